Source: an optimization exercise on an open RTL-to-GDS flow (aim: small area). Production flows keep margins and buffers that such runs may drop. At most, simulation tests tie the RTL to the original design; equivalence was not proved. Order is by start time. A run may have started before the one above it ended, and the first run may already hold edits. Some runs may be left out. An edit can pass the tests and still lose a function that they never use. For runs 1 and 2, only the layout was checked, not whether the RTL still works. Power figures rest on the tool's default switching activity, not on a simulated workload.

--- flow/design.v ---
module TypeDecode(
  input  [4:0] io_opcode,
  output       io_rtype,
  output       io_itype,
  output       io_load,
  output       io_stype,
  output       io_sbtype,
  output       io_lui,
  output       io_auipc,
  output       io_ujtype,
  output       io_jalr
);
  wire  _T;  
  wire  _T_1;  
  wire  _T_2;  
  wire  _T_3;  
  wire  _T_4;  
  wire  _T_5;  
  wire  _T_6;  
  wire  _T_7;  
  wire  _T_8;  
  wire  _GEN_2;  
  wire  _GEN_4;  
  wire  _GEN_5;  
  wire  _GEN_7;  
  wire  _GEN_8;  
  wire  _GEN_9;  
  wire  _GEN_11;  
  wire  _GEN_12;  
  wire  _GEN_13;  
  wire  _GEN_14;  
  wire  _GEN_16;  
  wire  _GEN_17;  
  wire  _GEN_18;  
  wire  _GEN_19;  
  wire  _GEN_20;  
  wire  _GEN_22;  
  wire  _GEN_23;  
  wire  _GEN_24;  
  wire  _GEN_25;  
  wire  _GEN_26;  
  wire  _GEN_27;  
  wire  _GEN_29;  
  wire  _GEN_30;  
  wire  _GEN_31;  
  wire  _GEN_32;  
  wire  _GEN_33;  
  wire  _GEN_34;  
  wire  _GEN_35;  
  assign _T = io_opcode == 5'hc;  
  assign _T_1 = io_opcode == 5'h4;  
  assign _T_2 = io_opcode == 5'h0;  
  assign _T_3 = io_opcode == 5'h8;  
  assign _T_4 = io_opcode == 5'h18;  
  assign _T_5 = io_opcode == 5'hd;  
  assign _T_6 = io_opcode == 5'h5;  
  assign _T_7 = io_opcode == 5'h1b;  
  assign _T_8 = io_opcode == 5'h19;  
  assign _GEN_2 = _T_7 ? 1'h0 : _T_8;  
  assign _GEN_4 = _T_6 ? 1'h0 : _T_7;  
  assign _GEN_5 = _T_6 ? 1'h0 : _GEN_2;  
  assign _GEN_7 = _T_5 ? 1'h0 : _T_6;  
  assign _GEN_8 = _T_5 ? 1'h0 : _GEN_4;  
  assign _GEN_9 = _T_5 ? 1'h0 : _GEN_5;  
  assign _GEN_11 = _T_4 ? 1'h0 : _T_5;  
  assign _GEN_12 = _T_4 ? 1'h0 : _GEN_7;  
  assign _GEN_13 = _T_4 ? 1'h0 : _GEN_8;  
  assign _GEN_14 = _T_4 ? 1'h0 : _GEN_9;  
  assign _GEN_16 = _T_3 ? 1'h0 : _T_4;  
  assign _GEN_17 = _T_3 ? 1'h0 : _GEN_11;  
  assign _GEN_18 = _T_3 ? 1'h0 : _GEN_12;  
  assign _GEN_19 = _T_3 ? 1'h0 : _GEN_13;  
  assign _GEN_20 = _T_3 ? 1'h0 : _GEN_14;  
  assign _GEN_22 = _T_2 ? 1'h0 : _T_3;  
  assign _GEN_23 = _T_2 ? 1'h0 : _GEN_16;  
  assign _GEN_24 = _T_2 ? 1'h0 : _GEN_17;  
  assign _GEN_25 = _T_2 ? 1'h0 : _GEN_18;  
  assign _GEN_26 = _T_2 ? 1'h0 : _GEN_19;  
  assign _GEN_27 = _T_2 ? 1'h0 : _GEN_20;  
  assign _GEN_29 = _T_1 ? 1'h0 : _T_2;  
  assign _GEN_30 = _T_1 ? 1'h0 : _GEN_22;  
  assign _GEN_31 = _T_1 ? 1'h0 : _GEN_23;  
  assign _GEN_32 = _T_1 ? 1'h0 : _GEN_24;  
  assign _GEN_33 = _T_1 ? 1'h0 : _GEN_25;  
  assign _GEN_34 = _T_1 ? 1'h0 : _GEN_26;  
  assign _GEN_35 = _T_1 ? 1'h0 : _GEN_27;  
  assign io_rtype = io_opcode == 5'hc;  
  assign io_itype = _T ? 1'h0 : _T_1;  
  assign io_load = _T ? 1'h0 : _GEN_29;  
  assign io_stype = _T ? 1'h0 : _GEN_30;  
  assign io_sbtype = _T ? 1'h0 : _GEN_31;  
  assign io_lui = _T ? 1'h0 : _GEN_32;  
  assign io_auipc = _T ? 1'h0 : _GEN_33;  
  assign io_ujtype = _T ? 1'h0 : _GEN_34;  
  assign io_jalr = _T ? 1'h0 : _GEN_35;  
endmodule
module ControlDecode(
  input        io_rtype,
  input        io_itype,
  input        io_load,
  input        io_stype,
  input        io_sbtype,
  input        io_lui,
  input        io_auipc,
  input        io_ujtype,
  input        io_jalr,
  output       io_regWrite,
  output       io_memtoReg,
  output       io_memRead,
  output       io_memWrite,
  output       io_branch,
  output [1:0] io_oprndAsel,
  output       io_oprndBsel,
  output [1:0] io_immSel,
  output [1:0] io_nextPCsel,
  output [2:0] io_aluOP
);
  wire [1:0] _GEN_1;  
  wire [1:0] _GEN_2;  
  wire  _GEN_3;  
  wire [1:0] _GEN_4;  
  wire [1:0] _GEN_5;  
  wire [1:0] _GEN_6;  
  wire  _GEN_7;  
  wire [1:0] _GEN_8;  
  wire [1:0] _GEN_10;  
  wire [2:0] _GEN_11;  
  wire [1:0] _GEN_12;  
  wire  _GEN_13;  
  wire  _GEN_14;  
  wire [1:0] _GEN_15;  
  wire [2:0] _GEN_16;  
  wire [1:0] _GEN_17;  
  wire [1:0] _GEN_18;  
  wire [1:0] _GEN_20;  
  wire [2:0] _GEN_21;  
  wire  _GEN_22;  
  wire  _GEN_23;  
  wire [1:0] _GEN_24;  
  wire [1:0] _GEN_25;  
  wire  _GEN_27;  
  wire [1:0] _GEN_28;  
  wire [2:0] _GEN_29;  
  wire  _GEN_30;  
  wire [1:0] _GEN_31;  
  wire  _GEN_32;  
  wire [1:0] _GEN_33;  
  wire  _GEN_34;  
  wire  _GEN_36;  
  wire [2:0] _GEN_37;  
  wire  _GEN_38;  
  wire [1:0] _GEN_39;  
  wire  _GEN_40;  
  wire [1:0] _GEN_41;  
  wire [1:0] _GEN_42;  
  wire  _GEN_43;  
  wire  _GEN_44;  
  wire [2:0] _GEN_45;  
  wire  _GEN_46;  
  wire  _GEN_47;  
  wire [1:0] _GEN_48;  
  wire  _GEN_49;  
  wire [1:0] _GEN_50;  
  wire [1:0] _GEN_51;  
  assign _GEN_1 = io_jalr ? 2'h2 : 2'h0;  
  assign _GEN_2 = io_jalr ? 2'h3 : 2'h0;  
  assign _GEN_3 = io_ujtype | io_jalr;  
  assign _GEN_4 = io_ujtype ? 2'h2 : _GEN_1;  
  assign _GEN_5 = io_ujtype ? 2'h2 : _GEN_2;  
  assign _GEN_6 = io_ujtype ? 2'h3 : _GEN_2;  
  assign _GEN_7 = io_auipc | _GEN_3;  
  assign _GEN_8 = io_auipc ? 2'h1 : _GEN_4;  
  assign _GEN_10 = io_auipc ? 2'h2 : 2'h0;  
  assign _GEN_11 = io_auipc ? 3'h4 : {{1'd0}, _GEN_6};  
  assign _GEN_12 = io_auipc ? 2'h0 : _GEN_5;  
  assign _GEN_13 = io_lui | _GEN_7;  
  assign _GEN_14 = io_lui | io_auipc;  
  assign _GEN_15 = io_lui ? 2'h2 : _GEN_10;  
  assign _GEN_16 = io_lui ? 3'h4 : _GEN_11;  
  assign _GEN_17 = io_lui ? 2'h0 : _GEN_8;  
  assign _GEN_18 = io_lui ? 2'h0 : _GEN_12;  
  assign _GEN_20 = io_sbtype ? 2'h1 : _GEN_18;  
  assign _GEN_21 = io_sbtype ? 3'h2 : _GEN_16;  
  assign _GEN_22 = io_sbtype ? 1'h0 : _GEN_13;  
  assign _GEN_23 = io_sbtype ? 1'h0 : _GEN_14;  
  assign _GEN_24 = io_sbtype ? 2'h0 : _GEN_15;  
  assign _GEN_25 = io_sbtype ? 2'h0 : _GEN_17;  
  assign _GEN_27 = io_stype | _GEN_23;  
  assign _GEN_28 = io_stype ? 2'h1 : _GEN_24;  
  assign _GEN_29 = io_stype ? 3'h4 : _GEN_21;  
  assign _GEN_30 = io_stype ? 1'h0 : io_sbtype;  
  assign _GEN_31 = io_stype ? 2'h0 : _GEN_20;  
  assign _GEN_32 = io_stype ? 1'h0 : _GEN_22;  
  assign _GEN_33 = io_stype ? 2'h0 : _GEN_25;  
  assign _GEN_34 = io_load | _GEN_32;  
  assign _GEN_36 = io_load | _GEN_27;  
  assign _GEN_37 = io_load ? 3'h4 : _GEN_29;  
  assign _GEN_38 = io_load ? 1'h0 : io_stype;  
  assign _GEN_39 = io_load ? 2'h0 : _GEN_28;  
  assign _GEN_40 = io_load ? 1'h0 : _GEN_30;  
  assign _GEN_41 = io_load ? 2'h0 : _GEN_31;  
  assign _GEN_42 = io_load ? 2'h0 : _GEN_33;  
  assign _GEN_43 = io_itype | _GEN_34;  
  assign _GEN_44 = io_itype | _GEN_36;  
  assign _GEN_45 = io_itype ? 3'h1 : _GEN_37;  
  assign _GEN_46 = io_itype ? 1'h0 : io_load;  
  assign _GEN_47 = io_itype ? 1'h0 : _GEN_38;  
  assign _GEN_48 = io_itype ? 2'h0 : _GEN_39;  
  assign _GEN_49 = io_itype ? 1'h0 : _GEN_40;  
  assign _GEN_50 = io_itype ? 2'h0 : _GEN_41;  
  assign _GEN_51 = io_itype ? 2'h0 : _GEN_42;  
  assign io_regWrite = io_rtype | _GEN_43;  
  assign io_memtoReg = io_rtype ? 1'h0 : _GEN_46;  
  assign io_memRead = io_rtype ? 1'h0 : _GEN_46;  
  assign io_memWrite = io_rtype ? 1'h0 : _GEN_47;  
  assign io_branch = io_rtype ? 1'h0 : _GEN_49;  
  assign io_oprndAsel = io_rtype ? 2'h0 : _GEN_51;  
  assign io_oprndBsel = io_rtype ? 1'h0 : _GEN_44;  
  assign io_immSel = io_rtype ? 2'h0 : _GEN_48;  
  assign io_nextPCsel = io_rtype ? 2'h0 : _GEN_50;  
  assign io_aluOP = io_rtype ? 3'h0 : _GEN_45;  
endmodule
module Control(
  input   [4:0] io_opcode,
  output       io_regWrite,
  output       io_memtoReg,
  output       io_memRead,
  output       io_memWrite,
  output       io_branch,
  output [1:0] io_oprndAsel,
  output       io_oprndBsel,
  output [1:0] io_immSel,
  output [1:0] io_nextPCsel,
  output [2:0] io_aluOP
);
  wire [4:0] typeDecode_io_opcode;  
  wire  typeDecode_io_rtype;  
  wire  typeDecode_io_itype;  
  wire  typeDecode_io_load;  
  wire  typeDecode_io_stype;  
  wire  typeDecode_io_sbtype;  
  wire  typeDecode_io_lui;  
  wire  typeDecode_io_auipc;  
  wire  typeDecode_io_ujtype;  
  wire  typeDecode_io_jalr;  
  wire  controlDecode_io_rtype;  
  wire  controlDecode_io_itype;  
  wire  controlDecode_io_load;  
  wire  controlDecode_io_stype;  
  wire  controlDecode_io_sbtype;  
  wire  controlDecode_io_lui;  
  wire  controlDecode_io_auipc;  
  wire  controlDecode_io_ujtype;  
  wire  controlDecode_io_jalr;  
  wire  controlDecode_io_regWrite;  
  wire  controlDecode_io_memtoReg;  
  wire  controlDecode_io_memRead;  
  wire  controlDecode_io_memWrite;  
  wire  controlDecode_io_branch;  
  wire [1:0] controlDecode_io_oprndAsel;  
  wire  controlDecode_io_oprndBsel;  
  wire [1:0] controlDecode_io_immSel;  
  wire [1:0] controlDecode_io_nextPCsel;  
  wire [2:0] controlDecode_io_aluOP;  
  TypeDecode typeDecode (  
    .io_opcode(typeDecode_io_opcode),
    .io_rtype(typeDecode_io_rtype),
    .io_itype(typeDecode_io_itype),
    .io_load(typeDecode_io_load),
    .io_stype(typeDecode_io_stype),
    .io_sbtype(typeDecode_io_sbtype),
    .io_lui(typeDecode_io_lui),
    .io_auipc(typeDecode_io_auipc),
    .io_ujtype(typeDecode_io_ujtype),
    .io_jalr(typeDecode_io_jalr)
  );
  ControlDecode controlDecode (  
    .io_rtype(controlDecode_io_rtype),
    .io_itype(controlDecode_io_itype),
    .io_load(controlDecode_io_load),
    .io_stype(controlDecode_io_stype),
    .io_sbtype(controlDecode_io_sbtype),
    .io_lui(controlDecode_io_lui),
    .io_auipc(controlDecode_io_auipc),
    .io_ujtype(controlDecode_io_ujtype),
    .io_jalr(controlDecode_io_jalr),
    .io_regWrite(controlDecode_io_regWrite),
    .io_memtoReg(controlDecode_io_memtoReg),
    .io_memRead(controlDecode_io_memRead),
    .io_memWrite(controlDecode_io_memWrite),
    .io_branch(controlDecode_io_branch),
    .io_oprndAsel(controlDecode_io_oprndAsel),
    .io_oprndBsel(controlDecode_io_oprndBsel),
    .io_immSel(controlDecode_io_immSel),
    .io_nextPCsel(controlDecode_io_nextPCsel),
    .io_aluOP(controlDecode_io_aluOP)
  );
  assign io_regWrite = controlDecode_io_regWrite;  
  assign io_memtoReg = controlDecode_io_memtoReg;  
  assign io_memRead = controlDecode_io_memRead;  
  assign io_memWrite = controlDecode_io_memWrite;  
  assign io_branch = controlDecode_io_branch;  
  assign io_oprndAsel = controlDecode_io_oprndAsel;  
  assign io_oprndBsel = controlDecode_io_oprndBsel;  
  assign io_immSel = controlDecode_io_immSel;  
  assign io_nextPCsel = controlDecode_io_nextPCsel;  
  assign io_aluOP = controlDecode_io_aluOP;  
  assign typeDecode_io_opcode = io_opcode;  
  assign controlDecode_io_rtype = typeDecode_io_rtype;  
  assign controlDecode_io_itype = typeDecode_io_itype;  
  assign controlDecode_io_load = typeDecode_io_load;  
  assign controlDecode_io_stype = typeDecode_io_stype;  
  assign controlDecode_io_sbtype = typeDecode_io_sbtype;  
  assign controlDecode_io_lui = typeDecode_io_lui;  
  assign controlDecode_io_auipc = typeDecode_io_auipc;  
  assign controlDecode_io_ujtype = typeDecode_io_ujtype;  
  assign controlDecode_io_jalr = typeDecode_io_jalr;  
endmodule
module ImmGen(
  input  [31:0] io_pc,
  input  [31:0] io_instruction,
  output [31:0] io_iImm_out,
  output [31:0] io_uImm_out,
  output [31:0] io_sImm_out,
  output [31:0] io_sbImm_out,
  output [31:0] io_ujImm_out
);
  wire [11:0] _T;  
  wire [11:0] i_imm;  
  wire [19:0] _T_1;  
  wire [19:0] u_imm;  
  wire [6:0] _T_2;  
  wire [4:0] _T_3;  
  wire [11:0] s_imm;  
  wire  _T_4;  
  wire  _T_5;  
  wire [5:0] _T_6;  
  wire [3:0] _T_7;  
  wire [12:0] sb_imm;  
  wire [7:0] _T_12;  
  wire  _T_13;  
  wire [9:0] _T_14;  
  wire [20:0] uj_imm;  
  wire  _T_18;  
  wire [19:0] _T_20;  
  wire [11:0] _T_21;  
  wire [31:0] _T_22;  
  wire  _T_24;  
  wire [11:0] _T_26;  
  wire [19:0] _T_27;  
  wire [31:0] _T_28;  
  wire [43:0] _GEN_0;  
  wire [46:0] _T_29;  
  wire [46:0] _T_30;  
  wire  _T_31;  
  wire [19:0] _T_33;  
  wire  _T_35;  
  wire [18:0] _T_37;  
  wire [31:0] _T_38;  
  wire  _T_41;  
  wire [10:0] _T_43;  
  wire [31:0] _T_44;  
  wire [31:0] _GEN_1;  
  assign _T = io_instruction[31:20];  
  assign i_imm = $signed(_T);  
  assign _T_1 = io_instruction[31:12];  
  assign u_imm = $signed(_T_1);  
  assign _T_2 = io_instruction[31:25];  
  assign _T_3 = io_instruction[11:7];  
  assign s_imm = {_T_2,_T_3};  
  assign _T_4 = io_instruction[31];  
  assign _T_5 = io_instruction[7];  
  assign _T_6 = io_instruction[30:25];  
  assign _T_7 = io_instruction[11:8];  
  assign sb_imm = {_T_4,_T_5,_T_6,_T_7,1'h0};  
  assign _T_12 = io_instruction[19:12];  
  assign _T_13 = io_instruction[20];  
  assign _T_14 = io_instruction[30:21];  
  assign uj_imm = {_T_4,_T_12,_T_13,_T_14,1'h0};  
  assign _T_18 = i_imm[11];  
  assign _T_20 = _T_18 ? 20'hfffff : 20'h0;  
  assign _T_21 = $unsigned(i_imm);  
  assign _T_22 = {_T_20,_T_21};  
  assign _T_24 = u_imm[19];  
  assign _T_26 = _T_24 ? 12'hfff : 12'h0;  
  assign _T_27 = $unsigned(u_imm);  
  assign _T_28 = {_T_26,_T_27};  
  assign _GEN_0 = {_T_28, 12'h0};  
  assign _T_29 = {{3'd0}, _GEN_0};  
  assign _T_30 = $signed(_T_29);  
  assign _T_31 = s_imm[11];  
  assign _T_33 = _T_31 ? 20'hfffff : 20'h0;  
  assign _T_35 = sb_imm[12];  
  assign _T_37 = _T_35 ? 19'h7ffff : 19'h0;  
  assign _T_38 = {_T_37,_T_4,_T_5,_T_6,_T_7,1'h0};  
  assign _T_41 = uj_imm[20];  
  assign _T_43 = _T_41 ? 11'h7ff : 11'h0;  
  assign _T_44 = {_T_43,_T_4,_T_12,_T_13,_T_14,1'h0};  
  assign io_iImm_out = $signed(_T_22);  
  assign _GEN_1 = _T_30[31:0];  
  assign io_uImm_out = $signed(_GEN_1);  
  assign io_sImm_out = {_T_33,s_imm};  
  assign io_sbImm_out = io_pc + _T_38;  
  assign io_ujImm_out = io_pc + _T_44;  
endmodule
module ALU(
  input  [31:0] io_oprndA,
  input  [31:0] io_oprndB,
  input  [4:0]  io_aluControl,
  output        io_branch,
  output [31:0] io_aluOUT
);
  wire [4:0] shamt;  
  wire [1:0] _T;  
  wire  _T_1;  
  wire  _T_2;  
  wire  _T_4;  
  wire [31:0] _T_6;  
  wire [31:0] _T_7;  
  wire  _T_8;  
  wire [62:0] _GEN_25;  
  wire [62:0] _T_9;  
  wire  _T_10;  
  wire  _T_11;  
  wire  _T_12;  
  wire [31:0] _T_13;  
  wire [31:0] _T_14;  
  wire  _T_15;  
  wire  _T_16;  
  wire [31:0] _T_17;  
  wire [31:0] _T_18;  
  wire  _T_19;  
  wire [31:0] _T_20;  
  wire  _T_21;  
  wire [31:0] _T_22;  
  wire [31:0] _T_23;  
  wire  _T_24;  
  wire [31:0] _T_25;  
  wire [31:0] _T_26;  
  wire  _T_27;  
  wire [31:0] _T_29;  
  wire [31:0] _T_30;  
  wire  _T_31;  
  wire  _T_33;  
  wire  _T_34;  
  wire [1:0] _GEN_2;  
  wire  _T_35;  
  wire  _T_36;  
  wire [1:0] _GEN_3;  
  wire  _T_37;  
  wire [1:0] _GEN_4;  
  wire  _T_39;  
  wire  _T_40;  
  wire [1:0] _GEN_5;  
  wire  _T_41;  
  wire [1:0] _GEN_6;  
  wire  _T_45;  
  wire  _T_48;  
  wire [1:0] _GEN_7;  
  wire  _T_49;  
  wire [31:0] _GEN_8;  
  wire [31:0] _GEN_9;  
  wire [31:0] _GEN_10;  
  wire [31:0] _GEN_11;  
  wire [31:0] _GEN_12;  
  wire [31:0] _GEN_13;  
  wire [31:0] _GEN_14;  
  wire [31:0] _GEN_15;  
  wire [31:0] _GEN_16;  
  wire [31:0] _GEN_17;  
  wire [31:0] _GEN_18;  
  wire [31:0] _GEN_19;  
  wire [31:0] _GEN_20;  
  wire [31:0] _GEN_21;  
  wire [31:0] _GEN_22;  
  wire [62:0] _GEN_23;  
  wire [62:0] _GEN_24;  
  wire [31:0] _GEN_26;  
  assign shamt = io_oprndB[4:0];  
  assign _T = io_aluControl[4:3];  
  assign _T_1 = _T == 2'h2;  
  assign _T_2 = $signed(io_aluOUT) == $signed(32'sh1);  
  assign _T_4 = io_aluControl == 5'h0;  
  assign _T_6 = $signed(io_oprndA) + $signed(io_oprndB);  
  assign _T_7 = $signed(_T_6);  
  assign _T_8 = io_aluControl == 5'h1;  
  assign _GEN_25 = {{31{io_oprndA[31]}},io_oprndA};  
  assign _T_9 = $signed(_GEN_25) << shamt;  
  assign _T_10 = io_aluControl == 5'h2;  
  assign _T_11 = $signed(io_oprndA) < $signed(io_oprndB);  
  assign _T_12 = io_aluControl == 5'h3;  
  assign _T_13 = $unsigned(io_oprndA);  
  assign _T_14 = $unsigned(io_oprndB);  
  assign _T_15 = _T_13 < _T_14;  
  assign _T_16 = io_aluControl == 5'h4;  
  assign _T_17 = $signed(io_oprndA) ^ $signed(io_oprndB);  
  assign _T_18 = $signed(_T_17);  
  assign _T_19 = io_aluControl == 5'h5;  
  assign _T_20 = $signed(io_oprndA) >>> shamt;  
  assign _T_21 = io_aluControl == 5'h6;  
  assign _T_22 = $signed(io_oprndA) | $signed(io_oprndB);  
  assign _T_23 = $signed(_T_22);  
  assign _T_24 = io_aluControl == 5'h7;  
  assign _T_25 = $signed(io_oprndA) & $signed(io_oprndB);  
  assign _T_26 = $signed(_T_25);  
  assign _T_27 = io_aluControl == 5'h8;  
  assign _T_29 = $signed(io_oprndA) - $signed(io_oprndB);  
  assign _T_30 = $signed(_T_29);  
  assign _T_31 = io_aluControl == 5'hd;  
  assign _T_33 = io_aluControl == 5'h10;  
  assign _T_34 = $signed(io_oprndA) == $signed(io_oprndB);  
  assign _GEN_2 = _T_34 ? $signed(2'sh1) : $signed(2'sh0);  
  assign _T_35 = io_aluControl == 5'h11;  
  assign _T_36 = $signed(io_oprndA) != $signed(io_oprndB);  
  assign _GEN_3 = _T_36 ? $signed(2'sh1) : $signed(2'sh0);  
  assign _T_37 = io_aluControl == 5'h12;  
  assign _GEN_4 = _T_11 ? $signed(2'sh1) : $signed(2'sh0);  
  assign _T_39 = io_aluControl == 5'h13;  
  assign _T_40 = $signed(io_oprndA) >= $signed(io_oprndB);  
  assign _GEN_5 = _T_40 ? $signed(2'sh1) : $signed(2'sh0);  
  assign _T_41 = io_aluControl == 5'h14;  
  assign _GEN_6 = _T_15 ? $signed(2'sh1) : $signed(2'sh0);  
  assign _T_45 = io_aluControl == 5'h15;  
  assign _T_48 = _T_13 >= _T_14;  
  assign _GEN_7 = _T_48 ? $signed(2'sh1) : $signed(2'sh0);  
  assign _T_49 = io_aluControl == 5'h1f;  
  assign _GEN_8 = _T_49 ? $signed(io_oprndA) : $signed(32'sh0);  
  assign _GEN_9 = _T_45 ? $signed({{30{_GEN_7[1]}},_GEN_7}) : $signed(_GEN_8);  
  assign _GEN_10 = _T_41 ? $signed({{30{_GEN_6[1]}},_GEN_6}) : $signed(_GEN_9);  
  assign _GEN_11 = _T_39 ? $signed({{30{_GEN_5[1]}},_GEN_5}) : $signed(_GEN_10);  
  assign _GEN_12 = _T_37 ? $signed({{30{_GEN_4[1]}},_GEN_4}) : $signed(_GEN_11);  
  assign _GEN_13 = _T_35 ? $signed({{30{_GEN_3[1]}},_GEN_3}) : $signed(_GEN_12);  
  assign _GEN_14 = _T_33 ? $signed({{30{_GEN_2[1]}},_GEN_2}) : $signed(_GEN_13);  
  assign _GEN_15 = _T_31 ? $signed(_T_20) : $signed(_GEN_14);  
  assign _GEN_16 = _T_27 ? $signed(_T_30) : $signed(_GEN_15);  
  assign _GEN_17 = _T_24 ? $signed(_T_26) : $signed(_GEN_16);  
  assign _GEN_18 = _T_21 ? $signed(_T_23) : $signed(_GEN_17);  
  assign _GEN_19 = _T_19 ? $signed(_T_20) : $signed(_GEN_18);  
  assign _GEN_20 = _T_16 ? $signed(_T_18) : $signed(_GEN_19);  
  assign _GEN_21 = _T_12 ? $signed(32'sh1) : $signed(_GEN_20);  
  assign _GEN_22 = _T_10 ? $signed(32'sh1) : $signed(_GEN_21);  
  assign _GEN_23 = _T_8 ? $signed(_T_9) : $signed({{31{_GEN_22[31]}},_GEN_22});  
  assign _GEN_24 = _T_4 ? $signed({{31{_T_7[31]}},_T_7}) : $signed(_GEN_23);  
  assign io_branch = _T_1 & _T_2;  
  assign _GEN_26 = _GEN_24[31:0];  
  assign io_aluOUT = $signed(_GEN_26);  
endmodule
module ALUcontrol(
  input  [2:0] io_aluOP,
  input  [2:0] io_fun_3,
  input        io_fun_7,
  output [4:0] io_aluControl
);
  wire  _T;  
  wire  _T_1;  
  wire  _T_2;  
  wire [3:0] _T_3;  
  wire  _T_6;  
  wire [3:0] _T_7;  
  wire  _T_8;  
  wire  _T_9;  
  wire  _T_10;  
  wire  _T_12;  
  wire  _T_18;  
  wire  _T_21;  
  wire  _T_22;  
  wire  _T_26;  
  wire [4:0] _T_27;  
  wire  _T_28;  
  wire [4:0] _GEN_0;  
  wire [4:0] _GEN_1;  
  wire [4:0] _GEN_2;  
  wire [4:0] _GEN_3;  
  wire [4:0] _GEN_4;  
  wire [4:0] _GEN_5;  
  wire [4:0] _GEN_6;  
  assign _T = io_aluOP == 3'h0;  
  assign _T_1 = io_fun_7 == 1'h0;  
  assign _T_2 = _T & _T_1;  
  assign _T_3 = {1'h0,io_fun_3};  
  assign _T_6 = _T & io_fun_7;  
  assign _T_7 = {1'h1,io_fun_3};  
  assign _T_8 = io_aluOP == 3'h1;  
  assign _T_9 = io_fun_3 == 3'h5;  
  assign _T_10 = _T_8 & _T_9;  
  assign _T_12 = _T_10 & _T_1;  
  assign _T_18 = _T_10 & io_fun_7;  
  assign _T_21 = io_fun_3 == 3'h1;  
  assign _T_22 = _T_8 & _T_21;  
  assign _T_26 = io_aluOP == 3'h2;  
  assign _T_27 = {2'h2,io_fun_3};  
  assign _T_28 = io_aluOP == 3'h3;  
  assign _GEN_0 = _T_28 ? 5'h1f : 5'h0;  
  assign _GEN_1 = _T_26 ? _T_27 : _GEN_0;  
  assign _GEN_2 = _T_8 ? {{1'd0}, _T_3} : _GEN_1;  
  assign _GEN_3 = _T_22 ? {{1'd0}, _T_3} : _GEN_2;  
  assign _GEN_4 = _T_18 ? {{1'd0}, _T_7} : _GEN_3;  
  assign _GEN_5 = _T_12 ? {{1'd0}, _T_3} : _GEN_4;  
  assign _GEN_6 = _T_6 ? {{1'd0}, _T_7} : _GEN_5;  
  assign io_aluControl = _T_2 ? {{1'd0}, _T_3} : _GEN_6;  
endmodule
module Regfile(
  input         clock,
  input         reset,
  input         io_regWrite,
  input  [4:0]  io_rs1_s,
  input  [4:0]  io_rs2_s,
  input  [4:0]  io_rd,
  input  [31:0] io_writeData,
  output [31:0] io_rs1,
  output [31:0] io_rs2,
  output [31:0] io_regout
);
  reg [31:0] register_0;  
  reg [31:0] register_1;  
  reg [31:0] register_2;  
  reg [31:0] register_3;  
  reg [31:0] register_4;  
  reg [31:0] register_5;  
  reg [31:0] register_6;  
  reg [31:0] register_7;  
  reg [31:0] register_8;  
  reg [31:0] register_9;  
  reg [31:0] register_10;  
  reg [31:0] register_11;  
  reg [31:0] register_12;  
  reg [31:0] register_13;  
  reg [31:0] register_14;  
  reg [31:0] register_15;  
  reg [31:0] register_16;  
  reg [31:0] register_17;  
  reg [31:0] register_18;  
  reg [31:0] register_19;  
  reg [31:0] register_20;  
  reg [31:0] register_21;  
  reg [31:0] register_22;  
  reg [31:0] register_23;  
  reg [31:0] register_24;  
  reg [31:0] register_25;  
  reg [31:0] register_26;  
  reg [31:0] register_27;  
  reg [31:0] register_28;  
  reg [31:0] register_29;  
  reg [31:0] register_30;  
  reg [31:0] register_31;  
  wire [31:0] _GEN_1;  
  wire [31:0] _GEN_2;  
  wire [31:0] _GEN_3;  
  wire [31:0] _GEN_4;  
  wire [31:0] _GEN_5;  
  wire [31:0] _GEN_6;  
  wire [31:0] _GEN_7;  
  wire [31:0] _GEN_8;  
  wire [31:0] _GEN_9;  
  wire [31:0] _GEN_10;  
  wire [31:0] _GEN_11;  
  wire [31:0] _GEN_12;  
  wire [31:0] _GEN_13;  
  wire [31:0] _GEN_14;  
  wire [31:0] _GEN_15;  
  wire [31:0] _GEN_16;  
  wire [31:0] _GEN_17;  
  wire [31:0] _GEN_18;  
  wire [31:0] _GEN_19;  
  wire [31:0] _GEN_20;  
  wire [31:0] _GEN_21;  
  wire [31:0] _GEN_22;  
  wire [31:0] _GEN_23;  
  wire [31:0] _GEN_24;  
  wire [31:0] _GEN_25;  
  wire [31:0] _GEN_26;  
  wire [31:0] _GEN_27;  
  wire [31:0] _GEN_28;  
  wire [31:0] _GEN_29;  
  wire [31:0] _GEN_30;  
  wire [31:0] _GEN_33;  
  wire [31:0] _GEN_34;  
  wire [31:0] _GEN_35;  
  wire [31:0] _GEN_36;  
  wire [31:0] _GEN_37;  
  wire [31:0] _GEN_38;  
  wire [31:0] _GEN_39;  
  wire [31:0] _GEN_40;  
  wire [31:0] _GEN_41;  
  wire [31:0] _GEN_42;  
  wire [31:0] _GEN_43;  
  wire [31:0] _GEN_44;  
  wire [31:0] _GEN_45;  
  wire [31:0] _GEN_46;  
  wire [31:0] _GEN_47;  
  wire [31:0] _GEN_48;  
  wire [31:0] _GEN_49;  
  wire [31:0] _GEN_50;  
  wire [31:0] _GEN_51;  
  wire [31:0] _GEN_52;  
  wire [31:0] _GEN_53;  
  wire [31:0] _GEN_54;  
  wire [31:0] _GEN_55;  
  wire [31:0] _GEN_56;  
  wire [31:0] _GEN_57;  
  wire [31:0] _GEN_58;  
  wire [31:0] _GEN_59;  
  wire [31:0] _GEN_60;  
  wire [31:0] _GEN_61;  
  wire [31:0] _GEN_62;  
  wire  _T_2;  
  assign _GEN_1 = 5'h1 == io_rs1_s ? $signed(register_1) : $signed(register_0);  
  assign _GEN_2 = 5'h2 == io_rs1_s ? $signed(register_2) : $signed(_GEN_1);  
  assign _GEN_3 = 5'h3 == io_rs1_s ? $signed(register_3) : $signed(_GEN_2);  
  assign _GEN_4 = 5'h4 == io_rs1_s ? $signed(register_4) : $signed(_GEN_3);  
  assign _GEN_5 = 5'h5 == io_rs1_s ? $signed(register_5) : $signed(_GEN_4);  
  assign _GEN_6 = 5'h6 == io_rs1_s ? $signed(register_6) : $signed(_GEN_5);  
  assign _GEN_7 = 5'h7 == io_rs1_s ? $signed(register_7) : $signed(_GEN_6);  
  assign _GEN_8 = 5'h8 == io_rs1_s ? $signed(register_8) : $signed(_GEN_7);  
  assign _GEN_9 = 5'h9 == io_rs1_s ? $signed(register_9) : $signed(_GEN_8);  
  assign _GEN_10 = 5'ha == io_rs1_s ? $signed(register_10) : $signed(_GEN_9);  
  assign _GEN_11 = 5'hb == io_rs1_s ? $signed(register_11) : $signed(_GEN_10);  
  assign _GEN_12 = 5'hc == io_rs1_s ? $signed(register_12) : $signed(_GEN_11);  
  assign _GEN_13 = 5'hd == io_rs1_s ? $signed(register_13) : $signed(_GEN_12);  
  assign _GEN_14 = 5'he == io_rs1_s ? $signed(register_14) : $signed(_GEN_13);  
  assign _GEN_15 = 5'hf == io_rs1_s ? $signed(register_15) : $signed(_GEN_14);  
  assign _GEN_16 = 5'h10 == io_rs1_s ? $signed(register_16) : $signed(_GEN_15);  
  assign _GEN_17 = 5'h11 == io_rs1_s ? $signed(register_17) : $signed(_GEN_16);  
  assign _GEN_18 = 5'h12 == io_rs1_s ? $signed(register_18) : $signed(_GEN_17);  
  assign _GEN_19 = 5'h13 == io_rs1_s ? $signed(register_19) : $signed(_GEN_18);  
  assign _GEN_20 = 5'h14 == io_rs1_s ? $signed(register_20) : $signed(_GEN_19);  
  assign _GEN_21 = 5'h15 == io_rs1_s ? $signed(register_21) : $signed(_GEN_20);  
  assign _GEN_22 = 5'h16 == io_rs1_s ? $signed(register_22) : $signed(_GEN_21);  
  assign _GEN_23 = 5'h17 == io_rs1_s ? $signed(register_23) : $signed(_GEN_22);  
  assign _GEN_24 = 5'h18 == io_rs1_s ? $signed(register_24) : $signed(_GEN_23);  
  assign _GEN_25 = 5'h19 == io_rs1_s ? $signed(register_25) : $signed(_GEN_24);  
  assign _GEN_26 = 5'h1a == io_rs1_s ? $signed(register_26) : $signed(_GEN_25);  
  assign _GEN_27 = 5'h1b == io_rs1_s ? $signed(register_27) : $signed(_GEN_26);  
  assign _GEN_28 = 5'h1c == io_rs1_s ? $signed(register_28) : $signed(_GEN_27);  
  assign _GEN_29 = 5'h1d == io_rs1_s ? $signed(register_29) : $signed(_GEN_28);  
  assign _GEN_30 = 5'h1e == io_rs1_s ? $signed(register_30) : $signed(_GEN_29);  
  assign _GEN_33 = 5'h1 == io_rs2_s ? $signed(register_1) : $signed(register_0);  
  assign _GEN_34 = 5'h2 == io_rs2_s ? $signed(register_2) : $signed(_GEN_33);  
  assign _GEN_35 = 5'h3 == io_rs2_s ? $signed(register_3) : $signed(_GEN_34);  
  assign _GEN_36 = 5'h4 == io_rs2_s ? $signed(register_4) : $signed(_GEN_35);  
  assign _GEN_37 = 5'h5 == io_rs2_s ? $signed(register_5) : $signed(_GEN_36);  
  assign _GEN_38 = 5'h6 == io_rs2_s ? $signed(register_6) : $signed(_GEN_37);  
  assign _GEN_39 = 5'h7 == io_rs2_s ? $signed(register_7) : $signed(_GEN_38);  
  assign _GEN_40 = 5'h8 == io_rs2_s ? $signed(register_8) : $signed(_GEN_39);  
  assign _GEN_41 = 5'h9 == io_rs2_s ? $signed(register_9) : $signed(_GEN_40);  
  assign _GEN_42 = 5'ha == io_rs2_s ? $signed(register_10) : $signed(_GEN_41);  
  assign _GEN_43 = 5'hb == io_rs2_s ? $signed(register_11) : $signed(_GEN_42);  
  assign _GEN_44 = 5'hc == io_rs2_s ? $signed(register_12) : $signed(_GEN_43);  
  assign _GEN_45 = 5'hd == io_rs2_s ? $signed(register_13) : $signed(_GEN_44);  
  assign _GEN_46 = 5'he == io_rs2_s ? $signed(register_14) : $signed(_GEN_45);  
  assign _GEN_47 = 5'hf == io_rs2_s ? $signed(register_15) : $signed(_GEN_46);  
  assign _GEN_48 = 5'h10 == io_rs2_s ? $signed(register_16) : $signed(_GEN_47);  
  assign _GEN_49 = 5'h11 == io_rs2_s ? $signed(register_17) : $signed(_GEN_48);  
  assign _GEN_50 = 5'h12 == io_rs2_s ? $signed(register_18) : $signed(_GEN_49);  
  assign _GEN_51 = 5'h13 == io_rs2_s ? $signed(register_19) : $signed(_GEN_50);  
  assign _GEN_52 = 5'h14 == io_rs2_s ? $signed(register_20) : $signed(_GEN_51);  
  assign _GEN_53 = 5'h15 == io_rs2_s ? $signed(register_21) : $signed(_GEN_52);  
  assign _GEN_54 = 5'h16 == io_rs2_s ? $signed(register_22) : $signed(_GEN_53);  
  assign _GEN_55 = 5'h17 == io_rs2_s ? $signed(register_23) : $signed(_GEN_54);  
  assign _GEN_56 = 5'h18 == io_rs2_s ? $signed(register_24) : $signed(_GEN_55);  
  assign _GEN_57 = 5'h19 == io_rs2_s ? $signed(register_25) : $signed(_GEN_56);  
  assign _GEN_58 = 5'h1a == io_rs2_s ? $signed(register_26) : $signed(_GEN_57);  
  assign _GEN_59 = 5'h1b == io_rs2_s ? $signed(register_27) : $signed(_GEN_58);  
  assign _GEN_60 = 5'h1c == io_rs2_s ? $signed(register_28) : $signed(_GEN_59);  
  assign _GEN_61 = 5'h1d == io_rs2_s ? $signed(register_29) : $signed(_GEN_60);  
  assign _GEN_62 = 5'h1e == io_rs2_s ? $signed(register_30) : $signed(_GEN_61);  
  assign _T_2 = io_rd == 5'h0;  
  assign io_rs1 = 5'h1f == io_rs1_s ? $signed(register_31) : $signed(_GEN_30);  
  assign io_rs2 = 5'h1f == io_rs2_s ? $signed(register_31) : $signed(_GEN_62);  
  assign io_regout = register_7; 
  always @(posedge clock) begin
    if (reset) begin
      register_0 <= 32'sh0;
    end else begin
      if (io_regWrite) begin
        if (_T_2) begin
          register_0 <= 32'sh0;
        end else begin
          if (5'h0 == io_rd) begin
            register_0 <= io_writeData;
          end else begin
            register_0 <= 32'sh0;
          end
        end
      end else begin
        register_0 <= 32'sh0;
      end
    end
    if (reset) begin
      register_1 <= 32'sh0;
    end else begin
      if (io_regWrite) begin
        if (_T_2) begin
          if (5'h1 == io_rd) begin
            register_1 <= 32'sh0;
          end
        end else begin
          if (5'h1 == io_rd) begin
            register_1 <= io_writeData;
          end
        end
      end
    end
    if (reset) begin
      register_2 <= 32'sh0;
    end else begin
      if (io_regWrite) begin
        if (_T_2) begin
          if (5'h2 == io_rd) begin
            register_2 <= 32'sh0;
          end
        end else begin
          if (5'h2 == io_rd) begin
            register_2 <= io_writeData;
          end
        end
      end
    end
    if (reset) begin
      register_3 <= 32'sh0;
    end else begin
      if (io_regWrite) begin
        if (_T_2) begin
          if (5'h3 == io_rd) begin
            register_3 <= 32'sh0;
          end
        end else begin
          if (5'h3 == io_rd) begin
            register_3 <= io_writeData;
          end
        end
      end
    end
    if (reset) begin
      register_4 <= 32'sh0;
    end else begin
      if (io_regWrite) begin
        if (_T_2) begin
          if (5'h4 == io_rd) begin
            register_4 <= 32'sh0;
          end
        end else begin
          if (5'h4 == io_rd) begin
            register_4 <= io_writeData;
          end
        end
      end
    end
    if (reset) begin
      register_5 <= 32'sh0;
    end else begin
      if (io_regWrite) begin
        if (_T_2) begin
          if (5'h5 == io_rd) begin
            register_5 <= 32'sh0;
          end
        end else begin
          if (5'h5 == io_rd) begin
            register_5 <= io_writeData;
          end
        end
      end
    end
    if (reset) begin
      register_6 <= 32'sh0;
    end else begin
      if (io_regWrite) begin
        if (_T_2) begin
          if (5'h6 == io_rd) begin
            register_6 <= 32'sh0;
          end
        end else begin
          if (5'h6 == io_rd) begin
            register_6 <= io_writeData;
          end
        end
      end
    end
    if (reset) begin
      register_7 <= 32'sh0;
    end else begin
      if (io_regWrite) begin
        if (_T_2) begin
          if (5'h7 == io_rd) begin
            register_7 <= 32'sh0;
          end
        end else begin
          if (5'h7 == io_rd) begin
            register_7 <= io_writeData;
          end
        end
      end
    end
    if (reset) begin
      register_8 <= 32'sh0;
    end else begin
      if (io_regWrite) begin
        if (_T_2) begin
          if (5'h8 == io_rd) begin
            register_8 <= 32'sh0;
          end
        end else begin
          if (5'h8 == io_rd) begin
            register_8 <= io_writeData;
          end
        end
      end
    end
    if (reset) begin
      register_9 <= 32'sh0;
    end else begin
      if (io_regWrite) begin
        if (_T_2) begin
          if (5'h9 == io_rd) begin
            register_9 <= 32'sh0;
          end
        end else begin
          if (5'h9 == io_rd) begin
            register_9 <= io_writeData;
          end
        end
      end
    end
    if (reset) begin
      register_10 <= 32'sh0;
    end else begin
      if (io_regWrite) begin
        if (_T_2) begin
          if (5'ha == io_rd) begin
            register_10 <= 32'sh0;
          end
        end else begin
          if (5'ha == io_rd) begin
            register_10 <= io_writeData;
          end
        end
      end
    end
    if (reset) begin
      register_11 <= 32'sh0;
    end else begin
      if (io_regWrite) begin
        if (_T_2) begin
          if (5'hb == io_rd) begin
            register_11 <= 32'sh0;
          end
        end else begin
          if (5'hb == io_rd) begin
            register_11 <= io_writeData;
          end
        end
      end
    end
    if (reset) begin
      register_12 <= 32'sh0;
    end else begin
      if (io_regWrite) begin
        if (_T_2) begin
          if (5'hc == io_rd) begin
            register_12 <= 32'sh0;
          end
        end else begin
          if (5'hc == io_rd) begin
            register_12 <= io_writeData;
          end
        end
      end
    end
    if (reset) begin
      register_13 <= 32'sh0;
    end else begin
      if (io_regWrite) begin
        if (_T_2) begin
          if (5'hd == io_rd) begin
            register_13 <= 32'sh0;
          end
        end else begin
          if (5'hd == io_rd) begin
            register_13 <= io_writeData;
          end
        end
      end
    end
    if (reset) begin
      register_14 <= 32'sh0;
    end else begin
      if (io_regWrite) begin
        if (_T_2) begin
          if (5'he == io_rd) begin
            register_14 <= 32'sh0;
          end
        end else begin
          if (5'he == io_rd) begin
            register_14 <= io_writeData;
          end
        end
      end
    end
    if (reset) begin
      register_15 <= 32'sh0;
    end else begin
      if (io_regWrite) begin
        if (_T_2) begin
          if (5'hf == io_rd) begin
            register_15 <= 32'sh0;
          end
        end else begin
          if (5'hf == io_rd) begin
            register_15 <= io_writeData;
          end
        end
      end
    end
    if (reset) begin
      register_16 <= 32'sh0;
    end else begin
      if (io_regWrite) begin
        if (_T_2) begin
          if (5'h10 == io_rd) begin
            register_16 <= 32'sh0;
          end
        end else begin
          if (5'h10 == io_rd) begin
            register_16 <= io_writeData;
          end
        end
      end
    end
    if (reset) begin
      register_17 <= 32'sh0;
    end else begin
      if (io_regWrite) begin
        if (_T_2) begin
          if (5'h11 == io_rd) begin
            register_17 <= 32'sh0;
          end
        end else begin
          if (5'h11 == io_rd) begin
            register_17 <= io_writeData;
          end
        end
      end
    end
    if (reset) begin
      register_18 <= 32'sh0;
    end else begin
      if (io_regWrite) begin
        if (_T_2) begin
          if (5'h12 == io_rd) begin
            register_18 <= 32'sh0;
          end
        end else begin
          if (5'h12 == io_rd) begin
            register_18 <= io_writeData;
          end
        end
      end
    end
    if (reset) begin
      register_19 <= 32'sh0;
    end else begin
      if (io_regWrite) begin
        if (_T_2) begin
          if (5'h13 == io_rd) begin
            register_19 <= 32'sh0;
          end
        end else begin
          if (5'h13 == io_rd) begin
            register_19 <= io_writeData;
          end
        end
      end
    end
    if (reset) begin
      register_20 <= 32'sh0;
    end else begin
      if (io_regWrite) begin
        if (_T_2) begin
          if (5'h14 == io_rd) begin
            register_20 <= 32'sh0;
          end
        end else begin
          if (5'h14 == io_rd) begin
            register_20 <= io_writeData;
          end
        end
      end
    end
    if (reset) begin
      register_21 <= 32'sh0;
    end else begin
      if (io_regWrite) begin
        if (_T_2) begin
          if (5'h15 == io_rd) begin
            register_21 <= 32'sh0;
          end
        end else begin
          if (5'h15 == io_rd) begin
            register_21 <= io_writeData;
          end
        end
      end
    end
    if (reset) begin
      register_22 <= 32'sh0;
    end else begin
      if (io_regWrite) begin
        if (_T_2) begin
          if (5'h16 == io_rd) begin
            register_22 <= 32'sh0;
          end
        end else begin
          if (5'h16 == io_rd) begin
            register_22 <= io_writeData;
          end
        end
      end
    end
    if (reset) begin
      register_23 <= 32'sh0;
    end else begin
      if (io_regWrite) begin
        if (_T_2) begin
          if (5'h17 == io_rd) begin
            register_23 <= 32'sh0;
          end
        end else begin
          if (5'h17 == io_rd) begin
            register_23 <= io_writeData;
          end
        end
      end
    end
    if (reset) begin
      register_24 <= 32'sh0;
    end else begin
      if (io_regWrite) begin
        if (_T_2) begin
          if (5'h18 == io_rd) begin
            register_24 <= 32'sh0;
          end
        end else begin
          if (5'h18 == io_rd) begin
            register_24 <= io_writeData;
          end
        end
      end
    end
    if (reset) begin
      register_25 <= 32'sh0;
    end else begin
      if (io_regWrite) begin
        if (_T_2) begin
          if (5'h19 == io_rd) begin
            register_25 <= 32'sh0;
          end
        end else begin
          if (5'h19 == io_rd) begin
            register_25 <= io_writeData;
          end
        end
      end
    end
    if (reset) begin
      register_26 <= 32'sh0;
    end else begin
      if (io_regWrite) begin
        if (_T_2) begin
          if (5'h1a == io_rd) begin
            register_26 <= 32'sh0;
          end
        end else begin
          if (5'h1a == io_rd) begin
            register_26 <= io_writeData;
          end
        end
      end
    end
    if (reset) begin
      register_27 <= 32'sh0;
    end else begin
      if (io_regWrite) begin
        if (_T_2) begin
          if (5'h1b == io_rd) begin
            register_27 <= 32'sh0;
          end
        end else begin
          if (5'h1b == io_rd) begin
            register_27 <= io_writeData;
          end
        end
      end
    end
    if (reset) begin
      register_28 <= 32'sh0;
    end else begin
      if (io_regWrite) begin
        if (_T_2) begin
          if (5'h1c == io_rd) begin
            register_28 <= 32'sh0;
          end
        end else begin
          if (5'h1c == io_rd) begin
            register_28 <= io_writeData;
          end
        end
      end
    end
    if (reset) begin
      register_29 <= 32'sh0;
    end else begin
      if (io_regWrite) begin
        if (_T_2) begin
          if (5'h1d == io_rd) begin
            register_29 <= 32'sh0;
          end
        end else begin
          if (5'h1d == io_rd) begin
            register_29 <= io_writeData;
          end
        end
      end
    end
    if (reset) begin
      register_30 <= 32'sh0;
    end else begin
      if (io_regWrite) begin
        if (_T_2) begin
          if (5'h1e == io_rd) begin
            register_30 <= 32'sh0;
          end
        end else begin
          if (5'h1e == io_rd) begin
            register_30 <= io_writeData;
          end
        end
      end
    end
    if (reset) begin
      register_31 <= 32'sh0;
    end else begin
      if (io_regWrite) begin
        if (_T_2) begin
          if (5'h1f == io_rd) begin
            register_31 <= 32'sh0;
          end
        end else begin
          if (5'h1f == io_rd) begin
            register_31 <= io_writeData;
          end
        end
      end
    end
  end
endmodule
module Jalr(
  input  [31:0] io_a,
  input  [31:0] io_b,
  output [31:0] io_out
);
  wire [31:0] _T_1;  
  wire [31:0] sum;  
  wire [32:0] _GEN_0;  
  wire [32:0] _T_2;  
  wire [32:0] _T_3;  
  wire [32:0] _T_4;  
  assign _T_1 = $signed(io_a) + $signed(io_b);  
  assign sum = $signed(_T_1);  
  assign _GEN_0 = {{1{sum[31]}},sum};  
  assign _T_2 = $signed(_GEN_0) & $signed(33'shfffffffe);  
  assign _T_3 = $signed(_T_2);  
  assign _T_4 = $unsigned(_T_3);  
  assign io_out = _T_4[31:0];  
endmodule
module PC(
  input         clock,
  input         reset,
  input  [31:0] io_in,
  output [31:0] io_out
);
  reg [31:0] reg_;  
  assign io_out = reg_;  
  always @(posedge clock) begin
    if (reset) begin
      reg_ <= 32'h0;
    end else begin
      reg_ <= io_in;
    end
  end
endmodule
module segment7(
     clock,
     reset,
     fibonacci,
     leda,ledb,ledc,ledd,lede,ledf,ledg
    );
     input clock;
     input reset;
     input [3:0] fibonacci;
     output leda;
     output ledb;
     output ledc;
     output ledd;
     output lede;
     output ledf;
     output ledg;
     reg [6:0] seg_data;
     reg [3:0] bcd;
     always@(posedge clock )begin
       bcd <= fibonacci;
       if (reset==1)    bcd<=4'b0000;
     end
    always @(bcd)
     case (bcd)
     4'b0000:seg_data=7'b0000001;  
     4'b0001:seg_data=7'b1001111;  
     4'b0010:seg_data=7'b0010010;  
     4'b0011:seg_data=7'b0000110;  
     4'b0100:seg_data=7'b1001100;  
     4'b0101:seg_data=7'b0100100;  
     4'b0110:seg_data=7'b0100000;  
     4'b0111:seg_data=7'b0001111;  
     4'b1000:seg_data=7'b0000000;  
     4'b1001:seg_data=7'b0000100;  
     4'b1010:seg_data=7'b0001000;
     4'b1011:seg_data=7'b1100000;
     4'b1100:seg_data=7'b0110001;
     4'b1101:seg_data=7'b1000010;
     4'b1110:seg_data=7'b0110000;
     4'b1111:seg_data=7'b0111000;
     endcase
     assign leda=seg_data[6];
     assign ledb=seg_data[5];
     assign ledc=seg_data[4];
     assign ledd=seg_data[3];
     assign lede=seg_data[2];
     assign ledf=seg_data[1];
     assign ledg=seg_data[0];
endmodule
module segmentTop(
    input clock,
    input reset,
    input [31:0] fibo,
    output led1a,led1b,led1c,led1d,led1e,led1f,led1g,
           led2a,led2b,led2c,led2d,led2e,led2f,led2g,
           led3a,led3b,led3c,led3d,led3e,led3f,led3g
    );
    wire [3:0]bcd0;
    wire [3:0]bcd1;
    wire [3:0]bcd2;
    segment7 seg0(
        .clock(clock),
        .reset(reset),
        .fibonacci(bcd0),
        .leda(led1a),
        .ledb(led1b),
        .ledc(led1c),
        .ledd(led1d),
        .lede(led1e),
        .ledf(led1f),
        .ledg(led1g)
     );
     segment7 seg1(
        .clock(clock),
        .reset(reset),
        .fibonacci(bcd1),
        .leda(led2a),
        .ledb(led2b),
        .ledc(led2c),
        .ledd(led2d),
        .lede(led2e),
        .ledf(led2f),
        .ledg(led2g)    
      );
     segment7 seg2(
        .clock(clock),
        .reset(reset),
        .fibonacci(bcd2),
        .leda(led3a),
        .ledb(led3b),
        .ledc(led3c),
        .ledd(led3d),
        .lede(led3e),
        .ledf(led3f),
        .ledg(led3g)   
      );
     assign bcd0 = fibo[3:0];
     assign bcd1 = fibo[7:4];
     assign bcd2 = fibo[11:8];
endmodule
module Top(
  input         clock,
  input         reset,
  output [9:0]  imem_addr,
  input  [31:0] imem_data,
  output [9:0]  dmem_addr,
  output [31:0] dmem_wdata,
  output        dmem_we,
  output        dmem_re,
  input  [31:0] dmem_rdata,
  output led1a,led1b,led1c,led1d,led1e,led1f,led1g,
         led2a,led2b,led2c,led2d,led2e,led2f,led2g,
         led3a,led3b,led3c,led3d,led3e,led3f,led3g
);
  wire [31:0] io_reg;
  wire  i_mem_clock;  
  wire [9:0] i_mem_io_address;  
  wire [31:0] i_mem_io_instruction;  
  wire  d_mem_clock;  
  wire [9:0] d_mem_io_address;  
  wire [31:0] d_mem_io_dataIn;  
  wire  d_mem_io_readEn;  
  wire  d_mem_io_writeEn;  
  wire [31:0] d_mem_io_dataOut;  
  wire [4:0] control_io_opcode;  
  wire  control_io_regWrite;  
  wire  control_io_memtoReg;  
  wire  control_io_memRead;  
  wire  control_io_memWrite;  
  wire  control_io_branch;  
  wire [1:0] control_io_oprndAsel;  
  wire  control_io_oprndBsel;  
  wire [1:0] control_io_immSel;  
  wire [1:0] control_io_nextPCsel;  
  wire [2:0] control_io_aluOP;  
  wire [31:0] immGen_io_pc;  
  wire [31:0] immGen_io_instruction;  
  wire [31:0] immGen_io_iImm_out;  
  wire [31:0] immGen_io_uImm_out;  
  wire [31:0] immGen_io_sImm_out;  
  wire [31:0] immGen_io_sbImm_out;  
  wire [31:0] immGen_io_ujImm_out;  
  wire [31:0] alu_io_oprndA;  
  wire [31:0] alu_io_oprndB;  
  wire [4:0] alu_io_aluControl;  
  wire  alu_io_branch;  
  wire [31:0] alu_io_aluOUT;  
  wire [2:0] aluCntrl_io_aluOP;  
  wire [2:0] aluCntrl_io_fun_3;  
  wire  aluCntrl_io_fun_7;  
  wire [4:0] aluCntrl_io_aluControl;  
  wire  regfile_clock;  
  wire  regfile_reset;  
  wire  regfile_io_regWrite;  
  wire [4:0] regfile_io_rs1_s;  
  wire [4:0] regfile_io_rs2_s;  
  wire [4:0] regfile_io_rd;  
  wire [31:0] regfile_io_writeData;  
  wire [31:0] regfile_io_rs1;  
  wire [31:0] regfile_io_rs2;  
  wire [31:0] regfile_io_regout;  
  wire [31:0] jalr_io_a;  
  wire [31:0] jalr_io_b;  
  wire [31:0] jalr_io_out;  
  wire  pc_clock;  
  wire  pc_reset;  
  wire [31:0] pc_io_in;  
  wire [31:0] pc_io_out;  
  wire [29:0] _T;  
  wire  _T_7;  
  wire  _T_8;  
  wire [31:0] _T_9;  
  wire  _T_10;  
  wire [31:0] _GEN_0;  
  wire [31:0] _GEN_1;  
  wire  _T_12;  
  wire  _T_13;  
  wire  _T_14;  
  wire [31:0] _T_15;  
  wire  _T_16;  
  wire [31:0] _GEN_3;  
  wire [31:0] _GEN_4;  
  wire [31:0] _GEN_5;  
  wire  _T_18;  
  wire  _T_19;  
  wire  _T_20;  
  wire  _T_21;  
  wire  _T_22;  
  wire  _T_23;  
  wire  _T_24;  
  wire  _T_25;  
  wire [31:0] _T_27;  
  wire [31:0] _GEN_8;  
  wire [31:0] _GEN_9;  
 segmentTop seg4(
      .clock(clock),       
      .reset(reset),
      .fibo(io_reg),
      .led1a(led1a),
      .led1b(led1b),
      .led1c(led1c),
      .led1d(led1d),
      .led1e(led1e),
      .led1f(led1f),
      .led1g(led1g),
      .led2a(led2a),
      .led2b(led2b),
      .led2c(led2c),
      .led2d(led2d),
      .led2e(led2e),
      .led2f(led2f),
      .led2g(led2g),
      .led3a(led3a),
      .led3b(led3b),
      .led3c(led3c),
      .led3d(led3d),
      .led3e(led3e),
      .led3f(led3f),
      .led3g(led3g)   
   );
  assign imem_addr = i_mem_io_address;
  assign i_mem_io_instruction = imem_data;
  assign dmem_addr = d_mem_io_address;
  assign dmem_wdata = d_mem_io_dataIn;
  assign dmem_we = d_mem_io_writeEn;
  assign dmem_re = d_mem_io_readEn;
  assign d_mem_io_dataOut = dmem_rdata;
  Control control (  
    .io_opcode(control_io_opcode),
    .io_regWrite(control_io_regWrite),
    .io_memtoReg(control_io_memtoReg),
    .io_memRead(control_io_memRead),
    .io_memWrite(control_io_memWrite),
    .io_branch(control_io_branch),
    .io_oprndAsel(control_io_oprndAsel),
    .io_oprndBsel(control_io_oprndBsel),
    .io_immSel(control_io_immSel),
    .io_nextPCsel(control_io_nextPCsel),
    .io_aluOP(control_io_aluOP)
  );
  ImmGen immGen (  
    .io_pc(immGen_io_pc),
    .io_instruction(immGen_io_instruction),
    .io_iImm_out(immGen_io_iImm_out),
    .io_uImm_out(immGen_io_uImm_out),
    .io_sImm_out(immGen_io_sImm_out),
    .io_sbImm_out(immGen_io_sbImm_out),
    .io_ujImm_out(immGen_io_ujImm_out)
  );
  ALU alu (  
    .io_oprndA(alu_io_oprndA),
    .io_oprndB(alu_io_oprndB),
    .io_aluControl(alu_io_aluControl),
    .io_branch(alu_io_branch),
    .io_aluOUT(alu_io_aluOUT)
  );
  ALUcontrol aluCntrl (  
    .io_aluOP(aluCntrl_io_aluOP),
    .io_fun_3(aluCntrl_io_fun_3),
    .io_fun_7(aluCntrl_io_fun_7),
    .io_aluControl(aluCntrl_io_aluControl)
  );
  Regfile regfile (  
    .clock(regfile_clock),
    .reset(regfile_reset),
    .io_regWrite(regfile_io_regWrite),
    .io_rs1_s(regfile_io_rs1_s),
    .io_rs2_s(regfile_io_rs2_s),
    .io_rd(regfile_io_rd),
    .io_writeData(regfile_io_writeData),
    .io_rs1(regfile_io_rs1),
    .io_rs2(regfile_io_rs2),
    .io_regout(regfile_io_regout)
  );
  Jalr jalr (  
    .io_a(jalr_io_a),
    .io_b(jalr_io_b),
    .io_out(jalr_io_out)
  );
  PC pc (  
    .clock(pc_clock),
    .reset(pc_reset),
    .io_in(pc_io_in),
    .io_out(pc_io_out)
  );
  assign _T = pc_io_out[31:2];  
  assign _T_7 = control_io_oprndAsel == 2'h0;  
  assign _T_8 = control_io_oprndAsel == 2'h1;  
  assign _T_9 = $signed(pc_io_out);  
  assign _T_10 = control_io_oprndAsel == 2'h2;  
  assign _GEN_0 = _T_10 ? $signed(_T_9) : $signed(regfile_io_rs1);  
  assign _GEN_1 = _T_8 ? $signed(_T_9) : $signed(_GEN_0);  
  assign _T_12 = control_io_oprndBsel;  
  assign _T_13 = control_io_immSel == 2'h0;  
  assign _T_14 = control_io_immSel == 2'h1;  
  assign _T_15 = $signed(immGen_io_sImm_out);  
  assign _T_16 = control_io_immSel == 2'h2;  
  assign _GEN_3 = _T_16 ? $signed(immGen_io_uImm_out) : $signed(32'sh0);  
  assign _GEN_4 = _T_14 ? $signed(_T_15) : $signed(_GEN_3);  
  assign _GEN_5 = _T_13 ? $signed(immGen_io_iImm_out) : $signed(_GEN_4);  
  assign _T_18 = control_io_memtoReg;  
  assign _T_19 = alu_io_branch;  
  assign _T_20 = control_io_branch;  
  assign _T_21 = _T_19 & _T_20;  
  assign _T_22 = control_io_nextPCsel == 2'h1;  
  assign _T_23 = _T_21 & _T_22;  
  assign _T_24 = control_io_nextPCsel == 2'h2;  
  assign _T_25 = control_io_nextPCsel == 2'h3;  
  assign _T_27 = pc_io_out + 32'h4;  
  assign _GEN_8 = _T_25 ? jalr_io_out : _T_27;  
  assign _GEN_9 = _T_24 ? immGen_io_ujImm_out : _GEN_8;  
  assign io_reg = regfile_io_regout;  
  assign i_mem_clock = clock;
  assign i_mem_io_address = _T[9:0];  
  assign d_mem_clock = clock;
  assign d_mem_io_address = alu_io_aluOUT[11:2];  
  assign d_mem_io_dataIn = regfile_io_rs2;  
  assign d_mem_io_readEn = control_io_memRead;  
  assign d_mem_io_writeEn = control_io_memWrite;  
  assign control_io_opcode = i_mem_io_instruction[6:2];  
  assign immGen_io_pc = pc_io_out;  
  assign immGen_io_instruction = i_mem_io_instruction;  
  assign alu_io_oprndA = _T_7 ? $signed(regfile_io_rs1) : $signed(_GEN_1);  
  assign alu_io_oprndB = _T_12 ? $signed(_GEN_5) : $signed(regfile_io_rs2);  
  assign alu_io_aluControl = aluCntrl_io_aluControl;  
  assign aluCntrl_io_aluOP = control_io_aluOP;  
  assign aluCntrl_io_fun_3 = i_mem_io_instruction[14:12];  
  assign aluCntrl_io_fun_7 = i_mem_io_instruction[30];  
  assign regfile_clock = clock;
  assign regfile_reset = reset;
  assign regfile_io_regWrite = control_io_regWrite;  
  assign regfile_io_rs1_s = i_mem_io_instruction[19:15];  
  assign regfile_io_rs2_s = i_mem_io_instruction[24:20];  
  assign regfile_io_rd = i_mem_io_instruction[11:7];  
  assign regfile_io_writeData = _T_18 ? $signed(d_mem_io_dataOut) : $signed(alu_io_aluOUT);  
  assign jalr_io_a = regfile_io_rs1;  
  assign jalr_io_b = immGen_io_iImm_out;  
  assign pc_clock = clock;
  assign pc_reset = reset;
  assign pc_io_in = _T_23 ? immGen_io_sbImm_out : _GEN_9;  
endmodule
--- flow/run.sh ---
#!/bin/bash
# synth_recipe.tcl (not shown) runs the flow's synth.tcl, then flattens the netlist and writes it again
# the make line also repeats each setting of config.mk as NAME=value (left out here)
make -C /OpenROAD-flow-scripts/flow DESIGN_CONFIG=/design/flow/config.mk WORK_HOME=/design/flow/orfs CLKGATE_MAP_FILE= SYNTH_SCRIPT=/design/flow/synth_recipe.tcl finish
--- flow/config.mk ---
export PLATFORM = sky130hd
export DESIGN_NAME = Top
export DESIGN_NICKNAME = Top
export VERILOG_FILES = /design/flow/design.v
export SDC_FILE = /design/flow/constraint.sdc
export NUM_CORES = 4
export LEC_CHECK = 0
export CAP_MARGIN = 20
export CORE_MARGIN = 2
export CORE_UTILIZATION = 30
export PLACE_DENSITY = 0.45
export SLEW_MARGIN = 20
--- flow/constraint.sdc ---
create_clock -name core_clock -period 14.0 [get_ports {clock}]
set_input_delay 2.8000 -clock core_clock [delete_from_list [all_inputs] [get_ports {clock}]]
set_output_delay 2.8000 -clock core_clock [all_outputs]
set_load 0.01 [all_outputs]
==> results of run 1 <==
path summary, 6_finish.rpt:
path | from | to | slack (ns)
setup / recovery | imem_data[22] | dmem_addr[9] | 0.38
hold / removal | regfile.register_29[1]$_SDFFE_PP0P_ | regfile.register_29[1]$_SDFFE_PP0P_ | 0.47
setup reg to reg | regfile.register_7[20]$_SDFFE_PP0P_ | pc.reg_[9]$_SDFF_PP0_ | 5.35
hold reg to reg | regfile.register_29[1]$_SDFFE_PP0P_ | regfile.register_29[1]$_SDFFE_PP0P_ | 0.47
final cells by class:
type                    count  area (um2)  share of cell area
diodes                     22       55.05           0.0006990
clock buffers             180        3786             0.04807
clock inverters            53       604.3            0.007673
inverters                 163       621.8            0.007895
multi-input cells        7068       43210              0.5486
flip-flops and latches   1044       20900              0.2654
well taps                2992        3744             0.04753
repair buffers            714        5842             0.07417
report_power, final:
part / total (uW) / switching [uW] / internal [uW]
clock network: 3570 / 1550 / 2020
registers: 3010 / 22.7 / 2990
logic: 2320 / 1700 / 614
total: 8900 / 3280 / 5630
placed cells by master (no fill, tap or decap), types with 42 or more instances in the layout:
| cell type | n |
|---|---|
| sky130_fd_sc_hd__o21ai_1 | 44 |
| sky130_fd_sc_hd__o22ai_1 | 169 |
| sky130_fd_sc_hd__mux2i_1 | 149 |
| sky130_fd_sc_hd__dfxtp_1 | 1044 |
| sky130_fd_sc_hd__xor2_1 | 45 |
| sky130_fd_sc_hd__clkbuf_16 | 134 |
| sky130_fd_sc_hd__o211ai_1 | 73 |
| sky130_fd_sc_hd__nand3_1 | 869 |
| sky130_fd_sc_hd__nor4_1 | 42 |
| sky130_fd_sc_hd__nor2_1 | 564 |
| sky130_fd_sc_hd__a21o_1 | 81 |
| sky130_fd_sc_hd__nor2_2 | 49 |
| sky130_fd_sc_hd__clkdlybuf4s50_1 | 126 |
| sky130_fd_sc_hd__buf_4 | 567 |
| sky130_fd_sc_hd__a31oi_1 | 126 |
| sky130_fd_sc_hd__a221oi_1 | 86 |
| sky130_fd_sc_hd__o21a_1 | 42 |
| sky130_fd_sc_hd__o221ai_1 | 54 |
| sky130_fd_sc_hd__a21oi_1 | 793 |
| sky130_fd_sc_hd__nand2_1 | 817 |
| sky130_fd_sc_hd__a211oi_1 | 107 |
| sky130_fd_sc_hd__a22o_1 | 78 |
| sky130_fd_sc_hd__nand4_1 | 95 |
| sky130_fd_sc_hd__o31ai_1 | 87 |
| sky130_fd_sc_hd__a22oi_1 | 268 |
| sky130_fd_sc_hd__nor3_1 | 148 |
| sky130_fd_sc_hd__nand2b_1 | 69 |
| sky130_fd_sc_hd__a2111oi_0 | 46 |
| sky130_fd_sc_hd__nor2b_1 | 60 |
| sky130_fd_sc_hd__inv_1 | 154 |
| sky130_fd_sc_hd__o21ai_0 | 956 |
| sky130_fd_sc_hd__xnor2_1 | 87 |
| sky130_fd_sc_hd__ha_1 | 189 |
| sky130_fd_sc_hd__and3_1 | 126 |
per-layer routing:
layer  up-vias  part of all wire
li1      34068                 -
met1     40989              0.40
met2      7273              0.38
met3      1532              0.15
met4        46             0.069
met5         -           0.00064
logic make-up after synthesis:
logic type | count (synthesis) | synth area share
muxes | 184 | 0.02834
adders and majority gates | 194 | 0.03630
and+or+nand+nor | 3134 | 0.2220
AOI/OAI and AO/OA | 3424 | 0.3218
xor gates and xnor gates | 132 | 0.01703
buffers and inverters | 1048 | 0.06662
DFF | 1044 | 0.3078
through the flow:
stage          cells    util  setup WS, ns
6_report       12236  0.3502        0.3763
3_3_place_gp   11979  0.3302        0.7507
5_1_grt        12215  0.3500        0.4518
2_1_floorplan   9160       -         3.635
3_5_place_dp   11980  0.3303        0.8186
4_1_cts        12213  0.3498        0.7890
worst max-delay path, stage by stage:
cell and delay (ns):
sky130_fd_sc_hd__buf_2 0.64, sky130_fd_sc_hd__buf_4 0.38, sky130_fd_sc_hd__nor2_1 0.08, sky130_fd_sc_hd__nand2_1 0.17
sky130_fd_sc_hd__nand2_1 0.61, sky130_fd_sc_hd__a21oi_1 0.34, sky130_fd_sc_hd__nand4_1 0.20, sky130_fd_sc_hd__nor2_1 0.48
sky130_fd_sc_hd__nor2_1 0.09, sky130_fd_sc_hd__o21ai_0 0.26, sky130_fd_sc_hd__a21oi_1 0.15, sky130_fd_sc_hd__nor2_1 0.11
sky130_fd_sc_hd__nor4_1 0.09, sky130_fd_sc_hd__a221o_1 0.51, sky130_fd_sc_hd__a22oi_1 0.38, sky130_fd_sc_hd__inv_1 0.08
sky130_fd_sc_hd__ha_1 0.26, sky130_fd_sc_hd__nor3_1 0.34, sky130_fd_sc_hd__nand2_1 0.14, sky130_fd_sc_hd__o31ai_1 0.46
sky130_fd_sc_hd__buf_4 0.20, sky130_fd_sc_hd__o41ai_1 0.07, sky130_fd_sc_hd__buf_4 0.19, sky130_fd_sc_hd__xnor2_1 0.13
sky130_fd_sc_hd__nor2_1 0.07, sky130_fd_sc_hd__o2bb2ai_1 0.80, sky130_fd_sc_hd__clkdlybuf4s50_1 0.70
==> out/qor.txt, run 1 <==
YOSYS
------------------------------------------------------------------------------
Top cell type by total area after synthesis                       sky130_fd_sc_hd__dfxtp_1
Fraction of registers with async set/reset                                   0
Synthesized area per cell                                            7.412 um2
Leading register cell type out of synthesis                       sky130_fd_sc_hd__dfxtp_1
Proportion of netlist area held by the largest area contributor         0.3078
Total number of yosys warnings                                               3
Most common library cells after synthesis                         1044 x sky130_fd_sc_hd__dfxtp_1, 960 x sky130_fd_sc_hd__o21ai_0, 869 x sky130_fd_sc_hd__nand3_1, 842 x sky130_fd_sc_hd__nand2_1, 796 x sky130_fd_sc_hd__a21oi_1
Share of synthesized area occupied by flip-flops and latches            0.3078
Number of enable-type register cells in the synthesized netlist              0
Number of flip-flops and latches in the synthesized netlist               1044
Leading post-synthesis cells by cell area                         sky130_fd_sc_hd__dfxtp_1 31%, sky130_fd_sc_hd__o21ai_0 7.1%, sky130_fd_sc_hd__nand3_1 6.4%
Cell area after synthesis                                          0.06789 mm2
Cell variety after synth                                                   118
Most common cell in the netlist                                   sky130_fd_sc_hd__dfxtp_1
Post-Synthesis Cells                                                      9160

STA
------------------------------------------------------------------------------
Setup repair after global routing missed its margin                         no
Highest clock frequency the design can meet                          73.40 MHz
Final Hold Violating Endpoints                                               0
Final critical path time including I/O delays and setup               13.62 ns
Max Slew Vio Count                                                           0
Worst slew pin tran                                                   1.318 ns
Final total negative setup slack                                          0 ns
Post-route fraction of the period consumed by the critical path         0.9731
Smallest hold slack                                                  0.4717 ns
Max Clock Skew                                                      0.05603 ns
Finish-stage setup viols                                                     0
Normalized max-slew margin                                              0.1195

CLOCK NETWORK
------------------------------------------------------------------------------
Clock Path Buffers                                                           3
Sinks on the clock net                                                    1044
Clk Tree Root Cell                                                sky130_fd_sc_hd__clkbuf_16
Clock Pin Slew Worst Setup and Hold Paths                              0.06 ns
# resized after CTS                                                          0
Number of buffers created by CTS                                           132
Cts hold-fix bufs                                                            0
Number of buffers inserted by post-CTS setup repair                          0
TritonCTS clock tree                                                       yes
CTS H-Tree Depth                                                             4
Clock latency reported for the late side of the worst-skew pair        0.83 ns

PLACED DESIGN
------------------------------------------------------------------------------
Number of input and output port buffers inserted                           138
Post-detail-place hpwl                                               359600 um
RePlAce Congestion                                                       1.098
Placed cell areas                                                  0.07427 mm2

FLOORPLANNING
------------------------------------------------------------------------------
Effective utilization at floorplan                                      0.3019
Number of ports placed on the die boundary                                 141
Row count                                                                  174
X dimension of the die                                                479.7 um
Placeable core region                                               0.2249 mm2
Vertical extent of the die                                            479.7 um
Die Footprint                                                       0.2301 mm2

WORST SETUP PATH
------------------------------------------------------------------------------
Data arrival time of the worst path                                   10.82 ns
Kind of critical path                                             input pin to primary output
Critical path startpoint category                                    input pin
Highest fanout seen on the critical path                                    17
Crit end category                                                 primary output
Crit path required time                                               11.20 ns
R2R depth                                                                   27

GLOBAL ROUTE
------------------------------------------------------------------------------
Pin count of the biggest net entering global routing                       211
Met1 track demand over resource                                         0.5421
Met3 layer usage reported by global route                               0.1695
Number of global-route vias before repair                                74635
Overall fraction of global-route tracks in use                          0.4063
GRT Residual Overflow                                                        0
Antenna violations before repair                                            55
Fraction of met2 tracks used by global routing                          0.5456
Busiest layer in global routing                                           met2
Wire length of the first global-routing pass                         651800 um

POWER
------------------------------------------------------------------------------
Largest voltage drop on the vdd net                                   104.8 uV
Cell leakage power                                                  0.02866 uW
Power Dens Cells                                                  113.0 mW/mm2
Overall power of the completed layout                                  8901 uW

ROUTING
------------------------------------------------------------------------------
Aggregate routed wire length                                         492400 um
Detailed Route Iter0 Violations                                          16684
Total number of vias                                                     83908
Routed wire per std cell                                              40.24 um
Antenna viol nets, final                                                     0
TritonRoute pass-1 iters                                                    10
Number of vias per cell after detailed routing                           6.857
Post-detailed-route DRC marker count                                         0

FINAL LAYOUT
------------------------------------------------------------------------------
Final net count                                                           9383
Count of fill cells added during filler insertion                        23916
Layout cells sized above 1                                              0.1175
Finished layout cell area                                          0.07876 mm2
Layout overhead on the synthesized area                                 16.01%

RUN STATUS
------------------------------------------------------------------------------
Status                                                timing/DRC/antenna clean

JOB
------------------------------------------------------------------------------
Number of maximum-capacitance violations                                     0

HOLD PATH
------------------------------------------------------------------------------
Worst hold path type                                              flip-flop to flip-flop
Number of cells traversed by the worst hold path                             2

==> run 2, diff against run 1 <==
==> flow/design.v (replaced) <==
module core_dp(
  input         reset,
  input  [31:0] in,
  input  [31:0] pc,
  input  [31:0] rs1,
  input  [31:0] rs2,
  input  [31:0] rdata,
  output [31:0] wd,
  output [31:1] we,
  output [31:1] pcn,
  output        isS,
  output        isL,
  output [31:0] sum
);
  wire [4:0]  op = in[6:2];
  wire [2:0]  f3 = in[14:12];
  wire        i30 = in[30];
  wire isR     = op == 5'b01100;
  wire isI     = op == 5'b00100;
  assign isL   = op == 5'b00000;
  assign isS   = op == 5'b01000;
  wire isB     = op == 5'b11000;
  wire isLUI   = op == 5'b01101;
  wire isAUIPC = op == 5'b00101;
  wire isJAL   = op == 5'b11011;
  wire isJALR  = op == 5'b11001;
  wire isU     = isLUI | isAUIPC;
  wire isJ     = isJAL | isJALR;
  wire regWrite = isR | isI | isL | isU | isJ;
  wire [31:0] iImm  = {{20{in[31]}}, in[31:20]};
  wire [31:0] sImm  = {{20{in[31]}}, in[31:25], in[11:7]};
  wire [31:0] uImm  = {in[31:12], 12'd0};
  wire [31:0] sbImm = {{19{in[31]}}, in[31], in[7], in[30:25], in[11:8], 1'b0};
  wire [31:0] ujImm = {{11{in[31]}}, in[31], in[19:12], in[20], in[30:21], 1'b0};
  wire [31:0] a = isAUIPC ? pc : rs1;
  wire [31:0] b = isS ? sImm : isU ? uImm : (isR | isB) ? rs2 : iImm;
  wire sub = isB | (isR & i30 & (f3 == 3'd0));
  wire co;
  add_rc #(32) alu_add (.a(a), .b(b ^ {32{sub}}), .ci(sub), .s(sum), .co(co));
  wire [31:0] sr;
  shifter sh (.x(rs1), .sh(b[4:0]), .left(~f3[2]), .y(sr));
  wire [31:0] srev;
  genvar i;
  generate for (i = 0; i < 32; i = i + 1) begin : rv
    assign srev[i] = sr[31-i];
  end endgenerate
  wire eq  = ~|sum;
  wire ltu = ~co;
  wire lt  = (rs1[31] ^ rs2[31]) ? rs1[31] : sum[31];
  reg  cond;
  always @* begin
    case (f3)
      3'd0: cond = eq;
      3'd1: cond = ~eq;
      3'd2: cond = lt;
      3'd3: cond = ~lt;
      3'd4: cond = ltu;
      3'd5: cond = ~ltu;
      default: cond = 1'b0;
    endcase
  end
  wire taken = isB & cond;
  reg [31:0] alu;
  always @* begin
    if (isR & i30 & (f3 != 3'd0) & (f3 != 3'd5)) alu = 32'd0;
    else if (isR | isI) begin
      case (f3)
        3'd0: alu = sum;
        3'd1: alu = srev;
        3'd2, 3'd3: alu = 32'd1;
        3'd4: alu = rs1 ^ b;
        3'd5: alu = sr;
        3'd6: alu = rs1 | b;
        default: alu = rs1 & b;
      endcase
    end else alu = sum;
  end
  assign wd = reset ? 32'd0 : isL ? rdata : isJ ? pc : alu;
  wire [4:0] rd = in[11:7];
  generate for (i = 1; i < 32; i = i + 1) begin : wdec
    assign we[i] = reset | (regWrite & (rd == i));
  end endgenerate
  pc_next pcu (.pc(pc[31:1]), .in(in), .sel_br(taken | isJAL), .isJAL(isJAL), .isJALR(isJALR), .sum(sum[31:1]), .pcn(pcn));
endmodule
module fa1(input a, input b, input c, output s, output co);
  assign s  = a ^ b ^ c;
  assign co = (a & b) | (c & (a ^ b));
endmodule
module ha1(input a, input b, output s, output co);
  assign s  = a ^ b;
  assign co = a & b;
endmodule
module add_rc #(parameter W = 32) (input [W-1:0] a, input [W-1:0] b, input ci, output [W-1:0] s, output co);
  wire [W:0] c;
  assign c[0] = ci;
  genvar i;
  generate for (i = 0; i < W; i = i + 1) begin : bit_
    fa1 u (.a(a[i]), .b(b[i]), .c(c[i]), .s(s[i]), .co(c[i+1]));
  end endgenerate
  assign co = c[W];
endmodule
module inc_rc #(parameter W = 30) (input [W-1:0] a, output [W-1:0] s);
  wire [W:0] c;
  assign c[0] = 1'b1;
  genvar i;
  generate for (i = 0; i < W; i = i + 1) begin : bit_
    ha1 u (.a(a[i]), .b(c[i]), .s(s[i]), .co(c[i+1]));
  end endgenerate
endmodule
module rf_aoi3(input a0, b0, a1, b1, a2, b2, output y);
  assign y = ~((a0 & b0) | (a1 & b1) | (a2 & b2));
endmodule
module rf_bit(input [31:1] s, input [31:1] d, output y);
  wire [10:0] g;
  genvar i;
  generate for (i = 0; i < 10; i = i + 1) begin : grp
    rf_aoi3 u (.a0(s[3*i+1]), .b0(d[3*i+1]), .a1(s[3*i+2]), .b1(d[3*i+2]), .a2(s[3*i+3]), .b2(d[3*i+3]), .y(g[i]));
  end endgenerate
  assign g[10] = ~(s[31] & d[31]);
  assign y = ~&g;
endmodule
module rf_read(input [4:0] sel, input [32*31-1:0] q, output [31:0] y);
  wire [31:1] s;
  genvar i, b;
  generate for (i = 1; i < 32; i = i + 1) begin : dec
    assign s[i] = sel == i;
  end endgenerate
  generate for (b = 0; b < 32; b = b + 1) begin : bits
    wire [31:1] d;
    for (i = 1; i < 32; i = i + 1) begin : col
      assign d[i] = q[32*(i-1) + b];
    end
    rf_bit u (.s(s), .d(d), .y(y[b]));
  end endgenerate
endmodule
module shifter(input [31:0] x, input [4:0] sh, input left, output [31:0] y);
  wire [31:0] xr;
  genvar i;
  generate for (i = 0; i < 32; i = i + 1) begin : rv
    assign xr[i] = left ? x[31-i] : x[i];
  end endgenerate
  wire fill = ~left & x[31];
  wire [63:0] ext = {{32{fill}}, xr};
  wire [63:0] s = ext >> sh;
  assign y = s[31:0];
endmodule
module pc_next(input [31:1] pc, input [31:0] in, input sel_br, input isJAL, input isJALR, input [31:1] sum, output [31:1] pcn);
  wire [31:1] sbImm = {{19{in[31]}}, in[31], in[7], in[30:25], in[11:8]};
  wire [31:1] ujImm = {{11{in[31]}}, in[31], in[19:12], in[20], in[30:21]};
  wire [31:1] off = isJAL ? ujImm : sbImm;
  wire [31:1] pcbr;
  wire co;
  add_rc #(31) pc_add (.a(pc), .b(off), .ci(1'b0), .s(pcbr), .co(co));
  wire [31:2] pc4;
  inc_rc #(30) pc_inc (.a(pc[31:2]), .s(pc4));
  assign pcn = sel_br ? pcbr : isJALR ? sum : {pc4, pc[1]};
endmodule
module seg7(input [3:0] v, output reg [6:0] y);
  always @* begin
    case (v)
      4'h0: y = 7'b0000001; 4'h1: y = 7'b1001111;
      4'h2: y = 7'b0010010; 4'h3: y = 7'b0000110;
      4'h4: y = 7'b1001100; 4'h5: y = 7'b0100100;
      4'h6: y = 7'b0100000; 4'h7: y = 7'b0001111;
      4'h8: y = 7'b0000000; 4'h9: y = 7'b0000100;
      4'ha: y = 7'b0001000; 4'hb: y = 7'b1100000;
      4'hc: y = 7'b0110001; 4'hd: y = 7'b1000010;
      4'he: y = 7'b0110000; default: y = 7'b0111000;
    endcase
  end
endmodule
module Top(
  input         clock,
  input         reset,
  output [9:0]  imem_addr,
  input  [31:0] imem_data,
  output [9:0]  dmem_addr,
  output [31:0] dmem_wdata,
  output        dmem_we,
  output        dmem_re,
  input  [31:0] dmem_rdata,
  output led1a,led1b,led1c,led1d,led1e,led1f,led1g,
         led2a,led2b,led2c,led2d,led2e,led2f,led2g,
         led3a,led3b,led3c,led3d,led3e,led3f,led3g
);
  wire [31:0] in = imem_data;
  reg  [31:1] pc_q;
  wire [31:0] pc = {pc_q, 1'b0};
  reg  [31:0] rf [1:31];
  wire [31:0] rs1, rs2;
  wire [32*31-1:0] rf_flat;
  genvar gi;
  generate for (gi = 1; gi < 32; gi = gi + 1) begin : flat
    assign rf_flat[32*(gi-1) +: 32] = rf[gi];
  end endgenerate
  rf_read rd1 (.sel(in[19:15]), .q(rf_flat), .y(rs1));
  rf_read rd2 (.sel(in[24:20]), .q(rf_flat), .y(rs2));
  wire [31:0] wd;
  wire [31:1] pcn;
  wire [31:1] we;
  wire        isS, isL;
  wire [31:0] sum;
  core_dp dp (.reset(reset), .in(in), .pc(pc), .rs1(rs1), .rs2(rs2), .rdata(dmem_rdata),
              .wd(wd), .we(we), .pcn(pcn), .isS(isS), .isL(isL), .sum(sum));
  always @(posedge clock) begin
    if (reset) pc_q <= 31'd0;
    else pc_q <= pcn;
  end
  genvar g;
  generate for (g = 1; g < 32; g = g + 1) begin : regs
    always @(posedge clock)
      if (we[g]) rf[g] <= wd;
  end endgenerate
  reg [11:0] bcd;
  always @(posedge clock) bcd <= reset ? 12'd0 : rf[7][11:0];
  seg7 s0 (.v(bcd[3:0]),  .y({led1a,led1b,led1c,led1d,led1e,led1f,led1g}));
  seg7 s1 (.v(bcd[7:4]),  .y({led2a,led2b,led2c,led2d,led2e,led2f,led2g}));
  seg7 s2 (.v(bcd[11:8]), .y({led3a,led3b,led3c,led3d,led3e,led3f,led3g}));
  assign imem_addr  = pc[11:2];
  assign dmem_addr  = sum[11:2];
  assign dmem_wdata = rs2;
  assign dmem_we    = isS;
  assign dmem_re    = isL;
endmodule
--- a/flow/config.mk
+++ b/flow/config.mk
@@ -12 +12,2 @@
 export SLEW_MARGIN = 20
+export SYNTH_HIERARCHICAL = 1
==> run 2 against run 1 <==
Compared with the run above: now fails the layout checks on negative setup slack; worst setup slack worse by 4.2 ns; routed wire length is 51% lower; total power is 16% higher; sequential share of layout area is 21 points higher; via count is 50% lower; cell count is 47% lower; hold slack better by 0.062 ns; first-iteration DRC count is 48% lower; utilization is 3.0 points higher; highest routed layer unchanged.
==> out/qor.txt, run 2 <==
RUN STATUS
--------------------------------------------------------------------------------------
Status                                                                    finished with violations
SO Faults                                                                 negative setup slack

YOSYS
--------------------------------------------------------------------------------------
Total number of yosys warnings                                                      10   +7
Leading register cell type out of synthesis                               sky130_fd_sc_hd__edfxtp_1
Synthesized area per cell                                                    14.78 um2   +99%
Number of enable-type register cells in the synthesized netlist                    992   +992
Most common cell in the netlist                                           sky130_fd_sc_hd__edfxtp_1
Cell area after synthesis                                                  0.05109 mm2   -25%
Cell variety after synth                                                            91   -23%
Proportion of netlist area held by the largest area contributor                 0.5830   +0.2752
Fraction of registers with async set/reset                                           0   unchanged
Post-Synthesis Cells                                                              3457   -62%
Most common library cells after synthesis                                 992 x sky130_fd_sc_hd__edfxtp_1, 646 x sky130_fd_sc_hd__a222oi_1, 218 x sky130_fd_sc_hd__nand2_1, 143 x sky130_fd_sc_hd__nor2_1, 130 x sky130_fd_sc_hd__nand4_1
Leading post-synthesis cells by cell area                                 sky130_fd_sc_hd__edfxtp_1 58%, sky130_fd_sc_hd__a222oi_1 13%, sky130_fd_sc_hd__ha_1 2.7%
Number of flip-flops and latches in the synthesized netlist                       1035   -0.86%
Share of synthesized area occupied by flip-flops and latches                    0.5999   +0.2920
Top cell type by total area after synthesis                               sky130_fd_sc_hd__edfxtp_1

WORST SETUP PATH
--------------------------------------------------------------------------------------
Biggest cell delay along the critical path                                     0.57 ns   -0.23 ns
Register-to-Register Setup Slack                                              -1.59 ns   -6.94 ns
Crit path required time                                                       14.61 ns   +3.41 ns
Crit end category                                                            flip-flop
Library cell contributing the largest single delay on the critical path   sky130_fd_sc_hd__fa_2
Highest fanout seen on the critical path                                             8   -9
Kind of critical path                                                     input pin to flip-flop
Cell occurring most often along the worst timing path                     sky130_fd_sc_hd__fa_2
Data arrival time of the worst path                                           18.44 ns   +7.62 ns
Critical path startpoint category                                            input pin

FINAL LAYOUT
--------------------------------------------------------------------------------------
Layout overhead on the synthesized area                                         26.11%
Biggest regs                                                              rf (992), pc_q (31), bcd (12)
Commonest cells after routing, fill and taps aside                        992 x sky130_fd_sc_hd__edfxtp_1, 646 x sky130_fd_sc_hd__a222oi_1, 487 x sky130_fd_sc_hd__buf_4, 191 x sky130_fd_sc_hd__nand2_1
Max FFs per register                                                               992
Final instance count without filler cells                                         6435   -47%
Register containing the most flip-flops in the final layout                         rf
Layout cells sized above 1                                                      0.2575   +0.1399
Final net count                                                                   4358   -54%
Count of fill cells added during filler insertion                                16020   -33%
Most common cell after layout, fill and taps aside                        sky130_fd_sc_hd__edfxtp_1

ROUTING
--------------------------------------------------------------------------------------
Antenna viol nets, final                                                             0   unchanged
Post-detailed-route DRC marker count                                                 0   unchanged
Routed wire per std cell                                                      37.40 um   -7.1%
Detailed Route Iter0 Violations                                                   8655   -48%
Number of vias per cell after detailed routing                                   6.476   -5.6%
Aggregate routed wire length                                                 240600 um   -51%
TritonRoute pass-1 iters                                                            10   unchanged
Total number of vias                                                             41670   -50%

STA
--------------------------------------------------------------------------------------
Highest clock frequency the design can meet                                  56.07 MHz   -24%
Setup repair after global routing missed its margin                                yes
Final critical path time including I/O delays and setup                       17.83 ns   +4.211 ns
Smallest hold slack                                                          0.5333 ns   +0.06164 ns
Worst slew pin tran                                                           1.184 ns   -0.1343 ns
Post-route fraction of the period consumed by the critical path                  1.274   +0.3008
Final Hold Violating Endpoints                                                       0   unchanged
Finish-stage setup viols                                                           341   +341
Normalized max-slew margin                                                      0.2108   +0.09133
Max Slew Vio Count                                                                   0   unchanged
Max Clock Skew                                                              0.05239 ns   -0.003639 ns
Crit path setup slack, layout                                                -3.834 ns   -4.211 ns

CLOCK NETWORK
--------------------------------------------------------------------------------------
Sinks on the clock net                                                            1035   -0.86%
Clock latency reported for the late side of the worst-skew pair                0.77 ns   -0.06 ns
CTS H-Tree Depth                                                                     3   -1
TritonCTS clock tree                                                               yes
Number of buffers created by CTS                                                   111   -16%
Clock Path Buffers                                                                   3   unchanged
Clock Pin Slew Worst Setup and Hold Paths                                      0.06 ns   about the same
Clk Tree Root Cell                                                        sky130_fd_sc_hd__clkbuf_16
Cts hold-fix bufs                                                                    0   unchanged

FLOORPLANNING
--------------------------------------------------------------------------------------
Vertical extent of the die                                                    416.7 um   -13%
Row count                                                                          151   -13%
X dimension of the die                                                        416.7 um   -13%
Number of ports placed on the die boundary                                         141   unchanged
Die Footprint                                                               0.1736 mm2   -25%
Placeable core region                                                       0.1693 mm2   -25%
Effective utilization at floorplan                                              0.3018   about the same

GLOBAL ROUTE
--------------------------------------------------------------------------------------
Wire length of the first global-routing pass                                 326100 um   -50%
Overall fraction of global-route tracks in use                                  0.2670   -0.1394
Pin count of the biggest net entering global routing                                64   -70%
GRT Residual Overflow                                                                0   unchanged
Number of global-route vias before repair                                        40093   -46%
Antenna violations before repair                                                    23   -58%

JOB
--------------------------------------------------------------------------------------
Number of maximum-capacitance violations                                             0   unchanged

POWER
--------------------------------------------------------------------------------------
Power Dens Cells                                                          160.8 mW/mm2   +42%
Cell leakage power                                                          0.02304 uW   -20%
Largest voltage drop on the vdd net                                           115.4 uV   +10%

PLACED DESIGN
--------------------------------------------------------------------------------------
Number of input and output port buffers inserted                                   138   unchanged
RePlAce Congestion                                                              0.9722   -11%
Post-detail-place hpwl                                                       161400 um   -55%
Place WS                                                                     -4.953 ns   -5.772 ns
Placed cells                                                                      6188   -48%

HOLD PATH
--------------------------------------------------------------------------------------
Worst hold path type                                                      flip-flop to flip-flop

-- run 2: report_power, final --
group | internal [uW] | total, uW | switching, uW
Clock | 1650 | 2940 | 1290
Combinational | 1050 | 2740 | 1690
Sequential | 4330 | 4680 | 355
-- run 2: layer usage --
metal / up-vias / global-route usage / routed length (um)
li1: 16861 / - / -
met1: 21480 / 0.3643 / 97030
met2: 2858 / 0.4084 / 106100
met3: 453 / 0.06559 / 27920
met4: 18 / 0.1033 / 9462
met5: - / 0 / 99
-- run 2: layout make-up --
class	instances	area, um2	area share
inverters	75	282.8	0.004389
diodes	7	17.52	0.0002719
clock buffers	139	2935	0.04556
multi-input cells	2201	20690	0.3211
repair buffers	695	6436	0.09989
well taps	2218	2775	0.04307
clock inverters	65	648.1	0.01006
flip-flops and latches	1035	30650	0.4757
-- run 2: through the flow --
| step | TNS, ns | utilization | instance area, um2 | power, uW |
|---|---|---|---|---|
| 2_1_floorplan | -626.21 | - | 51600 | 5793 |
| 6_report | -718.75 | 0.3806 | 64430 | 10360 |
| 3_3_place_gp | -1156.03 | 0.3539 | 59900 | 7247 |
| 5_1_grt | -796.62 | 0.3806 | 64420 | 10690 |
| 4_1_cts | -687.94 | 0.3788 | 64130 | 10310 |
| 3_5_place_dp | -1166.07 | 0.3540 | 59920 | 7254 |
-- run 2: what timing repair did --
item / CTS / global route
hold endpoints to repair: 0 / 0
setup buffers: 21 / 6
gates cloned: 10 / 7
resized for setup: 77 / 52
pin swaps: 19 / 16
endpoints found under the setup margin: 403 / 403
-- run 2: modules after synthesis (local to each module, per instance), excerpt --
module	copies in the design	area (um2)
Top	1	31020
shifter	1	2794
fa1	63	20.02
ha1	30	12.51
pc_next	1	835.8
rf_aoi3	640	10.01
seg7	3	275.3
rf_bit	64	27.53
rf_read	2	217.7
core_dp	1	5378
-- run 2: logic make-up (layout without fill, tap and decap cells) --
kind of cell / Yosys count / after routing / synth area share
and+or+nand+nor: 668 / 668 / 0.06536
AOI/OAI and AO/OA: 1115 / 1115 / 0.1972
xor gates and xnor gates: 35 / 35 / 0.006000
adders and majority gates: 179 / 179 / 0.05280
other: 3 / 11 / 0.0002204
DFF: 1035 / 1035 / 0.5999
muxes: 200 / 200 / 0.05640
buffers and inverters: 222 / 974 / 0.02214
-- run 2: critical path, delay by kind of cell --
family	cells	cell delay [ns]
fa+ha+maj	34	12.19
simple gates	6	0.75
xor+xnor	2	0.29
compound gates	7	1.66
buf+inv	6	0.74
-- run 2: path summary, 6_finish.rpt --
kind	cells past startpoint	from	to
hold reg to reg	1	rf[7][7]$_DFFE_PP_	bcd[7]$_SDFF_PP0_
setup reg to reg	50	rf[27][0]$_DFFE_PP_	pc_q[11]$_SDFF_PP0_
hold / removal	1	rf[7][7]$_DFFE_PP_	bcd[7]$_SDFF_PP0_
setup / recovery	55	imem_data[21]	pc_q[11]$_SDFF_PP0_
==> run 3, diff against run 2 <==
--- a/flow/design.v
+++ b/flow/design.v
@@ -17,2 +17,3 @@
   wire        i30 = in[30];
+  wire        nr = ~reset;
   wire isR     = op == 5'b01100;
@@ -26,5 +27,4 @@
   wire isJALR  = op == 5'b11001;
-  wire isU     = isLUI | isAUIPC;
   wire isJ     = isJAL | isJALR;
-  wire regWrite = isR | isI | isL | isU | isJ;
+  wire regWrite = isR | isI | isL | isLUI | isAUIPC | isJ;
   wire [31:0] iImm  = {{20{in[31]}}, in[31:20]};
@@ -32,19 +32,18 @@
   wire [31:0] uImm  = {in[31:12], 12'd0};
-  wire [31:0] sbImm = {{19{in[31]}}, in[31], in[7], in[30:25], in[11:8], 1'b0};
-  wire [31:0] ujImm = {{11{in[31]}}, in[31], in[19:12], in[20], in[30:21], 1'b0};
-  wire [31:0] a = isAUIPC ? pc : rs1;
-  wire [31:0] b = isS ? sImm : isU ? uImm : (isR | isB) ? rs2 : iImm;
+  wire [31:0] b = isS ? sImm : isLUI ? uImm : (isR | isB) ? rs2 : iImm;
   wire sub = isB | (isR & i30 & (f3 == 3'd0));
   wire co;
-  add_rc #(32) alu_add (.a(a), .b(b ^ {32{sub}}), .ci(sub), .s(sum), .co(co));
-  wire [31:0] sr;
-  shifter sh (.x(rs1), .sh(b[4:0]), .left(~f3[2]), .y(sr));
-  wire [31:0] srev;
-  genvar i;
-  generate for (i = 0; i < 32; i = i + 1) begin : rv
-    assign srev[i] = sr[31-i];
-  end endgenerate
-  wire eq  = ~|sum;
+  wire [31:0] p, g;
+  add_alt #(32) add (.a(rs1), .b(b ^ {32{sub}}), .ci(sub), .s(sum), .co(co), .pp(p), .gg(g));
+  wire [31:0] shn;
+  shifter sh (.x(rs1), .amt(b[4:0]), .left(~f3[2]), .yn(shn));
+  wire [15:0] pe, po;
+  genvar j;
+  generate for (j = 0; j < 16; j = j + 1) begin : pz
+    assign pe[j] = p[2*j];
+    assign po[j] = p[2*j+1];
+  end endgenerate
+  wire eq  = (&pe) & ~(|po);
   wire ltu = ~co;
-  wire lt  = (rs1[31] ^ rs2[31]) ? rs1[31] : sum[31];
+  wire lt  = p[31] ? rs1[31] : sum[31];
   reg  cond;
@@ -62,18 +61,31 @@
   wire taken = isB & cond;
-  reg [31:0] alu;
-  always @* begin
-    if (isR & i30 & (f3 != 3'd0) & (f3 != 3'd5)) alu = 32'd0;
-    else if (isR | isI) begin
-      case (f3)
-        3'd0: alu = sum;
-        3'd1: alu = srev;
-        3'd2, 3'd3: alu = 32'd1;
-        3'd4: alu = rs1 ^ b;
-        3'd5: alu = sr;
-        3'd6: alu = rs1 | b;
-        default: alu = rs1 & b;
-      endcase
-    end else alu = sum;
-  end
-  assign wd = reset ? 32'd0 : isL ? rdata : isJ ? pc : alu;
+  wire ri    = (isR & ~(i30 & (f3 != 3'd0) & (f3 != 3'd5))) | isI;
+  wire s_sum = nr & ((ri & (f3 == 3'd0)) | isLUI);
+  wire s_sh  = nr & ri & (f3[1:0] == 2'b01);
+  wire s_p   = nr & ri & f3[2] & ~f3[0];
+  wire s_g   = nr & ri & f3[2] & f3[1];
+  wire s_one = nr & ri & (f3[2:1] == 2'b01);
+  wire s_rd  = nr & isL;
+  wire s_pc  = nr & isJ;
+  wire s_pcb = nr & isAUIPC;
+  wire [31:1] pcbr;
+  genvar i;
+  wire s_pn  = ~s_p;
+  wire s_gn  = ~s_g;
+  wire s_shn = ~s_sh;
+  generate for (i = 0; i < 32; i = i + 1) begin : wbs
+    if (i == 0) begin : z
+      wb_slice_0 u (.sum(sum[i]), .shn(shn[i]), .p(p[i]), .g(g[i]), .rd(rdata[i]), .pcv(pc[i]), .one(s_one),
+                    .s_sum(s_sum), .s_shn(s_shn), .s_p(s_p), .s_g(s_g), .s_rd(s_rd), .s_pc(s_pc),
+                    .y(wd[i]));
+    end else if (i % 2 == 0) begin : e
+      wb_slice_e u (.sum(sum[i]), .shn(shn[i]), .p(p[i]), .g(g[i]), .rd(rdata[i]), .pcv(pc[i]), .pcb(pcbr[i]),
+                    .s_sum(s_sum), .s_shn(s_shn), .s_p(s_p), .s_g(s_g), .s_rd(s_rd), .s_pc(s_pc), .s_pcb(s_pcb),
+                    .y(wd[i]));
+    end else begin : o
+      wb_slice_o u (.sum(sum[i]), .shn(shn[i]), .pn(p[i]), .gn(g[i]), .rd(rdata[i]), .pcv(pc[i]), .pcb(pcbr[i]),
+                    .s_sum(s_sum), .s_shn(s_shn), .s_pn(s_pn), .s_gn(s_gn), .s_rd(s_rd), .s_pc(s_pc), .s_pcb(s_pcb),
+                    .y(wd[i]));
+    end
+  end endgenerate
   wire [4:0] rd = in[11:7];
@@ -82,7 +94,63 @@
   end endgenerate
-  pc_next pcu (.pc(pc[31:1]), .in(in), .sel_br(taken | isJAL), .isJAL(isJAL), .isJALR(isJALR), .sum(sum[31:1]), .pcn(pcn));
-endmodule
-module fa1(input a, input b, input c, output s, output co);
-  assign s  = a ^ b ^ c;
-  assign co = (a & b) | (c & (a ^ b));
+  wire [31:1] sbImm = {{19{in[31]}}, in[31], in[7], in[30:25], in[11:8]};
+  wire [31:1] ujImm = {{11{in[31]}}, in[31], in[19:12], in[20], in[30:21]};
+  wire [31:1] auImm = {in[31:12], 11'd0};
+  wire [31:1] off = isJAL ? ujImm : isAUIPC ? auImm : sbImm;
+  wire pco;
+  wire [31:1] pcp, pcg;
+  add_alt #(31) pc_add (.a(pc[31:1]), .b(off), .ci(1'b0), .s(pcbr), .co(pco), .pp(pcp), .gg(pcg));
+  wire [31:2] pc4;
+  inc_rc #(30) pc_inc (.a(pc[31:2]), .s(pc4));
+  wire s_br  = nr & (taken | isJAL);
+  wire s_jr  = nr & isJALR;
+  wire s_inc = nr & ~(taken | isJAL | isJALR);
+  generate for (i = 1; i < 32; i = i + 1) begin : pcs
+    pc_slice u (.br(pcbr[i]), .s_br(s_br), .jr(sum[i]), .s_jr(s_jr), .inc(i == 1 ? pc[1] : pc4[i]), .s_inc(s_inc), .y(pcn[i]));
+  end endgenerate
+endmodule
+module c_a222oi(input a1, input a2, input b1, input b2, input c1, input c2, output y);
+  assign y = ~((a1 & a2) | (b1 & b2) | (c1 & c2));
+endmodule
+module c_a221oi(input a1, input a2, input b1, input b2, input c1, output y);
+  assign y = ~((a1 & a2) | (b1 & b2) | c1);
+endmodule
+module c_o211ai(input a1, input a2, input b1, input c1, output y);
+  assign y = ~((a1 | a2) & b1 & c1);
+endmodule
+module c_o22a(input a1, input a2, input b1, input b2, output y);
+  assign y = (a1 | a2) & (b1 | b2);
+endmodule
+module c_o2111ai(input a1, input a2, input b1, input c1, input d1, output y);
+  assign y = ~((a1 | a2) & b1 & c1 & d1);
+endmodule
+module c_nand2(input a, input b, output y);
+  assign y = ~(a & b);
+endmodule
+module wb_slice_e(input sum, input shn, input p, input g, input rd, input pcv, input pcb,
+                  input s_sum, input s_shn, input s_p, input s_g, input s_rd, input s_pc, input s_pcb,
+                  output y);
+  wire n1, n2;
+  c_a222oi u1 (.a1(sum), .a2(s_sum), .b1(p), .b2(s_p), .c1(g), .c2(s_g), .y(n1));
+  c_a222oi u2 (.a1(rd), .a2(s_rd), .b1(pcv), .b2(s_pc), .c1(pcb), .c2(s_pcb), .y(n2));
+  c_o211ai u3 (.a1(shn), .a2(s_shn), .b1(n1), .c1(n2), .y(y));
+endmodule
+module wb_slice_0(input sum, input shn, input p, input g, input rd, input pcv, input one,
+                  input s_sum, input s_shn, input s_p, input s_g, input s_rd, input s_pc,
+                  output y);
+  wire n1, n2;
+  c_a222oi u1 (.a1(sum), .a2(s_sum), .b1(p), .b2(s_p), .c1(g), .c2(s_g), .y(n1));
+  c_a221oi u2 (.a1(rd), .a2(s_rd), .b1(pcv), .b2(s_pc), .c1(one), .y(n2));
+  c_o211ai u3 (.a1(shn), .a2(s_shn), .b1(n1), .c1(n2), .y(y));
+endmodule
+module wb_slice_o(input sum, input shn, input pn, input gn, input rd, input pcv, input pcb,
+                  input s_sum, input s_shn, input s_pn, input s_gn, input s_rd, input s_pc, input s_pcb,
+                  output y);
+  wire n1, n2, m;
+  c_a222oi u1 (.a1(sum), .a2(s_sum), .b1(rd), .b2(s_rd), .c1(pcv), .c2(s_pc), .y(n1));
+  c_nand2  u2 (.a(pcb), .b(s_pcb), .y(n2));
+  c_o22a   u3 (.a1(shn), .a2(s_shn), .b1(pn), .b2(s_pn), .y(m));
+  c_o2111ai u4 (.a1(gn), .a2(s_gn), .b1(n1), .c1(n2), .d1(m), .y(y));
+endmodule
+module pc_slice(input br, input s_br, input jr, input s_jr, input inc, input s_inc, output y);
+  assign y = (br & s_br) | (jr & s_jr) | (inc & s_inc);
 endmodule
@@ -92,4 +160,24 @@
 endmodule
-module add_rc #(parameter W = 32) (input [W-1:0] a, input [W-1:0] b, input ci, output [W-1:0] s, output co);
-  wire [W:0] c;
+module xn2(input a, input b, output y);
+  assign y = ~(a ^ b);
+endmodule
+module nd2(input a, input b, output y);
+  assign y = ~(a & b);
+endmodule
+module hn1(input a, input b, output pn, output gn);
+  xn2 x (.a(a), .b(b), .y(pn));
+  nd2 n (.a(a), .b(b), .y(gn));
+endmodule
+module cpe(input p, input g, input c, output cn);
+  assign cn = ~(g | (p & c));
+endmodule
+module cpo(input pn, input gn, input cn, output c);
+  assign c = ~((pn | cn) & gn);
+endmodule
+module x2(input a, input b, output y);
+  assign y = a ^ b;
+endmodule
+module add_alt #(parameter W = 32) (input [W-1:0] a, input [W-1:0] b, input ci,
+                                    output [W-1:0] s, output co, output [W-1:0] pp, output [W-1:0] gg);
+  wire [W:0] c;    
   assign c[0] = ci;
@@ -97,3 +185,10 @@
   generate for (i = 0; i < W; i = i + 1) begin : bit_
-    fa1 u (.a(a[i]), .b(b[i]), .c(c[i]), .s(s[i]), .co(c[i+1]));
+    if (i % 2 == 0) begin : e
+      ha1 h (.a(a[i]), .b(b[i]), .s(pp[i]), .co(gg[i]));
+      cpe k (.p(pp[i]), .g(gg[i]), .c(c[i]), .cn(c[i+1]));
+    end else begin : o
+      hn1 h (.a(a[i]), .b(b[i]), .pn(pp[i]), .gn(gg[i]));
+      cpo k (.pn(pp[i]), .gn(gg[i]), .cn(c[i]), .c(c[i+1]));
+    end
+    x2 x (.a(pp[i]), .b(c[i]), .y(s[i]));
   end endgenerate
@@ -135,37 +230,54 @@
 endmodule
-module shifter(input [31:0] x, input [4:0] sh, input left, output [31:0] y);
-  wire [31:0] xr;
-  genvar i;
-  generate for (i = 0; i < 32; i = i + 1) begin : rv
-    assign xr[i] = left ? x[31-i] : x[i];
-  end endgenerate
+module sh3(input x, input n, input xl, input l, input xr, input r, output y);
+  assign y = ~((x & n) | (xl & l) | (xr & r));
+endmodule
+module shifter(input [31:0] x, input [4:0] amt, input left, output [31:0] yn);
+  wire [32*6-1:0] st;
+  assign st[31:0] = x;
   wire fill = ~left & x[31];
-  wire [63:0] ext = {{32{fill}}, xr};
-  wire [63:0] s = ext >> sh;
-  assign y = s[31:0];
-endmodule
-module pc_next(input [31:1] pc, input [31:0] in, input sel_br, input isJAL, input isJALR, input [31:1] sum, output [31:1] pcn);
-  wire [31:1] sbImm = {{19{in[31]}}, in[31], in[7], in[30:25], in[11:8]};
-  wire [31:1] ujImm = {{11{in[31]}}, in[31], in[19:12], in[20], in[30:21]};
-  wire [31:1] off = isJAL ? ujImm : sbImm;
-  wire [31:1] pcbr;
-  wire co;
-  add_rc #(31) pc_add (.a(pc), .b(off), .ci(1'b0), .s(pcbr), .co(co));
-  wire [31:2] pc4;
-  inc_rc #(30) pc_inc (.a(pc[31:2]), .s(pc4));
-  assign pcn = sel_br ? pcbr : isJALR ? sum : {pc4, pc[1]};
-endmodule
-module seg7(input [3:0] v, output reg [6:0] y);
-  always @* begin
-    case (v)
-      4'h0: y = 7'b0000001; 4'h1: y = 7'b1001111;
-      4'h2: y = 7'b0010010; 4'h3: y = 7'b0000110;
-      4'h4: y = 7'b1001100; 4'h5: y = 7'b0100100;
-      4'h6: y = 7'b0100000; 4'h7: y = 7'b0001111;
-      4'h8: y = 7'b0000000; 4'h9: y = 7'b0000100;
-      4'ha: y = 7'b0001000; 4'hb: y = 7'b1100000;
-      4'hc: y = 7'b0110001; 4'hd: y = 7'b1000010;
-      4'he: y = 7'b0110000; default: y = 7'b0111000;
-    endcase
-  end
+  genvar k, i;
+  generate for (k = 0; k < 5; k = k + 1) begin : stage
+    localparam integer D = 1 << k;
+    wire n = ~amt[k];
+    wire l = amt[k] & left;
+    wire r = amt[k] & ~left;
+    wire f = (k % 2 == 1) ? ~fill : fill;
+    wire z = (k % 2 == 1) ? 1'b1 : 1'b0;
+    for (i = 0; i < 32; i = i + 1) begin : b
+      wire xl = (i >= D) ? st[32*k + i - D] : z;
+      wire xr = (i + D <= 31) ? st[32*k + i + D] : f;
+      sh3 u (.x(st[32*k + i]), .n(n), .xl(xl), .l(l), .xr(xr), .r(r), .y(st[32*(k+1) + i]));
+    end
+  end endgenerate
+  assign yn = st[32*5 +: 32];
+endmodule
+module seg_a(input [3:0] v, output y);
+  assign y = (~v[3]&~v[2]&~v[1]&v[0]) | (~v[3]&v[2]&~v[1]&~v[0]) | (v[3]&~v[2]&v[1]&v[0]) | (v[3]&v[2]&~v[1]&v[0]);
+endmodule
+module seg_b(input [3:0] v, output y);
+  assign y = (v[2]&v[1]&~v[0]) | (v[3]&v[1]&v[0]) | (v[3]&v[2]&~v[0]) | (~v[3]&v[2]&~v[1]&v[0]);
+endmodule
+module seg_c(input [3:0] v, output y);
+  assign y = (v[3]&v[2]&~v[0]) | (v[3]&v[2]&v[1]) | (~v[3]&~v[2]&v[1]&~v[0]);
+endmodule
+module seg_d(input [3:0] v, output y);
+  assign y = (v[2]&v[1]&v[0]) | (~v[3]&~v[2]&~v[1]&v[0]) | (~v[3]&v[2]&~v[1]&~v[0]) | (v[3]&~v[2]&v[1]&~v[0]);
+endmodule
+module seg_e(input [3:0] v, output y);
+  assign y = (~v[2]&~v[1]&v[0]) | (~v[3]&v[0]) | (~v[3]&v[2]&~v[1]);
+endmodule
+module seg_f(input [3:0] v, output y);
+  assign y = (~v[3]&v[1]&v[0]) | (~v[3]&~v[2]&v[0]) | (~v[3]&~v[2]&v[1]) | (v[3]&v[2]&~v[1]&v[0]);
+endmodule
+module seg_g(input [3:0] v, output y);
+  assign y = (~v[3]&~v[2]&~v[1]) | (~v[3]&v[2]&v[1]&v[0]) | (v[3]&v[2]&~v[1]&~v[0]);
+endmodule
+module seg7(input [3:0] v, output [6:0] y);
+  seg_a sa (.v(v), .y(y[6]));
+  seg_b sb (.v(v), .y(y[5]));
+  seg_c sc (.v(v), .y(y[4]));
+  seg_d sd (.v(v), .y(y[3]));
+  seg_e se (.v(v), .y(y[2]));
+  seg_f sf (.v(v), .y(y[1]));
+  seg_g sg (.v(v), .y(y[0]));
 endmodule
@@ -204,6 +316,3 @@
               .wd(wd), .we(we), .pcn(pcn), .isS(isS), .isL(isL), .sum(sum));
-  always @(posedge clock) begin
-    if (reset) pc_q <= 31'd0;
-    else pc_q <= pcn;
-  end
+  always @(posedge clock) pc_q <= pcn;
   genvar g;
==> flow/flow/run.sh (new file) <==
#!/bin/bash
# Standard ORFS layout (standard.sh) with two knobs changed:
#  - clock tree: default buffers and clustering, but no dummy loads
#  - port buffers: the smallest buffer cell instead of the default choice
set -euo pipefail
export CTS_ARGS="-sink_clustering_enable -repair_clock_nets -dont_use_dummy_load"
export BUFFER_PORTS_ARGS="-buffer_cell sky130_fd_sc_hd__buf_1"
bash standard.sh finish > standard_flow.log 2>&1
==> flow/standard.sh (new file) <==
#!/bin/bash
# synth_recipe.tcl (not shown) runs the flow's synth.tcl, then flattens the netlist and writes it again
# the make line also repeats each setting of config.mk as NAME=value (left out here)
make -C /OpenROAD-flow-scripts/flow DESIGN_CONFIG=/design/flow/config.mk WORK_HOME=/design/flow/orfs CLKGATE_MAP_FILE= SYNTH_SCRIPT=/design/flow/synth_recipe.tcl "${@:-finish}"
--- a/flow/config.mk
+++ b/flow/config.mk
@@ -9,4 +9,4 @@
 export CORE_MARGIN = 2
-export CORE_UTILIZATION = 30
-export PLACE_DENSITY = 0.45
+export CORE_UTILIZATION = 35
+export PLACE_DENSITY = 0.5
 export SLEW_MARGIN = 20
removed: flow/run.sh
==> run 3 against run 2 <==
Compared with the run above: the run now finishes clean; largest cell class unchanged; via count down 8.0%; total power decreased by 30%; sequential cell count did not move; largest power group unchanged.
==> out/qor.txt, run 3 <==
RUN STATUS
--------------------------------------------------------------------------------------
Status                                                        timing/DRC/antenna clean

JOB
--------------------------------------------------------------------------------------
Number of maximum-capacitance violations                                             0   unchanged

ROUTING
--------------------------------------------------------------------------------------
Aggregate routed wire length                                                 200400 um   -17%
Routed wire per std cell                                                      38.27 um   +2.3%
TritonRoute pass-1 iters                                                            25   +15
Post-detailed-route DRC marker count                                                 0   unchanged
Antenna viol nets, final                                                             0   unchanged
Detailed Route Iter0 Violations                                                  10647   +23%
Number of vias per cell after detailed routing                                   7.323   +13%
Total number of vias                                                             38343   -8.0%

CLOCK NETWORK
--------------------------------------------------------------------------------------
Clk Tree Root Cell                                                        sky130_fd_sc_hd__clkbuf_16
CTS H-Tree Depth                                                                     3   unchanged
Clock Pin Slew Worst Setup and Hold Paths                                      0.05 ns   about the same
Clock Path Buffers                                                                   3   unchanged
Sinks on the clock net                                                            1035   unchanged
Clock latency reported for the late side of the worst-skew pair                0.72 ns   -0.05 ns
TritonCTS clock tree                                                               yes
Number of buffers created by CTS                                                   113   +1.8%
# resized after CTS                                                                  0   -100%
Cts hold-fix bufs                                                                    0   unchanged
Number of buffers inserted by post-CTS setup repair                                  0   -100%

STA
--------------------------------------------------------------------------------------
Final Hold Violating Endpoints                                                       0   unchanged
Final total negative setup slack                                                  0 ns   +718.75 ns
Setup repair after global routing missed its margin                                 no
Max Clock Skew                                                              0.07785 ns   +0.02545 ns
Max Slew Vio Count                                                                   0   unchanged
Normalized max-slew margin                                                      0.2230   +0.01214
Finish-stage setup viols                                                             0   -100%
Highest clock frequency the design can meet                                  76.91 MHz   +37%
Post-route fraction of the period consumed by the critical path                 0.9287   -0.3452
Final critical path time including I/O delays and setup                       13.00 ns   -4.832 ns
Worst slew pin tran                                                           1.166 ns   -0.01822 ns

FLOORPLANNING
--------------------------------------------------------------------------------------
Effective utilization at floorplan                                              0.3517   +0.04989
Row count                                                                          135   -11%
Die Footprint                                                               0.1386 mm2   -20%
Vertical extent of the die                                                    372.3 um   -11%
Placeable core region                                                       0.1350 mm2   -20%
Number of ports placed on the die boundary                                         141   unchanged
X dimension of the die                                                        372.3 um   -11%

WORST SETUP PATH
--------------------------------------------------------------------------------------
Critical path startpoint category                                            input pin
Crit path required time                                                       14.59 ns   -0.02 ns
Crit end category                                                            flip-flop
Kind of critical path                                                     input pin to flip-flop
Data arrival time of the worst path                                           13.59 ns   -4.85 ns
Library cell contributing the largest single delay on the critical path   sky130_fd_sc_hd__buf_1
Cell occurring most often along the worst timing path                     sky130_fd_sc_hd__a21oi_2
Biggest cell delay along the critical path                                     0.83 ns   +0.26 ns
Highest fanout seen on the critical path                                            31   +23

YOSYS
--------------------------------------------------------------------------------------
Cell area after synthesis                                                  0.04747 mm2   -7.1%
Post-Synthesis Cells                                                              3024   -13%
Synthesized area per cell                                                    15.70 um2   +6.2%
Total number of yosys warnings                                                       9   -1

FINAL LAYOUT
--------------------------------------------------------------------------------------
Layout overhead on the synthesized area                                         16.05%
Max FFs per register                                                               992   unchanged
Register containing the most flip-flops in the final layout                         rf
Layout cells sized above 1                                                      0.1540   -0.1035
Final net count                                                                   3584   -18%
Commonest cells after routing, fill and taps aside                        992 x sky130_fd_sc_hd__edfxtp_1, 878 x sky130_fd_sc_hd__a222oi_1, 194 x sky130_fd_sc_hd__buf_4, 148 x sky130_fd_sc_hd__nand2_1
Most common cell after layout, fill and taps aside                        sky130_fd_sc_hd__edfxtp_1
Biggest regs                                                              rf (992), pc_q (31), bcd (12)
Final instance count without filler cells                                         5236   -19%

POWER
--------------------------------------------------------------------------------------
Power Dens Cells                                                          131.5 mW/mm2   -18%
Net switching share of the total power                                          0.2711   -0.05047
Gate power share                                                                 0.142   -0.122
Cell leakage power                                                          0.01891 uW   -18%
Proportion of power drawn by the clock network                                   0.349   +0.065
Sequential share of power                                                        0.509   +0.057
Switching Power                                                                1964 uW   -41%
Internal Power                                                                 5278 uW   -25%
Largest voltage drop on the vdd net                                           100.2 uV   -13%

HOLD PATH
--------------------------------------------------------------------------------------
Worst hold path type                                                      flip-flop to flip-flop

GLOBAL ROUTE
--------------------------------------------------------------------------------------
Number of global-route vias before repair                                        34658   -14%
Wire length of the first global-routing pass                                 271500 um   -17%
Pin count of the biggest net entering global routing                                53   -17%
Antenna violations before repair                                                    12   -48%
Overall fraction of global-route tracks in use                                  0.2772   +0.01022
GRT Residual Overflow                                                                0   unchanged

PLACED DESIGN
--------------------------------------------------------------------------------------
Number of input and output port buffers inserted                                   138   unchanged
Placed cells                                                                      5122   -17%
Post-detail-place hpwl                                                       127900 um   -21%
RePlAce Congestion                                                              0.9409   -3.2%

run 3: cell types whose count changed in the layout (fill, tap and decap cells not counted), sizes merged, moves of 64 or more:
cell           before  now
a222oi            646  878
mux2i              88    2
xor2                2   71
clkdlybuf4s50     130    0
o21ai             111   41
nand2             218  148
buf               559  333
mux4               64    0
run 3: routing by layer:
layer  vias up  track usage  part of all wire
met5         -            0           0.00014
met4         4       0.1216             0.049
met3       414      0.05225              0.13
met2      3120       0.4146              0.44
met1     19382       0.3911              0.39
li1      15423            -                 -
run 3: critical path: cells and delay by family:
| kind | cells | cell delay, ns |
|---|---|---|
| multiplexers | 2 | 0.53 |
| AND/OR/NAND/NOR | 3 | 1.06 |
| adder cells (fa/ha/maj) | 1 | 0.42 |
| buffers and inverters | 5 | 1.45 |
| XOR/XNOR | 1 | 0.20 |
| AO/OA/AOI/OAI | 37 | 7.05 |
run 3: layout make-up:
class / instances / area, um2
antenna: 1 / 2.502
clock buffer: 113 / 2828
fill: 12338 / 79870
inverter: 54 / 202.7
multi-input combinational: 1918 / 17160
sequential: 1035 / 30650
tap: 1781 / 2228
timing repair buffer: 334 / 2016
run 3: power groups by stage:
stage	logic (uW)	registers (uW)	clock network [uW]
2_1_floorplan	548	3720	0
3_3_place_gp	995	3740	0
3_5_place_dp	998	3750	0
4_1_cts	1000	3680	2560
5_1_grt	1060	3700	2660
6_report	1030	3690	2520
run 3: path summary, 6_finish.rpt:
check                                    startpoint  depth (start not counted)  slack, ns               end
worst min-delay path                pc_q[1]$_DFF_P_                          2       0.54   pc_q[1]$_DFF_P_
worst max register to register  rf[13][0]$_DFFE_PP_                         50       3.89  pc_q[16]$_DFF_P_
worst min register to register      pc_q[1]$_DFF_P_                          2       0.54   pc_q[1]$_DFF_P_
worst max-delay path                  imem_data[16]                         49        1.0  pc_q[16]$_DFF_P_
run 3: metrics by stage:
step                      area [um2]    util  total power (uW)  setup slack (ns)  hold slack (ns)
final                          55090  0.4082              7242            0.9977           0.5426
after global routing           55090  0.4082              7425            0.4088           0.5573
after detailed placement       52260  0.3872              4744            0.5733           0.5233
after CTS                      55090  0.4082              7242             1.280           0.5408
after floorplan                47580       -              4271            0.6176           0.4810
after global placement         52260  0.3872              4734            0.6255           0.5256
==> run 4, diff against run 3 <==
==> flow/run.sh (new file) <==
#!/bin/bash
# synth_recipe.tcl (not shown) runs the flow's synth.tcl, then flattens the netlist and writes it again
# the make line also repeats each setting of config.mk as NAME=value (left out here)
make -C /OpenROAD-flow-scripts/flow DESIGN_CONFIG=/design/flow/config.mk WORK_HOME=/design/flow/orfs CLKGATE_MAP_FILE= SYNTH_SCRIPT=/design/flow/synth_recipe.tcl finish
removed: flow/flow/run.sh
removed: flow/standard.sh
==> run 4 against run 3 <==
Compared with the run above: cell area is 3.2% higher; critical path depth shrank 1; combinational power increased by 9.7%; sequential power hardly changed; total power grew 5.6%; maximum frequency fell by 2.6%; clock power is 12% higher; via count up 1.1%; clock-buffer cell count grew 22; worst setup slack got worse by 0.35 ns; area after synthesis is the same; highest routed layer unchanged.
==> out/qor.txt, run 4 <==
CLOCK NETWORK
--------------------------------------------------------------------------------------
Clock Pin Slew Worst Setup and Hold Paths                                      0.06 ns   about the same
Cts hold-fix bufs                                                                    0   unchanged
Number of buffers created by CTS                                                   112   -0.88%
Clock Path Buffers                                                                   3   unchanged
Number of buffers inserted by post-CTS setup repair                                  0   unchanged
Clock latency reported for the late side of the worst-skew pair                0.73 ns   about the same
Sinks on the clock net                                                            1035   unchanged
TritonCTS clock tree                                                               yes
Clk Tree Root Cell                                                        sky130_fd_sc_hd__clkbuf_16
# resized after CTS                                                                  0   unchanged
CTS H-Tree Depth                                                                     3   unchanged

WORST SETUP PATH
--------------------------------------------------------------------------------------
Crit end category                                                            flip-flop
Biggest cell delay along the critical path                                     0.80 ns   -0.03 ns
Crit. Startpoint                                                          imem_data[19]
Kind of critical path                                                     input pin to flip-flop
Data arrival time of the worst path                                           13.96 ns   +0.37 ns
Cell occurring most often along the worst timing path                     sky130_fd_sc_hd__a21oi_2
Critical path startpoint category                                            input pin
Crit Reg-Reg Startpoint                                                   rf[1][0]$_DFFE_PP_
Crit path required time                                                       14.61 ns   +0.02 ns
Highest fanout seen on the critical path                                            31   unchanged
Library cell contributing the largest single delay on the critical path   sky130_fd_sc_hd__clkdlybuf4s50_1

FINAL LAYOUT
--------------------------------------------------------------------------------------
Count of fill cells added during filler insertion                                12116   -1.8%
Register containing the most flip-flops in the final layout                         rf
Register cell area after layout                                            0.03065 mm2   unchanged
Most common cell after layout, fill and taps aside                        sky130_fd_sc_hd__edfxtp_1
Final net count                                                                   3621   +1.0%
Commonest cells after routing, fill and taps aside                        992 x sky130_fd_sc_hd__edfxtp_1, 878 x sky130_fd_sc_hd__a222oi_1, 225 x sky130_fd_sc_hd__buf_4, 148 x sky130_fd_sc_hd__nand2_1
Biggest regs                                                              rf (992), pc_q (31), bcd (12)
Layout overhead on the synthesized area                                         19.82%
Finished layout cell area                                                  0.05688 mm2   +3.2%
Footprint of the multi-input gates                                         0.01712 mm2   -0.24%
Layout cells sized above 1                                                      0.1698   +0.01576
Max FFs per register                                                               992   unchanged

FLOORPLANNING
--------------------------------------------------------------------------------------
Die Footprint                                                               0.1386 mm2   unchanged
Number of ports placed on the die boundary                                         141   unchanged
Placeable core region                                                       0.1350 mm2   unchanged
Vertical extent of the die                                                    372.3 um   unchanged
Row count                                                                          135   unchanged
X dimension of the die                                                        372.3 um   unchanged
Effective utilization at floorplan                                              0.3517   unchanged

STA
--------------------------------------------------------------------------------------
Final Hold Violating Endpoints                                                       0   unchanged
Max Clock Skew                                                              0.05156 ns   -0.02628 ns
Max Slew Vio Count                                                                   0   unchanged
Post-route fraction of the period consumed by the critical path                 0.9535   +0.02481
Setup repair after global routing missed its margin                                 no
Worst slew pin tran                                                           1.236 ns   +0.07080 ns
Normalized max-slew margin                                                      0.1758   -0.04720
Highest clock frequency the design can meet                                  74.91 MHz   -2.6%
Final critical path time including I/O delays and setup                       13.35 ns   +0.3473 ns
Finish-stage setup viols                                                             0   unchanged
Final total negative setup slack                                                  0 ns   unchanged

ROUTING
--------------------------------------------------------------------------------------
Total number of vias                                                             38780   +1.1%
Number of vias per cell after detailed routing                                   7.230   -1.3%
Aggregate routed wire length                                                 208800 um   +4.2%
Detailed Route Iter0 Violations                                                  10324   -3.0%
TritonRoute pass-1 iters                                                            23   -8.0%
Post-detailed-route DRC marker count                                                 0   unchanged
Antenna viol nets, final                                                             0   unchanged
Routed wire per std cell                                                      38.92 um   +1.7%

GLOBAL ROUTE
--------------------------------------------------------------------------------------
GRT Residual Overflow                                                                0   unchanged
Number of global-route vias before repair                                        36512   +5.3%
Pin count of the biggest net entering global routing                                53   unchanged
Overall fraction of global-route tracks in use                                  0.2900   +0.01279
Antenna violations before repair                                                     8   -4
Wire length of the first global-routing pass                                 283600 um   +4.5%

POWER
--------------------------------------------------------------------------------------
Power Dens Cells                                                          134.5 mW/mm2   +2.3%
Cell leakage power                                                          0.01976 uW   +4.5%
Largest voltage drop on the vdd net                                           98.81 uV   -1.4%
Overall power of the completed layout                                          7649 uW   +5.6%

PLACED DESIGN
--------------------------------------------------------------------------------------
Placed cell areas                                                          0.05331 mm2   +2.0%
RePlAce Congestion                                                              0.9545   +1.4%
Number of input and output port buffers inserted                                   138   unchanged
Post-detail-place hpwl                                                       135900 um   +6.2%

HOLD PATH
--------------------------------------------------------------------------------------
Start point of the worst min-delay path                                   pc_q[1]$_DFF_P_
Worst hold path type                                                      flip-flop to flip-flop

YOSYS
--------------------------------------------------------------------------------------
Synthesized area per cell                                                    15.70 um2   unchanged
Total number of yosys warnings                                                       9   unchanged
Cell area after synthesis                                                  0.04747 mm2   unchanged
Post-Synthesis Cells                                                              3024   unchanged

JOB
--------------------------------------------------------------------------------------
Number of maximum-capacitance violations                                             0   unchanged

RUN STATUS
--------------------------------------------------------------------------------------
Status                                                        timing/DRC/antenna clean

[run 4: changes by cell type in the layout (fill, tap and decap cells not counted), moves of 4 or more]
| cell | previous run | this run |
|---|---|---|
| sky130_fd_sc_hd__nor2_2 | 11 | 26 |
| sky130_fd_sc_hd__bufinv_16 | 0 | 6 |
| sky130_fd_sc_hd__clkinv_2 | 0 | 16 |
| sky130_fd_sc_hd__buf_1 | 137 | 0 |
| sky130_fd_sc_hd__clkbuf_1 | 0 | 22 |
| sky130_fd_sc_hd__o211ai_4 | 1 | 5 |
| sky130_fd_sc_hd__o211ai_2 | 15 | 11 |
| sky130_fd_sc_hd__clkinv_1 | 0 | 32 |
| sky130_fd_sc_hd__clkdlybuf4s50_1 | 0 | 137 |
| sky130_fd_sc_hd__buf_4 | 194 | 225 |
| sky130_fd_sc_hd__inv_6 | 0 | 4 |
| sky130_fd_sc_hd__nor2_4 | 53 | 38 |
[run 4: layout make-up]
cell class,count,area share
antenna,2,0.00008800
clock buffer,135,0.05117
sequential,1035,0.5389
inverter,54,0.003564
tap,1781,0.03918
multi-input combinational,1918,0.3010
timing repair buffer,372,0.05632
clock inverter,67,0.009789
[run 4: per-layer routing]
layer  up-vias  track usage  routed length, um
met5         -            0                 10
met4         2       0.1370              10990
met3       423      0.06412              25770
met2      3065       0.4489              93250
met1     19710       0.3863              78780
li1      15580            -                  -
[run 4: power breakdown]
group | internal, uW | total [uW] | switching [uW]
logic | 359 | 1130 | 772
registers | 3590 | 3690 | 100
clock network | 1590 | 2830 | 1240
total | 5540 | 7650 | 2110
[run 4: metrics by stage]
step | utilization | worst slack (ns) | cells | hold slack (ns)
2_1_floorplan | - | 0.6176 | 3054 | 0.4810
3_3_place_gp | 0.3948 | 0.3440 | 5154 | 0.5142
3_5_place_dp | 0.3950 | 0.2629 | 5156 | 0.5249
4_1_cts | 0.4207 | 0.9790 | 5358 | 0.5399
5_1_grt | 0.4214 | 0.1842 | 5362 | 0.5683
6_report | 0.4214 | 0.6504 | 5364 | 0.5436
[run 4: final timing paths]
check | end | slack [ns] | cells past startpoint
max | pc_q[18]$_DFF_P_ | 0.65 | 48
min | pc_q[1]$_DFF_P_ | 0.54 | 2
max reg2reg | pc_q[18]$_DFF_P_ | 3.75 | 49
min reg2reg | pc_q[1]$_DFF_P_ | 0.54 | 2
[run 4: worst max-delay path: cells and delay by family]
kind | cells | cell delay, ns
AOI/OAI and AO/OA | 37 | 7.34
buffers and inverters | 4 | 1.27
and+or+nand+nor | 3 | 1.18
muxes | 2 | 0.65
adders and majority gates | 1 | 0.42
xor gates and xnor gates | 1 | 0.20

afterwards: timing with drivers on the ports:
In the flow no input, the clock included, has a driving cell. The finished layouts below were timed again as built, in two steps. Step 1: set_driving_cell puts a clkbuf_16 on clock and a buf_2 on each other input, an assumption about the parent block. Step 2 adds t to the input delays and takes it off the output delays; t is the mean of the earliest and latest rising clock arrival at the registers after step 1. Input paths then give back, and output paths get back, about the clock's delay inside the block. Slacks: no drivers / after step 1 / after step 2; pairs: no drivers / after step 1.
| run | t, ns | slack for setup (ns) | latest minus earliest clock arrival (ns) |
|---|---|---|---|
| run 1 | 0.896 | 0.376 / 0.343 / 0.343 | 0.056 / 0.056 |
| run 2 | 0.834 | -3.834 / -3.850 / -4.684 | 0.053 / 0.053 |
| run 3 | 0.753 | 0.998 / 1.042 / 0.289 | 0.078 / 0.078 |
| run 4 | 0.778 | 0.650 / 0.701 / -0.077 | 0.051 / 0.052 |
Met with ideal ports but missed after step 2: setup timing in run 4. The setup slack of run 2, which loses most, moves by -0.016 ns with the drivers and by -0.850 ns with both steps.
